What follows belongs to an exercise in optimizing a design on an open flow for a short achievable clock period and few clock cycles; a production flow would make more cautious choices. At most, simulation tests tie the RTL to the original design; equivalence was not proved. The runs stand in the order in which they began. Some may have run side by side, so a run need not build on the results above it, and the first need not be the original design. The series may have gaps, and a smaller design here may also do less where the tests do not look. Only the layout flow was run in runs 2 to 6; the RTL was not checked for function there. No activity file was given, so power comes from the tool's default toggle rates.

==> design/flow/design.v <==
module flopenrc#(parameter M=8)(input clk,input reset,input clear,input en,
										input [M-1:0]d,output reg [M-1:0] q);
	always @(posedge clk,posedge reset)begin
		if(reset) 		q <= 0;
		else if(clear) q <= 0;
		else if(en) 	q <= d;
	end
endmodule
module adder #(parameter N=8)(input [N-1:0]a,b,input cin,output [N-1:0]s,output cout);
	assign {cout,s} = a + b + cin;
endmodule
module mux2#(parameter M=32)(input [M-1:0]d0,input [M-1:0]d1,input sel,output [M-1:0]y);
	assign y = sel ? d1:d0;
endmodule
module signextend#(parameter N=16,M=32)(input [N-1:0]a,output [M-1:0]y);
	assign y = {{(M-N){a[N-1]}},a};
endmodule
module alu#(parameter M=32)(input [M-1:0]a,input [M-1:0]b,input [2:0]f,output reg [M-1:0]y,output reg overflow,output zero);
	wire [M-1:0] s,bout;
	assign bout = f[2] ? ~b : b;
	assign s = a + bout + f[2];
	assign zero = s==0;
	always @(*)begin
		case(f[1:0])
		2'b00:y = a & bout;
		2'b01:y = a | bout;
		2'b10:y = s;
		2'b11:y = s[M-1];
		endcase
	end
	always @(*)begin
		case(f[2])
		1'b0:overflow = a[M-1] & b[M-1] & ~s[M-1] | ~a[M-1] & ~b[M-1] & s[M-1];
		1'b1:overflow = ~a[M-1] & b[M-1] & s[M-1] | a[M-1] & ~b[M-1] & ~s[M-1];
		default:overflow = 1'b0;
		endcase
	end
endmodule
module regfile#(parameter N=5,M=32)(input clk,input [N-1:0]a1
											 ,input [N-1:0]a2
											 ,input [N-1:0]a3
											 ,input [M-1:0]wd3
											 ,input we3
											 ,output [M-1:0]rd1
											 ,output [M-1:0]rd2);
	reg [M-1:0]rf[2**N-1:0];
	always @(posedge clk)
	begin
		if(we3)begin
			rf[a3] <= wd3;
		end
	end
	assign rd1 = a1==0?0:(a3 == a1 && we3 ? wd3 : rf[a1]);
	assign rd2 = a2==0?0:(a3 == a2 && we3 ? wd3 : rf[a2]);
endmodule
module controller#(parameter INST_WIDTH=32)(input [INST_WIDTH-1:0]inst,
											 output reg  [2:0]alu_control,
											 output reg reg_write,
											 output reg mem_write,
											 output reg reg_dst,
											 output reg alu_src,
											 output reg mem_to_reg,
											 output reg beq_inst,
											 output reg j_inst);
	always @(*)begin
		case(inst[31:26])
		6'b100011: begin 
			alu_control = 3'b010;
			reg_write = 1'b1;
			mem_write = 1'b0;
			reg_dst = 1'b0;
			alu_src = 1'b1;
			mem_to_reg  = 1'b1;
			beq_inst = 1'b0;
			j_inst = 1'b0;
		end
		6'b001000: begin 
			alu_control = 3'b010;
			reg_write = 1'b1;
			mem_write = 1'b0;
			reg_dst = 1'b0;
			alu_src = 1'b1;
			mem_to_reg  = 1'b0;
			beq_inst = 1'b0;
			j_inst = 1'b0;
		end
		6'b101011:begin 
			alu_control = 3'b010;
			reg_write = 1'b0;
			mem_write = 1'b1;
			reg_dst = 1'b0;
			alu_src = 1'b1;
			mem_to_reg  = 1'b0;
			beq_inst = 1'b0;
			j_inst = 1'b0;
		end
		6'b000000:begin  
			case(inst[5:0])
			6'b100000:begin 
				alu_control = 3'b010; 
				reg_write = 1'b1;
				mem_write = 1'b0;
				reg_dst = 1'b1;
				alu_src = 1'b0;
				mem_to_reg  = 1'b0;
				beq_inst = 1'b0;
				j_inst = 1'b0;
			end
			6'b100010:begin
				alu_control = 3'b110; 
				reg_write = 1'b1;
				mem_write = 1'b0;
				reg_dst = 1'b1;
				alu_src = 1'b0;
				mem_to_reg  = 1'b0;
				beq_inst = 1'b0;
				j_inst = 1'b0;
			end
			6'b100100:begin 
				alu_control = 3'b000; 
				reg_write = 1'b1;
				mem_write = 1'b0;
				reg_dst = 1'b1;
				alu_src = 1'b0;
				mem_to_reg  = 1'b0;
				beq_inst = 1'b0;
				j_inst = 1'b0;
			end
			6'b100101:begin 
				alu_control = 3'b001; 
				reg_write = 1'b1;
				mem_write = 1'b0;
				reg_dst = 1'b1;
				alu_src = 1'b0;
				mem_to_reg  = 1'b0;
				beq_inst = 1'b0;
				j_inst = 1'b0;
			end
			6'b101010:begin
				alu_control = 3'b111; 
				reg_write = 1'b1;
				mem_write = 1'b0;
				reg_dst = 1'b1;
				alu_src = 1'b0;
				mem_to_reg  = 1'b0;
				beq_inst = 1'b0;
				j_inst = 1'b0;
			end
			default:begin
				alu_control = 3'b010;
				reg_write = 1'b0;
				mem_write = 1'b0;
				reg_dst = 1'b0;
				alu_src = 1'b0;
				mem_to_reg  = 1'b0;
				beq_inst = 1'b0;
				j_inst = 1'b0;
			end
			endcase
		end
		6'b000100:begin  
			alu_control = 3'b110; 
			reg_write = 1'b0;
			mem_write = 1'b0;
			reg_dst = 1'b0;
			alu_src = 1'b0;
			mem_to_reg  = 1'b0;
			beq_inst = 1'b1;
			j_inst = 1'b0;
		end
		6'b000010:begin  
			alu_control = 3'b010; 
			reg_write = 1'b0;
			mem_write = 1'b0;
			reg_dst = 1'b0;
			alu_src = 1'b0;
			mem_to_reg  = 1'b0;
			beq_inst = 1'b0;
			j_inst = 1'b1;
		end
		default:begin
			alu_control = 3'b010;
			reg_write = 1'b0;
			mem_write = 1'b0;
			reg_dst = 1'b0;
			alu_src = 1'b0;
			mem_to_reg  = 1'b0;
			beq_inst = 1'b0;
			j_inst = 1'b0;
		end
		endcase
	end
endmodule
module datapath#(parameter WIDTH=32,INST_WIDTH=32,REG_COUNT_BITS=5)
					(input clk,input reset,output [WIDTH-1:0]pc,input [INST_WIDTH-1:0]inst,output [INST_WIDTH-1:0]inst_decode,
					input [2:0]alu_control_decode,output [WIDTH-1:0] mem_addr,input [WIDTH-1:0] read_data,input reg_write_decode,
					input mem_write_decode,output mem_write,
					output [WIDTH-1:0]write_data,
					input reg_dst_decode,
					input alu_src_decode,
					input mem_to_reg_decode,
					input beq_inst_decode,
					input j_inst_decode);
	wire [WIDTH-1:0]write_data_decode,write_data_execute,write_data_mem;
	reg [WIDTH-1:0]pc_branch;
	wire [WIDTH-1:0]pc_next;
	reg pc_jump;
	wire [WIDTH-1:0]pc_plus4,pc_plus4_decode,pc_plus4_execute;
	wire [WIDTH-1:0]rd1,rd2;
	wire [WIDTH-1:0]sign_imm;
	wire [WIDTH-1:0]alu_src_a_decode,alu_src_b_decode,alu_src_a_execute,alu_src_b_execute,alu_result_mem,alu_result_wb,read_data_wb;
	wire [WIDTH-1:0]alu_result;
	wire [REG_COUNT_BITS-1:0]dst_reg_decode,dst_reg_execute,dst_reg_mem,dst_reg_wb; 
	wire [WIDTH-1:0]wd3;
	wire [2:0]alu_control_execute;
	wire reg_write_execute,reg_write_mem,reg_write_wb;
	wire mem_write_execute,mem_write_mem;
	wire mem_to_reg_execute,mem_to_reg_mem,mem_to_reg_wb;
	wire [INST_WIDTH-1:0]inst_execute,inst_mem,inst_wb;
	reg [WIDTH-1:0]alu_src_a,alu_src_b;
	wire j_inst_execute,beq_inst_execute;
	reg fetch_enable,decode_enable,decode_clear,execute_clear,execute_clear1;
	reg forward_a_mem_decode,forward_a_wb_decode;
	reg forward_b_mem_decode,forward_b_wb_decode;
	wire forward_a_mem_execute,forward_a_wb_execute;
	wire forward_b_mem_execute,forward_b_wb_execute;
	reg forward_w_mem_decode,forward_w_wb_decode;
	wire forward_w_mem_execute,forward_w_wb_execute;
	reg [WIDTH-1:0]write_data_fwd;
	adder #(WIDTH)addr_pc_plus4(.a(pc),.b(32'd4),.cin(1'b0),.s(pc_plus4));
	mux2 #(WIDTH)pc_next_mux(.d0(pc_plus4),.d1(pc_branch),.sel(pc_jump),.y(pc_next));
	flopenrc #(WIDTH)pc_register(.clk(clk),.reset(reset),.clear(1'b0),.en(fetch_enable),.d(pc_next),.q(pc));
	flopenrc #(INST_WIDTH)inst_decode_ff(.clk(clk),.reset(reset),.clear(decode_clear),.en(decode_enable),.d(inst),.q(inst_decode));
	flopenrc #(WIDTH)pc_plus4_decode_ff(.clk(clk),.reset(reset),.clear(decode_clear),.en(decode_enable),.d(pc_plus4),.q(pc_plus4_decode));
	regfile #(REG_COUNT_BITS,WIDTH)rf(.clk(clk),.a1(inst_decode[25:21]),.a2(inst_decode[20:16]),.a3(dst_reg_wb),.wd3(wd3),.we3(reg_write_wb),.rd1(rd1),.rd2(rd2));
	signextend #(16,WIDTH)sign_extend(.a(inst_decode[15:0]),.y(sign_imm));
	assign alu_src_a_decode = rd1;
	mux2 #(32)alu_src_b_mux(.d0(rd2),.d1(sign_imm),.sel(alu_src_decode),.y(alu_src_b_decode));
	mux2 #(5)dst_reg_mux(.d0(inst_decode[20:16]),.d1(inst_decode[15:11]),.sel(reg_dst_decode),.y(dst_reg_decode));
	assign write_data_decode = rd2;
	always @(*)
	begin
		if(reg_write_execute && dst_reg_execute == inst_decode[25:21] && inst_decode[25:21]!= 0 && mem_to_reg_execute == 0)begin		 
			forward_a_mem_decode = 1'b1;
			forward_a_wb_decode  = 1'b0;
		end
		else if(reg_write_mem && dst_reg_mem == inst_decode[25:21] && inst_decode[25:21]!= 0)begin    
			forward_a_mem_decode = 1'b0;
			forward_a_wb_decode  = 1'b1;
		end
		else begin
			forward_a_mem_decode = 1'b0;
			forward_a_wb_decode  = 1'b0;
		end
		if(reg_write_execute && dst_reg_execute == inst_decode[20:16] && alu_src_decode == 0 && inst_decode[20:16] != 0 && mem_to_reg_execute == 0)begin 
			forward_b_mem_decode = 1'b1;
			forward_b_wb_decode  = 1'b0;
		end
		else if(reg_write_mem && dst_reg_mem == inst_decode[20:16] && alu_src_decode == 0 && inst_decode[20:16]!= 0)begin    
			forward_b_mem_decode = 1'b0;
			forward_b_wb_decode  = 1'b1;
		end
		else begin
			forward_b_mem_decode = 1'b0;
			forward_b_wb_decode  = 1'b0;
		end
		if(reg_write_execute && dst_reg_execute == inst_decode[20:16] && mem_write_decode && inst_decode[20:16] != 0 && mem_to_reg_execute == 0)begin
			forward_w_mem_decode = 1'b1;
			forward_w_wb_decode  = 1'b0;
		end
		else if(reg_write_mem && dst_reg_mem == inst_decode[20:16] && mem_write_decode && inst_decode[20:16]!= 0)begin
			forward_w_mem_decode = 1'b0;
			forward_w_wb_decode  = 1'b1;
		end
		else begin
			forward_w_mem_decode = 1'b0;
			forward_w_wb_decode  = 1'b0;
		end
		if((reg_write_execute && dst_reg_execute == inst_decode[25:21] && inst_decode[25:21]!= 0 && mem_to_reg_execute == 1)||
			(reg_write_execute && dst_reg_execute == inst_decode[20:16] && (alu_src_decode == 0 || mem_write_decode) && inst_decode[20:16] != 0 && mem_to_reg_execute == 1))begin
			fetch_enable = 1'b0;
			decode_enable = 1'b0;
			execute_clear = 1'b1;
		end
		else begin
			fetch_enable = 1'b1;
			decode_enable = 1'b1;
			execute_clear = 1'b0;		
		end
	end
	flopenrc #(WIDTH)pc_plus4_ex_ff(.clk(clk),.reset(reset),.clear(execute_clear || execute_clear1),.en(1'b1),.d(pc_plus4_decode),.q(pc_plus4_execute));
	flopenrc #(1)j_inst_mem_ex_ff(.clk(clk),.reset(reset),.clear(execute_clear|| execute_clear1),.en(1'b1),.d(j_inst_decode),.q(j_inst_execute));
	flopenrc #(1)beq_inst_mem_ex_ff(.clk(clk),.reset(reset),.clear(execute_clear|| execute_clear1),.en(1'b1),.d(beq_inst_decode),.q(beq_inst_execute));
	flopenrc #(1)forward_a_mem_ex_ff(.clk(clk),.reset(reset),.clear(execute_clear|| execute_clear1),.en(1'b1),.d(forward_a_mem_decode),.q(forward_a_mem_execute));
	flopenrc #(1)forward_b_mem_ex_ff(.clk(clk),.reset(reset),.clear(execute_clear|| execute_clear1),.en(1'b1),.d(forward_b_mem_decode),.q(forward_b_mem_execute));
	flopenrc #(1)forward_a_wb_ex_ff(.clk(clk),.reset(reset),.clear(execute_clear|| execute_clear1),.en(1'b1),.d(forward_a_wb_decode),.q(forward_a_wb_execute));
	flopenrc #(1)forward_b_wb_ex_ff(.clk(clk),.reset(reset),.clear(execute_clear|| execute_clear1),.en(1'b1),.d(forward_b_wb_decode),.q(forward_b_wb_execute));
	flopenrc #(1)forward_w_mem_ex_ff(.clk(clk),.reset(reset),.clear(execute_clear|| execute_clear1),.en(1'b1),.d(forward_w_mem_decode),.q(forward_w_mem_execute));
	flopenrc #(1)forward_w_wb_ex_ff(.clk(clk),.reset(reset),.clear(execute_clear|| execute_clear1),.en(1'b1),.d(forward_w_wb_decode),.q(forward_w_wb_execute));
	flopenrc #(INST_WIDTH)inst_ex_ff(.clk(clk),.reset(reset),.clear(execute_clear|| execute_clear1),.en(1'b1),.d(inst_decode),.q(inst_execute));
	flopenrc #(3)alu_control_ex_ff(.clk(clk),.reset(reset),.clear(execute_clear|| execute_clear1),.en(1'b1),.d(alu_control_decode),.q(alu_control_execute));
	flopenrc #(1)reg_write_ex_ff(.clk(clk),.reset(reset),.clear(execute_clear|| execute_clear1),.en(1'b1),.d(reg_write_decode),.q(reg_write_execute));
	flopenrc #(1)mem_write_ex_ff(.clk(clk),.reset(reset),.clear(execute_clear|| execute_clear1),.en(1'b1),.d(mem_write_decode),.q(mem_write_execute));
	flopenrc #(1)mem_to_reg_ex_ff(.clk(clk),.reset(reset),.clear(execute_clear|| execute_clear1),.en(1'b1),.d(mem_to_reg_decode),.q(mem_to_reg_execute));
	flopenrc #(WIDTH)alu_src_a_ex_ff(.clk(clk),.reset(reset),.clear(execute_clear|| execute_clear1),.en(1'b1),.d(alu_src_a_decode),.q(alu_src_a_execute));
	flopenrc #(WIDTH)alu_src_b_ex_ff(.clk(clk),.reset(reset),.clear(execute_clear|| execute_clear1),.en(1'b1),.d(alu_src_b_decode),.q(alu_src_b_execute));
	flopenrc #(WIDTH)write_data_ex_ff(.clk(clk),.reset(reset),.clear(execute_clear|| execute_clear1),.en(1'b1),.d(write_data_decode),.q(write_data_execute));
	flopenrc #(REG_COUNT_BITS)dst_reg_ex_ff(.clk(clk),.reset(reset),.clear(execute_clear|| execute_clear1),.en(1'b1),.d(dst_reg_decode),.q(dst_reg_execute));
	always @(*)
	begin
		if(forward_a_mem_execute == 1'b1)begin
			alu_src_a = alu_result_mem;
		end
		else if(forward_a_wb_execute == 1'b1)begin
			alu_src_a = wd3;
		end
		else begin
			alu_src_a = alu_src_a_execute;
		end
		if(forward_b_mem_execute == 1'b1)begin
			alu_src_b = alu_result_mem;
		end
		else if(forward_b_wb_execute == 1'b1)begin
			alu_src_b = wd3;
		end
		else begin
			alu_src_b = alu_src_b_execute;
		end
		if(forward_w_mem_execute == 1'b1)begin
			write_data_fwd = alu_result_mem;
		end
		else if(forward_w_wb_execute == 1'b1)begin
			write_data_fwd = wd3;
		end
		else begin
			write_data_fwd = write_data_execute;
		end
		if(j_inst_execute)begin
			pc_branch = {pc_plus4_execute[31:28],inst_execute[25:0],1'b0,1'b0};
			pc_jump = 1'b1;
		end
		else if(beq_inst_execute && alu_src_b == alu_src_a)begin
			pc_branch = ({{16{inst_execute[15]}},inst_execute[15:0]}<<2) + pc_plus4_execute;
			pc_jump = 1'b1;
		end
		else begin
			pc_branch = 0;
			pc_jump = 1'b0;
		end
		if(pc_jump == 1'b1)begin
			decode_clear = 1'b1;
			execute_clear1 = 1'b1;
		end
		else begin
			decode_clear = 1'b0;
			execute_clear1 = 1'b0;
		end
	end
	alu #(WIDTH)alu(.a(alu_src_a),.b(alu_src_b),.f(alu_control_execute),.y(alu_result));
	flopenrc #(INST_WIDTH)inst_mem_ff(.clk(clk),.reset(reset),.clear(1'b0),.en(1'b1),.d(inst_execute),.q(inst_mem));
	flopenrc #(WIDTH)alu_result_mem_ff(.clk(clk),.reset(reset),.clear(1'b0),.en(1'b1),.d(alu_result),.q(alu_result_mem));
	flopenrc #(1)reg_write_mem_ff(.clk(clk),.reset(reset),.clear(1'b0),.en(1'b1),.d(reg_write_execute),.q(reg_write_mem));
	flopenrc #(1)mem_write_mem_ff(.clk(clk),.reset(reset),.clear(1'b0),.en(1'b1),.d(mem_write_execute),.q(mem_write_mem));
	flopenrc #(1)mem_to_reg_mem_ff(.clk(clk),.reset(reset),.clear(1'b0),.en(1'b1),.d(mem_to_reg_execute),.q(mem_to_reg_mem));
	flopenrc #(REG_COUNT_BITS)dst_reg_mem_ff(.clk(clk),.reset(reset),.clear(1'b0),.en(1'b1),.d(dst_reg_execute),.q(dst_reg_mem));
	flopenrc #(WIDTH)write_data_mem_ff(.clk(clk),.reset(reset),.clear(1'b0),.en(1'b1),.d(write_data_fwd),.q(write_data_mem));
	assign mem_addr = alu_result_mem;
	assign write_data = write_data_mem;
	assign mem_write = mem_write_mem;
	flopenrc #(INST_WIDTH)inst_wb_ff(.clk(clk),.reset(reset),.clear(1'b0),.en(1'b1),.d(inst_mem),.q(inst_wb));
	flopenrc #(WIDTH)alu_result_wb_ff(.clk(clk),.reset(reset),.clear(1'b0),.en(1'b1),.d(alu_result_mem),.q(alu_result_wb));
	flopenrc #(WIDTH)read_data_wb_ff(.clk(clk),.reset(reset),.clear(1'b0),.en(1'b1),.d(read_data),.q(read_data_wb));
	flopenrc #(1)reg_write_wb_ff(.clk(clk),.reset(reset),.clear(1'b0),.en(1'b1),.d(reg_write_mem),.q(reg_write_wb));
	flopenrc #(1)mem_to_reg_wb_ff(.clk(clk),.reset(reset),.clear(1'b0),.en(1'b1),.d(mem_to_reg_mem),.q(mem_to_reg_wb));
	flopenrc #(REG_COUNT_BITS)dst_reg_wb_ff(.clk(clk),.reset(reset),.clear(1'b0),.en(1'b1),.d(dst_reg_mem),.q(dst_reg_wb));
	mux2 #(32)mem_to_reg_mux(.d0(alu_result_wb),.d1(read_data_wb),.sel(mem_to_reg_wb),.y(wd3));
endmodule
module mips#(parameter WIDTH=32,INST_WIDTH=32,REG_COUNT_BITS=5)
				(input clk,input reset,output [WIDTH-1:0]pc,input [INST_WIDTH-1:0]inst,
				 output [WIDTH-1:0] mem_addr,input [WIDTH-1:0] read_data,output  mem_write,output [WIDTH-1:0]write_data);
	wire [2:0]alu_control_decode;
	wire reg_write_decode,reg_dst_decode,alu_src_decode,mem_to_reg_decode,beq_inst_decode,j_inst_decode;
	wire [INST_WIDTH-1:0] inst_decode;
	wire mem_write_decode;
	datapath #(WIDTH,INST_WIDTH,REG_COUNT_BITS)dp(.clk(clk),
																 .reset(reset),
																 .pc(pc),
																 .inst(inst),
																 .inst_decode(inst_decode),
																 .alu_control_decode(alu_control_decode),
																 .mem_addr(mem_addr),
																 .read_data(read_data),
																 .reg_write_decode(reg_write_decode),
																 .mem_write_decode(mem_write_decode),
																 .mem_write(mem_write),
																 .write_data(write_data),
																 .reg_dst_decode(reg_dst_decode),
																 .alu_src_decode(alu_src_decode),
																 .mem_to_reg_decode(mem_to_reg_decode),
																 .beq_inst_decode(beq_inst_decode),
																 .j_inst_decode(j_inst_decode));
	controller #(INST_WIDTH)ctl(.inst(inst_decode),
										 .alu_control(alu_control_decode),
										 .reg_write(reg_write_decode),
										 .mem_write(mem_write_decode),
										 .reg_dst(reg_dst_decode),
										 .alu_src(alu_src_decode),
										 .mem_to_reg(mem_to_reg_decode),
										 .beq_inst(beq_inst_decode),
										 .j_inst(j_inst_decode));
endmodule
==> design/flow/run.sh <==
#!/bin/bash
# synth_recipe.tcl (not shown) runs the flow's synth.tcl, then flattens the netlist and writes it again
# the make line also repeats each setting of config.mk as NAME=value (left out here)
make -C /OpenROAD-flow-scripts/flow DESIGN_CONFIG=/design/flow/config.mk WORK_HOME=/design/flow/orfs CLKGATE_MAP_FILE= SYNTH_SCRIPT=/design/flow/synth_recipe.tcl finish
==> design/flow/config.mk <==
export PLATFORM = sky130hd
export DESIGN_NAME = mips
export DESIGN_NICKNAME = mips
export VERILOG_FILES = /design/flow/design.v
export SDC_FILE = /design/flow/constraint.sdc
export NUM_CORES = 4
export LEC_CHECK = 0
export CAP_MARGIN = 20
export CORE_MARGIN = 2
export CORE_UTILIZATION = 40
export SLEW_MARGIN = 20
==> design/flow/constraint.sdc <==
create_clock -name core_clock -period 5.2 [get_ports {clk}]
set_input_delay 1.0400 -clock core_clock [delete_from_list [all_inputs] [get_ports {clk}]]
set_output_delay 1.0400 -clock core_clock [all_outputs]
set_load 0.01 [all_outputs]
==> reports/metrics.csv, run 1 <==
stage,metric,value,unit
run_status,status,no timing/DRC/antenna violations,
die,core,0.174,mm2
place,placed_area,0.0761,mm2
yosys,synth_edf_count,1024,
sta,finalHoldWorstSlack,0.373,ns
worst_setup_path,crit_path_start,dp.mem_to_reg_wb_ff.q$_DFF_PP0_,
run,drv_cap,0,
worst_setup_path,end_kind,flop,
cts,h-tree-depth,4,
sta,rsz0062_at_grt,false,
cts,cts_tree,done,
drt,met1Wirelength,91600,um
worst_setup_path,r2r_end,dp.alu_result_mem_ff.q[0]$_DFF_PP0_,
cts,clockRootBuffer,clkbuf_16,
drt,drc,0,
cts,clk_latency,0.83,ns
cells_and_area,fill_cells,14955,
place,io_buffers,162,
worst_hold_path,hold_path.class,reg -> reg,
yosys,synth-main-ff-cell,edfxtp_1,
sta,drv_slew,0,
drt,viasPerCell,6.22,
cts,post_cts_buffers,0,
power_and_ir_drop,p_total,33000,uW
sta,period_needed,4.97,ns
yosys,syn_inst,4571,
grt,grt_start_max_net_pins,123,
grt,first_global_vias,44381,
cts,clock_sinks,1436,
place,gp_congestion,0.984,
cells_and_area,layout_commonest_cell,edfxtp_1,
drt,antenna_left,0,
die,io_pins,163,
yosys,syn_area,0.0703,mm2
worst_setup_path,crit_fanout,12,
yosys,yosys_warnings,8,
cells_and_area,layout-drive-gt1-share,24.4,%
die,dieArea,0.179,mm2
worst_setup_path,reg2reg_from,dp.mem_to_reg_wb_ff.q$_DFF_PP0_,
power_and_ir_drop,power_density,407,mW/mm2
grt,antenna_found_initial,5,
worst_setup_path,critPathLaunchType,flop,
power_and_ir_drop,leakage,0.0283,uW
die,die_w,423,um
grt,grt_usage,25.3,%
drt,dr.first_iter.drc_count,5718,
die,die_y,423,um
drt,vias,45020,
grt,grt_pass1_wl,327000,um
sta,finalCritPeriodShare,95.7,%
sta,fmax,0.201,GHz
yosys,synth_seq_area_share,58.4,%
cts,numCtsBuffers,152,
sta,worst_slew_pin_slew,1.26,ns
cells_and_area,layoutNonFillerInstCount,7243,
yosys,avgSynthCellArea,15.4,um2
drt,top_layer,met5,
worst_setup_path,arrival,5.66,ns
place,dpl.hpwl,149000,um
sta,fin_skew,0.0437,ns
worst_setup_path,crit_required,5.89,ns
die,start_util,40.4,%
worst_setup_path,path_class,reg -> reg,
worst_hold_path,hold_start,dp.mem_to_reg_mem_ff.q$_DFF_PP0_,
place,dpl.cell_count,6961,
yosys,synth-async-reset-ratio,28.7,%
worst_setup_path,critPathCapture,dp.alu_result_mem_ff.q[0]$_DFF_PP0_,
drt,dr.pass1.iters,7,
drt,wl_met3,20300,um
sta,finalSetupViolations,0,
cells_and_area,nNetsFinal,4953,
drt,wl_per_cell,31.4,um
cells_and_area,layout_common_cells,"edfxtp_1, mux4_2, dfrtp_1",
sta,hold_violations,0,
cts,clk_pin_slew,0.06,ns
worst_setup_path,regToRegSetupSlack,0.23,ns
worst_setup_path,r2r_cells,15,
drt,drt-total-wl,227000,um
cells_and_area,layout-area-overhead-vs-synth,15.3,%
power_and_ir_drop,ir_drop,0.370,mV
drt,met2_length,106000,um
sta,relSlewSlack,15.6,%
die,row_count,153,
cts,clock_path_buffers,3,
yosys,yosysUniqueCellTypes,88,
cells_and_area,fin_area,0.0811,mm2
grt,grt.overflow.total,0,
yosys,ys_ff_latch,1436,
==> cell families after synthesis <==
kind of cell	Yosys count	share of synthesized area, %
flops	1436	58.4
xor+xnor	169	2.11
fa+ha+maj	96	1.73
buf+inv	463	2.63
mux	763	22.1
simple gates	853	5.71
compound gates	791	7.33
==> cell type report <==
cell class	instances	area, um2	area share (%)
Antenna cell	1	2.50	0.00309
Clock buffer	193	4070	5.02
Clock inverter	87	917	1.13
Inverter	132	499	0.616
Multi-Input combinational cell	2672	27700	34.2
Sequential cell	1436	41100	50.7
Tap cell	2325	2910	3.59
Timing Repair Buffer	397	3880	4.79
==> state kept, by name, summed over array words and instances (netlist names), 3 cells and up <==
register	flops
dp.alu_control_ex_ff.q	3
dp.alu_result_mem_ff.q	32
dp.alu_result_wb_ff.q	32
dp.alu_src_a_ex_ff.q	32
dp.alu_src_b_ex_ff.q	32
dp.dst_reg_ex_ff.q	5
dp.dst_reg_mem_ff.q	5
dp.dst_reg_wb_ff.q	5
dp.inst_decode_ff.q	32
dp.inst_ex_ff.q	26
dp.pc_plus4_decode_ff.q	32
dp.pc_plus4_ex_ff.q	32
dp.pc_register.q	32
dp.read_data_wb_ff.q	32
dp.rf.rf	1024
dp.write_data_ex_ff.q	32
dp.write_data_mem_ff.q	32
==> per-stage QoR <==
stage	util [%]	setup WS, ns	TNS, ns
after CTS	46.5	0.244	0
final	46.5	0.225	0
after floorplan	-	-1.39	-574.17
after detailed placement	43.7	0.272	0
after global routing	46.5	0.0684	0
after global placement	43.5	0.291	0
==> critical path, stage by stage (launching register included) <==
cell and delay, ns:
dfrtp_2 0.58, buf_4 0.34, mux2i_2 0.40, inv_2 0.09, a222oi_1 0.55, inv_1 0.14, ha_1 0.37, and4_1 0.19
o21ai_0 0.08, a31oi_1 0.42, o211ai_1 0.21, a31oi_1 0.26, o22ai_1 0.13, o41a_1 0.46, xnor2_1 0.15, mux4_2 0.46
==> report_power, final <==
group	total (uW)	switching, uW	leakage [uW]	internal, uW
combinational	7000	4350	0.0118	2650
clock	10900	4760	0.00243	6110
sequential	15100	926	0.0141	14200
==> worst min-delay path by stage <==
stage,to,cells after the start
final,dp.mem_to_reg_wb_ff.q$_DFF_PP0_,0
after CTS,dp.mem_to_reg_wb_ff.q$_DFF_PP0_,0
after detailed placement,dp.mem_to_reg_wb_ff.q$_DFF_PP0_,0
after floorplan,dp.mem_to_reg_wb_ff.q$_DFF_PP0_,0
after global routing,dp.mem_to_reg_wb_ff.q$_DFF_PP0_,0
after global placement,dp.mem_to_reg_wb_ff.q$_DFF_PP0_,0
==> cell usage after synthesis, drive strengths merged (7+ instances only) <==
cell | count | area (um2)
a21o | 36 | 270
a31oi | 26 | 163
xor2 | 68 | 596
nor3 | 31 | 155
a211oi | 139 | 1040
ha | 94 | 1180
o21ai | 167 | 836
mux2i | 130 | 1360
edfxtp | 1024 | 30700
and3 | 31 | 194
or2 | 7 | 43.8
clkbuf | 202 | 758
nand4 | 12 | 75.1
dfrtp | 412 | 10300
a21oi | 204 | 1020
a221oi | 10 | 118
or3 | 18 | 113
nand3 | 36 | 180
nor4 | 15 | 100
o22ai | 31 | 194
nand2 | 253 | 952
xnor2 | 101 | 885
buf | 129 | 592
inv | 131 | 492
mux2 | 8 | 105
nand2b | 21 | 131
o31ai | 10 | 75.1
a22o | 8 | 70.1
nor2 | 279 | 1060
nor2b | 37 | 231
o211ai | 23 | 173
mux4 | 625 | 14100
and2 | 78 | 488
a21boi | 8 | 67.6
and4 | 8 | 70.1
a222oi | 14 | 140
o21a | 20 | 150
or3b | 7 | 61.3
a22oi | 25 | 188
==> repair_timing <==
item                                    CTS  global route
resized for setup                         0             2
hold buffers                              0             0
endpoints found under the setup margin    0             2
==> per-layer routing <==
metal  up-vias  track usage, %
met1     23546            35.2
met5         -               0
li1      18555               -
met2      2464            39.4
met3       451            4.81
met4         4            10.0
Testbench counts, summed over its fixed seeds: cycles 40,585.
==> run 2, diff against run 1 <==
==> design/flow/design.v (replaced) <==
module mips#(parameter WIDTH=32,INST_WIDTH=32,REG_COUNT_BITS=5)
				(input clk,input reset,output [WIDTH-1:0]pc,input [INST_WIDTH-1:0]inst,
				 output [WIDTH-1:0] mem_addr,input [WIDTH-1:0] read_data,output  mem_write,output [WIDTH-1:0]write_data);
	reg [31:0] pc_f;
	reg [31:0] inst_d, pc4_d;
	reg        valid_d;
	reg [31:0] a_x, b_x, sd_x, btgt_x;
	reg        fa_x, fb_x, fsda_x, fsdl_x;
	reg        add_x, sub_x, and_x, or_x, slt_x;
	reg        we_x, load_x, store_x, beq_x;
	reg [4:0]  dst_x;
	reg [31:0] res_m, sd_m;
	reg        we_m, load_m, store_m;
	reg [4:0]  dst_m;
	reg [31:0] rf [1:31];
	wire stall, mispredict;
	wire [31:0] pc4_f = pc_f + 32'd4;
	wire f_j  = inst[31:26] == 6'b000010;
	wire f_bt = inst[31:26] == 6'b000100 && inst[25:21] == inst[20:16];
	wire [31:0] f_jtgt = {pc4_f[31:28], inst[25:0], 2'b00};
	wire [31:0] f_btgt = pc4_f + {{14{inst[15]}}, inst[15:0], 2'b00};
	wire [31:0] f_next = f_j ? f_jtgt : f_bt ? f_btgt : pc4_f;
	always @(posedge clk, posedge reset) begin
		if (reset) pc_f <= 32'd0;
		else if (mispredict) pc_f <= btgt_x;
		else if (!stall) pc_f <= f_next;
	end
	always @(posedge clk, posedge reset) begin
		if (reset) valid_d <= 1'b0;
		else if (mispredict) valid_d <= 1'b0;
		else if (!stall) valid_d <= 1'b1;
	end
	always @(posedge clk) begin
		if (!stall) begin
			inst_d <= inst;
			pc4_d  <= pc4_f;
		end
	end
	wire [5:0] op = inst_d[31:26];
	wire [5:0] fn = inst_d[5:0];
	wire [4:0] rs = inst_d[25:21];
	wire [4:0] rt = inst_d[20:16];
	wire [4:0] rd = inst_d[15:11];
	wire rtype  = op == 6'b000000;
	wire d_add  = rtype && fn == 6'b100000;
	wire d_sub  = rtype && fn == 6'b100010;
	wire d_and  = rtype && fn == 6'b100100;
	wire d_or   = rtype && fn == 6'b100101;
	wire d_slt  = rtype && fn == 6'b101010;
	wire d_r    = d_add | d_sub | d_and | d_or | d_slt;
	wire d_lw   = op == 6'b100011;
	wire d_sw   = op == 6'b101011;
	wire d_addi = op == 6'b001000;
	wire d_beq  = op == 6'b000100 && rs != rt;
	wire [4:0] dst = d_r ? rd : rt;
	wire d_we   = valid_d && (d_r || d_lw || d_addi) && dst != 5'd0;
	wire uses_rs = d_r | d_lw | d_sw | d_addi | d_beq;
	wire uses_rt = d_r | d_beq;
	wire use_imm = d_lw | d_sw | d_addi;
	wire [31:0] simm = {{16{inst_d[15]}}, inst_d[15:0]};
	wire [31:0] wval = load_m ? read_data : res_m;
	wire [31:0] rs_val = (we_m && dst_m == rs) ? wval : (rs == 5'd0 ? 32'd0 : rf[rs]);
	wire [31:0] rt_val = (we_m && dst_m == rt) ? wval : (rt == 5'd0 ? 32'd0 : rf[rt]);
	assign stall = valid_d && load_x && ((dst_x == rs && uses_rs) || (dst_x == rt && uses_rt));
	wire bubble = stall || mispredict || !valid_d;
	always @(posedge clk) begin
		a_x    <= rs_val;
		b_x    <= use_imm ? simm : rt_val;
		sd_x   <= rt_val;
		btgt_x <= pc4_d + {simm[29:0], 2'b00};
		fa_x   <= we_x && !load_x && dst_x == rs;
		fb_x   <= we_x && !load_x && dst_x == rt && !use_imm;
		fsda_x <= we_x && !load_x && dst_x == rt;
		fsdl_x <= we_x && load_x && dst_x == rt;
		add_x  <= d_add | d_lw | d_sw | d_addi;
		sub_x  <= d_sub;
		and_x  <= d_and;
		or_x   <= d_or;
		slt_x  <= d_slt;
		dst_x  <= dst;
	end
	always @(posedge clk, posedge reset) begin
		if (reset) begin
			we_x    <= 1'b0;
			load_x  <= 1'b0;
			store_x <= 1'b0;
			beq_x   <= 1'b0;
		end else begin
			we_x    <= d_we && !bubble;
			load_x  <= d_we && d_lw && !bubble;
			store_x <= d_sw && !bubble;
			beq_x   <= d_beq && !bubble;
		end
	end
	wire [31:0] a = fa_x ? res_m : a_x;
	wire [31:0] b = fb_x ? res_m : b_x;
	wire [31:0] sum = a + b;
	wire [31:0] dif = a - b;
	wire [31:0] res = ({32{add_x}} & sum) | ({32{sub_x}} & dif) |
	                  ({32{and_x}} & (a & b)) | ({32{or_x}} & (a | b)) |
	                  {31'd0, slt_x & dif[31]};
	assign mispredict = beq_x && a == b;
	wire [31:0] sd = fsda_x ? res_m : fsdl_x ? read_data : sd_x;
	always @(posedge clk) begin
		res_m <= res;
		sd_m  <= sd;
		dst_m <= dst_x;
	end
	always @(posedge clk, posedge reset) begin
		if (reset) begin
			we_m    <= 1'b0;
			load_m  <= 1'b0;
			store_m <= 1'b0;
		end else begin
			we_m    <= we_x;
			load_m  <= load_x;
			store_m <= store_x;
		end
	end
	always @(posedge clk) begin
		if (we_m) rf[dst_m] <= wval;
	end
	assign pc = pc_f;
	assign mem_addr = res_m;
	assign mem_write = store_m;
	assign write_data = sd_m;
endmodule
==> reports/metrics.csv, run 2 <==
stage,metric,value,unit
worst_hold_path,hold_path.class,reg -> reg,
power_and_ir_drop,seqPwrFrac,45.6,%
cts,post_cts_buffers,0,
drt,dr.first_iter.drc_count,5271,
die,die_y,409,um
cts,numCtsBuffers,141,
grt,grt_pass1_wl,295000,um
yosys,synth-async-reset-ratio,3.04,%
power_and_ir_drop,ir_drop,0.324,mV
grt,first_global_vias,41340,
yosys,synthTopCellsByCount,"edfxtp_1, mux4_2, nor2_1, mux2i_1, dfxtp_1",
cells_and_area,largest_register,rf,
drt,antenna_left,0,
cts,clk_latency,0.79,ns
yosys,yosysTopAreaCell,edfxtp_1,
die,die_w,409,um
sta,relSlewSlack,20.3,%
worst_setup_path,cpMaxStageDelayCell,dfxtp_2,
place,gp_congestion,0.929,
cells_and_area,layout_commonest_cell,edfxtp_1,
worst_setup_path,arrival,5.07,ns
cells_and_area,register_area,0.0372,mm2
place,io_buffers,162,
sta,finalSetupViolations,0,
yosys,yosys_warnings,1,
yosys,syn_area,0.0655,mm2
worst_setup_path,path_cells,mux2i_1 -> ha_1 -> nor4_1 -> nand3_1 -> or4_1 -> and2_4 -> a221o_1 -> a311oi_1 -> nor2_1,
cts,hold_buffers,0,
drt,dr.pass1.iters,5,
power_and_ir_drop,internal-power,20300,uW
worst_setup_path,path_delay_family,simple AND/OR/NAND/NOR gates,
yosys,synth_most_common_cell,edfxtp_1,
grt,grt.overflow.total,0,
grt,antenna_found_initial,5,
power_and_ir_drop,p_total,28400,uW
die,dieArea,0.167,mm2
drt,vias,42131,
drt,wl_per_cell,30.1,um
die,io_pins,163,
yosys,yosysTopAreaCellShare,48.4,%
grt,grt_usage,24.2,%
worst_setup_path,crit_required,5.87,ns
power_and_ir_drop,combinationalPowerShare,19.1,%
power_and_ir_drop,power_density,379,mW/mm2
run,drv_cap,0,
cts,clk_pin_slew,0.06,ns
sta,finalHoldWorstSlack,0.348,ns
yosys,synth_seq_area_share,56.7,%
drt,drt-total-wl,205000,um
cells_and_area,layout-drive-gt1-share,21.5,%
sta,fmax,0.227,GHz
cts,clock_path_buffers,3,
cells_and_area,layout_common_cells,"edfxtp_1, mux4_2, mux2i_1",
place,dpl.cell_count,6537,
drt,drc,0,
cts,clockRootBuffer,clkbuf_16,
cts,cts_resized,0,
sta,worst_slew_pin_slew,1.16,ns
cells_and_area,layoutNonFillerInstCount,6801,
sta,period_needed,4.41,ns
cts,cts_tree,done,
drt,viasPerCell,6.19,
cells_and_area,largest_reg_flops,992,
worst_setup_path,cp_num_buf_inv,0,
cells_and_area,nNetsFinal,4735,
sta,finalSetupTns,0,ns
sta,fin_skew,0.0309,ns
yosys,synth_area_leaders,"edfxtp_1, mux4_2, dfxtp_1",
worst_setup_path,crit_fanout,19,
run_status,status,no timing/DRC/antenna violations,
cts,h-tree-depth,4,
cells_and_area,post-route-util,46.0,%
sta,rsz0062_at_grt,false,
worst_setup_path,path_class,reg -> reg,
die,core,0.163,mm2
cells_and_area,multi_input_area,0.0269,mm2
yosys,synth-main-ff-cell,edfxtp_1,
power_and_ir_drop,p_sw_share,28.5,%
worst_setup_path,max_stage_delay,0.82,ns
worst_setup_path,end_kind,flop,
grt,grt_start_max_net_pins,108,
die,row_count,148,
yosys,yosysUniqueCellTypes,81,
die,start_util,40.2,%
power_and_ir_drop,switching_power,8090,uW
cts,clock_sinks,1317,
yosys,ys_ff_latch,1317,
yosys,syn_inst,4356,
power_and_ir_drop,pwr-share-clk,35.4,%
cells_and_area,layout-area-overhead-vs-synth,14.3,%
power_and_ir_drop,leakage,0.0257,uW
cells_and_area,fill_cells,13954,
sta,drv_slew,0,
sta,finalCritPeriodShare,84.8,%
sta,hold_violations,0,
yosys,synth_edf_count,1056,
worst_setup_path,critPathLaunchType,flop,
yosys,avgSynthCellArea,15.0,um2
place,dpl.hpwl,130000,um
## run 2: final timing paths
kind	startpoint	endpoint	slack, ns	cells past startpoint
hold reg to reg	pc4_d[1]$_DFFE_PN_	btgt_x[1]$_DFF_P_	0.35	0
hold / removal	pc4_d[1]$_DFFE_PN_	btgt_x[1]$_DFF_P_	0.35	0
min in group asynchronous	reset	pc_f[4]$_DFFE_PP0P_	0.77	3
max in group asynchronous	reset	load_m$_DFF_PP0_	3.95	3
setup / recovery	fb_x$_DFF_P_	pc_f[24]$_DFFE_PP0P_	0.79	9
setup reg to reg	fb_x$_DFF_P_	pc_f[24]$_DFFE_PP0P_	0.79	9
## run 2: kinds of logic after synthesis
| kind of cell | Yosys count | synth area share [%] |
|---|---|---|
| buffers and inverters | 459 | 2.72 |
| AO/OA/AOI/OAI | 764 | 7.76 |
| adder cells (fa/ha/maj) | 164 | 3.18 |
| AND/OR/NAND/NOR | 721 | 5.06 |
| multiplexers | 822 | 23.1 |
| flip-flops | 1317 | 56.7 |
| XOR/XNOR | 109 | 1.46 |
## run 2: power by group through the flow
stage	registers [uW]	logic, uW	clock network [uW]
floorplan	12900	3460	0
finish	12900	5410	10000
detailed placement	13100	5310	0
CTS	12900	5340	10200
global placement	13100	5270	0
global route	13000	5840	10600
## run 2: stage by stage
stage                     instance area, um2  worst slack, ns
final                                  74900            0.793
after global routing                   74900            0.484
after CTS                              74900            0.821
after detailed placement               70300            0.487
after global placement                 70300            0.412
after floorplan                        65500            0.748
## run 2: routing by layer
| metal | up-vias | global-route usage (%) | wire length (um) |
|---|---|---|---|
| li1 | 17759 | - | - |
| met1 | 21945 | 33.5 | 84300 |
| met4 | 6 | 8.07 | 6540 |
| met3 | 353 | 3.79 | 16000 |
| met2 | 2068 | 39.1 | 98100 |
| met5 | - | 0 | 42 |
## run 2: layout make-up
type,count,share of cell area (%)
diodes,2,0.00668
clock buffers,192,5.16
clock inverters,70,0.937
inverters,170,0.854
multi-input cells,2580,35.9
flip-flops and latches,1317,49.6
well taps,2175,3.63
repair buffers,295,3.89
==> run 3, diff against run 2 <==
--- a/design/flow/config.mk
+++ b/design/flow/config.mk
@@ -7,2 +7,3 @@
 export LEC_CHECK = 0
+export ABC_CLOCK_PERIOD_IN_PS = 2500
 export CAP_MARGIN = 20
@@ -10,2 +11,3 @@
 export CORE_UTILIZATION = 40
+export SETUP_SLACK_MARGIN = 2.6
 export SLEW_MARGIN = 20
==> reports/metrics.csv, run 3 <==
stage,metric,value,unit
yosys,syn_inst,4356,
yosys,synth-main-ff-cell,edfxtp_1,
yosys,yosysUniqueCellTypes,81,
cts,clockRootBuffer,clkbuf_16,
cells_and_area,largest_register,rf,
yosys,synth_edf_count,1056,
cells_and_area,layout-area-overhead-vs-synth,30.6,%
yosys,yosysTopAreaCellShare,48.4,%
worst_hold_path,hold_path.class,reg -> reg,
cells_and_area,layout-drive-gt1-share,42.5,%
drt,dr.pass1.iters,5,
yosys,synth-async-reset-ratio,3.04,%
sta,relSlewSlack,31.5,%
sta,worst_slew_pin_slew,1.01,ns
drt,drt-total-wl,228000,um
cts,clk_pin_slew,0.06,ns
worst_setup_path,crit_top_cell,or4_4,
cts,clk_latency,0.80,ns
run,drv_cap,0,
worst_setup_path,max_stage_delay,0.61,ns
sta,drv_slew,0,
yosys,syn_area,0.0655,mm2
die,die_y,409,um
yosys,ys_ff_latch,1317,
grt,grt.overflow.total,0,
worst_setup_path,critPathLaunchType,flop,
worst_setup_path,path_class,reg -> reg,
sta,period_needed,3.64,ns
grt,first_global_vias,44243,
grt,grt_start_max_net_pins,79,
sta,hold_violations,0,
die,start_util,40.2,%
drt,vias,45986,
yosys,synthTopCellsByCount,"edfxtp_1, mux4_2, nor2_1, mux2i_1, dfxtp_1",
power_and_ir_drop,power_density,358,mW/mm2
worst_setup_path,path_cells,buf_12 -> buf_4 -> mux2i_1 -> ha_2 -> or2_4 -> or4_4 -> or4_4 -> and2_4 -> a221o_1 -> a311oi_2 -> nor2_1,
worst_setup_path,crit_required,5.88,ns
cts,h-tree-depth,4,
grt,grt_pass1_wl,320000,um
drt,antenna_left,0,
worst_setup_path,arrival,4.32,ns
grt,grt_usage,26.5,%
place,io_buffers,162,
run_status,status,no timing/DRC/antenna violations,
power_and_ir_drop,ir_drop,0.394,mV
cells_and_area,layout_common_cells,"edfxtp_1, mux4_2, buf_4",
die,dieArea,0.167,mm2
cells_and_area,largest_reg_flops,992,
die,core,0.163,mm2
drt,wl_per_cell,31.1,um
power_and_ir_drop,leakage,0.0299,uW
yosys,synth_seq_area_share,56.7,%
yosys,avgSynthCellArea,15.0,um2
cts,hold_buffers,0,
sta,finalSetupTns,0,ns
yosys,yosysTopAreaCell,edfxtp_1,
drt,viasPerCell,6.26,
worst_setup_path,cpMaxStageDelayCell,or4_4,
die,die_w,409,um
drt,drc,0,
die,row_count,148,
cts,clock_sinks,1317,
place,dpl.hpwl,130000,um
sta,fmax,0.275,GHz
cts,clock_path_buffers,3,
power_and_ir_drop,p_total,30700,uW
drt,dr.first_iter.drc_count,6130,
cts,numCtsBuffers,140,
yosys,yosys_warnings,1,
cells_and_area,layout_commonest_cell,edfxtp_1,
sta,fin_skew,0.0343,ns
sta,finalCritPeriodShare,70.0,%
grt,antenna_found_initial,4,
cts,cts_tree,done,
yosys,synth_most_common_cell,edfxtp_1,
sta,finalSetupViolations,0,
place,gp_congestion,0.914,
cells_and_area,nNetsFinal,5288,
worst_setup_path,end_kind,flop,
yosys,synth_area_leaders,"edfxtp_1, mux4_2, dfxtp_1",
sta,rsz0062_at_grt,true,
die,io_pins,163,
worst_setup_path,crit_fanout,9,
-- run 3: logic make-up (layout without fill, tap and decap cells) --
logic type	count (synthesis)	in the layout	synth area share (%)
adders and majority gates	164	164	3.18
muxes	822	822	23.1
and+or+nand+nor	721	721	5.06
xor gates and xnor gates	109	109	1.46
DFF	1317	1317	56.7
buffers and inverters	459	1267	2.72
AOI/OAI and AO/OA	764	764	7.76
other	0	4	0
-- run 3: worst max-delay path, delay by kind of cell (launching register included) --
family	cells	cell delay, ns
mux	1	0.24
buf+inv	2	0.27
fa+ha+maj	1	0.39
simple gates	5	1.71
compound gates	2	0.53
flops	1	0.38
-- run 3: per-layer routing --
| metal | GRT usage (%) | part of all wire [%] | vias to the layer above |
|---|---|---|---|
| met5 | 0 | 0.0057 | - |
| met4 | 11.7 | 4.6 | 2 |
| met3 | 5.10 | 9.7 | 483 |
| met2 | 41.8 | 47 | 2758 |
| met1 | 35.7 | 39 | 23822 |
| li1 | - | - | 18921 |
-- run 3: repair_timing --
action	CTS	global route
hold endpoints to repair	0	0
endpoints found under the setup margin	1529	893
cloned	47	9
pin swaps	148	168
buffers inserted	347	147
resized for setup	876	346
-- run 3: path summary, 6_finish.rpt --
path / startpoint / end / slack (ns) / cells after the start
hold / removal: pc4_d[1]$_DFFE_PN_ / btgt_x[1]$_DFF_P_ / 0.35 / 0
setup reg to reg: fa_x$_DFF_P_ / pc_f[24]$_DFFE_PP0P_ / 1.56 / 11
hold reg to reg: pc4_d[1]$_DFFE_PN_ / btgt_x[1]$_DFF_P_ / 0.35 / 0
min in group asynchronous: reset / pc_f[10]$_DFFE_PP0P_ / 0.51 / 2
max in group asynchronous: reset / load_m$_DFF_PP0_ / 4.15 / 3
setup / recovery: fa_x$_DFF_P_ / pc_f[24]$_DFFE_PP0P_ / 1.56 / 11
-- run 3: stage by stage --
stage	hold slack, ns	cells	util (%)	worst slack, ns	instance area, um2
2_1_floorplan	0.323	4356	-	1.61	66600
3_5_place_dp	0.330	6540	43.7	0.688	71100
6_report	0.346	7343	52.6	1.56	85500
3_3_place_gp	0.333	6539	43.7	0.668	71100
5_1_grt	0.354	7342	52.5	1.44	85500
4_1_cts	0.351	7182	50.7	1.61	82500
-- run 3: power breakdown --
group          internal (uW)  switching, uW
sequential             12400            572
combinational           3520           4340
clock                   5530           4260
-- run 3: layout make-up --
class                           count  area (um2)
Tap cell                         2175        2720
Multi-Input combinational cell   2580       31100
Antenna cell                        4        10.0
Timing Repair Buffer              831        9100
Fill cell                       12851       77200
Inverter                          170         723
Clock inverter                     61         484
Clock buffer                      187        3910
Timing Repair inverter             18         130
Sequential cell                  1317       37300
==> run 4, diff against run 3 <==
--- a/design/flow/config.mk
+++ b/design/flow/config.mk
@@ -7,7 +7,8 @@
 export LEC_CHECK = 0
-export ABC_CLOCK_PERIOD_IN_PS = 2500
+export ABC_CLOCK_PERIOD_IN_PS = 2000
 export CAP_MARGIN = 20
 export CORE_MARGIN = 2
-export CORE_UTILIZATION = 40
-export SETUP_SLACK_MARGIN = 2.6
+export CORE_UTILIZATION = 60
+export PLACE_DENSITY = 0.7
+export SETUP_SLACK_MARGIN = 3.0
 export SLEW_MARGIN = 20
==> reports/metrics.csv, run 4 <==
stage,metric,value,unit
place,dpl.hpwl,126000,um
cells_and_area,layout_common_cells,"edfxtp_1, mux4_2, buf_4",
worst_setup_path,cpMaxStageDelayCell,nor4_1,
yosys,avgSynthCellArea,15.0,um2
sta,finalCritPeriodShare,72.7,%
drt,antenna_left,0,
drt,drc,0,
worst_setup_path,critPathLaunchType,flop,
power_and_ir_drop,seqPwrFrac,39.9,%
yosys,yosysUniqueCellTypes,81,
cts,clk_latency,0.78,ns
grt,grt_pass1_wl,329000,um
power_and_ir_drop,power_density,369,mW/mm2
yosys,yosys_warnings,1,
die,row_count,121,
cts,hold_buffers,0,
run_status,status,no timing/DRC/antenna violations,
die,dieArea,0.112,mm2
yosys,synth_seq_area_share,56.7,%
die,die_w,334,um
yosys,yosysTopAreaCell,edfxtp_1,
cells_and_area,nNetsFinal,5446,
die,die_y,334,um
worst_setup_path,path_cells,buf_6 -> and3_1 -> nand3_1 -> xnor2_2 -> ha_1 -> nor4_1 -> o21ai_2 -> a41oi_4 -> o31ai_2 -> buf_4 -> o211ai_1 -> o21ba_2 -> mux2_4 -> o32a_1 -> o21ai_1,
power_and_ir_drop,ir_drop,0.331,mV
cells_and_area,post-route-util,81.2,%
worst_setup_path,end_kind,flop,
power_and_ir_drop,p_total,32500,uW
worst_setup_path,crit_fanout,4,
grt,grt_usage,41.1,%
power_and_ir_drop,p_sw_share,30.5,%
sta,fin_skew,0.0303,ns
power_and_ir_drop,switching_power,9910,uW
cts,clockRootBuffer,clkbuf_16,
worst_setup_path,r2r_cells,15,
power_and_ir_drop,combinationalPowerShare,28.1,%
sta,finalSetupTns,0,ns
sta,period_needed,3.78,ns
worst_setup_path,max_stage_delay,0.42,ns
sta,worst_slew_pin_slew,1.23,ns
worst_hold_path,whs_path_depth,0,
cells_and_area,fill_cells,5264,
cells_and_area,layout_commonest_cell,edfxtp_1,
cells_and_area,largest_reg_flops,992,
grt,grt.overflow.total,0,
yosys,synth_edf_count,1056,
cells_and_area,layout-drive-gt1-share,47.4,%
cts,clock_sinks,1317,
yosys,synth_most_common_cell,edfxtp_1,
place,io_buffers,162,
cells_and_area,largest_register,rf,
yosys,syn_inst,4356,
cts,clk_pin_slew,0.06,ns
sta,drv_slew,0,
yosys,ys_ff_latch,1317,
yosys,yosysTopAreaCellShare,48.4,%
worst_setup_path,arrival,4.48,ns
cells_and_area,layout-area-overhead-vs-synth,34.5,%
place,gp_congestion,0.930,
grt,grt_start_max_net_pins,65,
place,placed_area,0.0703,mm2
sta,finalSetupViolations,0,
die,core,0.109,mm2
cells_and_area,fin_area,0.0881,mm2
worst_setup_path,crit_required,5.90,ns
cts,clock_path_buffers,3,
power_and_ir_drop,pwr-share-clk,32.1,%
cts,numCtsBuffers,142,
yosys,synth-main-ff-cell,edfxtp_1,
drt,vias,49385,
sta,fin_ws,1.42,ns
drt,dr.first_iter.drc_count,7366,
place,pre_cts_ws,0.639,ns
drt,viasPerCell,7.32,
worst_hold_path,hold_path.class,reg -> reg,
yosys,syn_area,0.0655,mm2
sta,fmax,0.265,GHz
sta,hold_violations,0,
cts,h-tree-depth,4,
die,io_pins,163,
run,drv_cap,0,
grt,antenna_found_initial,8,
yosys,synth_area_leaders,"edfxtp_1, mux4_2, dfxtp_1",
grt,first_global_vias,47059,
cts,cts_tree,done,
worst_setup_path,path_class,reg -> reg,
power_and_ir_drop,leakage,0.0312,uW
yosys,synthTopCellsByCount,"edfxtp_1, mux4_2, nor2_1, mux2i_1, dfxtp_1",
drt,wl_per_cell,35.9,um
drt,drt-total-wl,242000,um
drt,dr.pass1.iters,8,
power_and_ir_drop,internal-power,22600,uW
die,start_util,60.3,%
yosys,synth-async-reset-ratio,3.04,%
sta,rsz0062_at_grt,true,
sta,relSlewSlack,18.1,%
## run 4: cell counts after synthesis
No cell type changed its count.
## run 4: cell type report
class,instances,area [um2],share of cell area (%)
clock buffers,185,3860,4.38
inverters,170,766,0.869
repair inverters,28,204,0.231
repair buffers,973,11400,13.0
flip-flops and latches,1317,37400,42.4
clock inverters,73,877,0.995
diodes,5,12.5,0.0142
well taps,1414,1770,2.01
multi-input cells,2584,31800,36.1
## run 4: through the flow
step	hold WS, ns	cells
6_report	0.353	6749
4_1_cts	0.348	6537
5_1_grt	0.359	6745
2_1_floorplan	0.323	4356
3_3_place_gp	0.328	5767
3_5_place_dp	0.334	5772
## run 4: final timing paths
path | start | endpoint | slack, ns
setup / recovery | pc_f[6]$_DFFE_PP0P_ | pc_f[31]$_DFFE_PP0P_ | 1.42
hold / removal | pc4_d[0]$_DFFE_PN_ | btgt_x[0]$_DFF_P_ | 0.35
setup reg to reg | pc_f[6]$_DFFE_PP0P_ | pc_f[31]$_DFFE_PP0P_ | 1.42
hold reg to reg | pc4_d[0]$_DFFE_PN_ | btgt_x[0]$_DFF_P_ | 0.35
max in group asynchronous | reset | load_m$_DFF_PP0_ | 3.66
min in group asynchronous | reset | pc_f[4]$_DFFE_PP0P_ | 0.82
## run 4: cells by family (layout without fill, tap and decap cells)
family	count (synthesis)	in the layout	synth area share, %
other cells	0	5	0
xor+xnor	109	109	1.46
mux	822	822	23.1
compound gates	764	765	7.76
simple gates	721	724	5.06
buf+inv	459	1429	2.72
flops	1317	1317	56.7
fa+ha+maj	164	164	3.18
## run 4: worst max-delay path, delay by kind of cell (launching register included)
kind / cells / cell delay [ns]
AOI/OAI and AO/OA: 7 / 1.51
muxes: 1 / 0.30
adders and majority gates: 1 / 0.29
DFF: 1 / 0.38
xor gates and xnor gates: 1 / 0.22
buffers and inverters: 2 / 0.30
and+or+nand+nor: 3 / 0.69
## run 4: repair_timing
item                                     CTS  global route
endpoints found under the setup margin  2284          1132
gates cloned                              70            19
setup buffers                            437           188
pin swaps                                207           213
gates resized for setup                 1336           434
## run 4: power groups by stage
stage | combinational (uW) | sequential [uW] | clock [uW]
final | 9120 | 13000 | 10400
after global routing | 9460 | 13000 | 10800
after CTS | 7480 | 12900 | 10400
after detailed placement | 5500 | 13200 | 0
after global placement | 5450 | 13200 | 0
after floorplan | 3770 | 13000 | 0
## run 4: metal layers
| metal | GRT usage, % | up-vias | wire, um |
|---|---|---|---|
| li1 | - | 19239 | - |
| met1 | 54.3 | 24828 | 81600 |
| met4 | 21.6 | 6 | 17300 |
| met5 | 0 | - | 39 |
| met3 | 11.6 | 1060 | 34000 |
| met2 | 62.9 | 4252 | 109000 |
==> run 5, diff against run 4 <==
--- a/design/flow/design.v
+++ b/design/flow/design.v
@@ -1 +1,29 @@
+module adder #(parameter N=32)(input [N-1:0] a, input [N-1:0] b, input cin, output [N-1:0] s);
+	localparam L = $clog2(N);
+	wire [N-1:0] p0 = a ^ b;
+	wire [N-1:0] g0 = a & b;
+	wire [N-1:0] gl [0:L];
+	wire [N-1:0] pl [0:L];
+	assign gl[0] = {g0[N-1:1], g0[0] | (p0[0] & cin)};
+	assign pl[0] = p0;
+	genvar k, i;
+	generate
+		for (k = 0; k < L; k = k + 1) begin : lvl
+			for (i = 0; i < N; i = i + 1) begin : bit_
+				if (i >= (1 << k)) begin : comb
+					pgcell c(.gh(gl[k][i]), .ph(pl[k][i]), .gl(gl[k][i - (1 << k)]), .pl(pl[k][i - (1 << k)]),
+					         .g(gl[k+1][i]), .p(pl[k+1][i]));
+				end else begin : pass
+					assign gl[k+1][i] = gl[k][i];
+					assign pl[k+1][i] = pl[k][i];
+				end
+			end
+		end
+	endgenerate
+	assign s = p0 ^ {gl[L][N-2:0], cin};
+endmodule
+module pgcell(input gh, input ph, input gl, input pl, output g, output p);
+	assign g = gh | (ph & gl);
+	assign p = ph & pl;
+endmodule
 module mips#(parameter WIDTH=32,INST_WIDTH=32,REG_COUNT_BITS=5)
@@ -8,4 +36,8 @@
 	reg        fa_x, fb_x, fsda_x, fsdl_x;
-	reg        add_x, sub_x, and_x, or_x, slt_x;
-	reg        we_x, load_x, store_x, beq_x;
+	reg        and_x, or_x;
+	reg        add_xx, add_mx, add_xm, add_mm;
+	reg        sub_xx, sub_mx, sub_xm;
+	reg        slt_xx, slt_mx, slt_xm;
+	reg        we_x, load_x, store_x;
+	reg        bq_xx, bq_mx, bq_xm, bq_mm;
 	reg [4:0]  dst_x;
@@ -20,3 +52,5 @@
 	wire [31:0] f_jtgt = {pc4_f[31:28], inst[25:0], 2'b00};
-	wire [31:0] f_btgt = pc4_f + {{14{inst[15]}}, inst[15:0], 2'b00};
+	wire [29:0] f_btgt_w;
+	adder #(30) u_fbt(.a(pc_f[31:2]), .b({{14{inst[15]}}, inst[15:0]}), .cin(1'b1), .s(f_btgt_w));
+	wire [31:0] f_btgt = {f_btgt_w, 2'b00};
 	wire [31:0] f_next = f_j ? f_jtgt : f_bt ? f_btgt : pc4_f;
@@ -60,2 +94,4 @@
 	wire [31:0] simm = {{16{inst_d[15]}}, inst_d[15:0]};
+	wire [29:0] d_btgt;
+	adder #(30) u_dbt(.a(pc4_d[31:2]), .b(simm[29:0]), .cin(1'b0), .s(d_btgt));
 	wire [31:0] wval = load_m ? read_data : res_m;
@@ -65,2 +101,6 @@
 	wire bubble = stall || mispredict || !valid_d;
+	wire fa = we_x && !load_x && dst_x == rs;
+	wire fb = we_x && !load_x && dst_x == rt && !use_imm;
+	wire d_addop = d_add | d_lw | d_sw | d_addi;
+	wire d_bq = d_beq && !bubble;
 	always @(posedge clk) begin
@@ -69,12 +109,19 @@
 		sd_x   <= rt_val;
-		btgt_x <= pc4_d + {simm[29:0], 2'b00};
-		fa_x   <= we_x && !load_x && dst_x == rs;
-		fb_x   <= we_x && !load_x && dst_x == rt && !use_imm;
+		btgt_x <= {d_btgt, 2'b00};
+		fa_x   <= fa;
+		fb_x   <= fb;
 		fsda_x <= we_x && !load_x && dst_x == rt;
 		fsdl_x <= we_x && load_x && dst_x == rt;
-		add_x  <= d_add | d_lw | d_sw | d_addi;
-		sub_x  <= d_sub;
 		and_x  <= d_and;
 		or_x   <= d_or;
-		slt_x  <= d_slt;
+		add_xx <= d_addop && !fa && !fb;
+		add_mx <= d_addop &&  fa && !fb;
+		add_xm <= d_addop && !fa &&  fb;
+		add_mm <= d_addop &&  fa &&  fb;
+		sub_xx <= d_sub && !fa && !fb;
+		sub_mx <= d_sub &&  fa && !fb;
+		sub_xm <= d_sub && !fa &&  fb;
+		slt_xx <= d_slt && !fa && !fb;
+		slt_mx <= d_slt &&  fa && !fb;
+		slt_xm <= d_slt && !fa &&  fb;
 		dst_x  <= dst;
@@ -86,3 +133,6 @@
 			store_x <= 1'b0;
-			beq_x   <= 1'b0;
+			bq_xx   <= 1'b0;
+			bq_mx   <= 1'b0;
+			bq_xm   <= 1'b0;
+			bq_mm   <= 1'b0;
 		end else begin
@@ -90,14 +140,27 @@
 			load_x  <= d_we && d_lw && !bubble;
-			store_x <= d_sw && !bubble;
-			beq_x   <= d_beq && !bubble;
+			store_x <= d_sw && valid_d && !bubble;
+			bq_xx   <= d_bq && !fa && !fb;
+			bq_mx   <= d_bq &&  fa && !fb;
+			bq_xm   <= d_bq && !fa &&  fb;
+			bq_mm   <= d_bq &&  fa &&  fb;
 		end
 	end
+	wire [31:0] sum_xx, sum_mx, sum_xm, dif_xx, dif_mx, dif_xm;
+	adder #(32) u_sum_xx(.a(a_x),   .b(b_x),    .cin(1'b0), .s(sum_xx));
+	adder #(32) u_sum_mx(.a(res_m), .b(b_x),    .cin(1'b0), .s(sum_mx));
+	adder #(32) u_sum_xm(.a(a_x),   .b(res_m),  .cin(1'b0), .s(sum_xm));
+	adder #(32) u_dif_xx(.a(a_x),   .b(~b_x),   .cin(1'b1), .s(dif_xx));
+	adder #(32) u_dif_mx(.a(res_m), .b(~b_x),   .cin(1'b1), .s(dif_mx));
+	adder #(32) u_dif_xm(.a(a_x),   .b(~res_m), .cin(1'b1), .s(dif_xm));
+	wire [31:0] sum_mm = {res_m[30:0], 1'b0};
 	wire [31:0] a = fa_x ? res_m : a_x;
 	wire [31:0] b = fb_x ? res_m : b_x;
-	wire [31:0] sum = a + b;
-	wire [31:0] dif = a - b;
-	wire [31:0] res = ({32{add_x}} & sum) | ({32{sub_x}} & dif) |
+	wire [31:0] res = ({32{add_xx}} & sum_xx) | ({32{add_mx}} & sum_mx) |
+	                  ({32{add_xm}} & sum_xm) | ({32{add_mm}} & sum_mm) |
+	                  ({32{sub_xx}} & dif_xx) | ({32{sub_mx}} & dif_mx) |
+	                  ({32{sub_xm}} & dif_xm) |
 	                  ({32{and_x}} & (a & b)) | ({32{or_x}} & (a | b)) |
-	                  {31'd0, slt_x & dif[31]};
-	assign mispredict = beq_x && a == b;
+	                  {31'd0, (slt_xx & dif_xx[31]) | (slt_mx & dif_mx[31]) | (slt_xm & dif_xm[31])};
+	assign mispredict = (bq_xx && a_x == b_x) || (bq_mx && res_m == b_x) ||
+	                    (bq_xm && a_x == res_m) || bq_mm;
 	wire [31:0] sd = fsda_x ? res_m : fsdl_x ? read_data : sd_x;
==> design/flow/config.mk (replaced) <==
export PLATFORM = sky130hd
export DESIGN_NAME = mips
export DESIGN_NICKNAME = mips
export VERILOG_FILES = /design/flow/design.v
export SDC_FILE = /design/flow/constraint.sdc
export NUM_CORES = 4
export LEC_CHECK = 0
export CAP_MARGIN = 20
export CORE_MARGIN = 2
export CORE_UTILIZATION = 40
export SETUP_SLACK_MARGIN = 2.6
export SLEW_MARGIN = 20
export SYNTH_HIERARCHICAL = 1
export SYNTH_MINIMUM_KEEP_SIZE = 0
==> reports/metrics.csv, run 5 <==
stage,metric,value,unit
run_status,status,no timing/DRC/antenna violations,
power_and_ir_drop,ir_drop,0.329,mV
place,io_buffers,160,
grt,first_global_vias,58967,
worst_setup_path,end_kind,flop,
sta,finalSetupTns,0,ns
drt,wl_per_cell,34.0,um
sta,finalCritPeriodShare,57.5,%
sta,fin_skew,0.0677,ns
drt,viasPerCell,6.30,
worst_setup_path,crit_required,5.85,ns
cts,clk_pin_slew,0.06,ns
place,dpl.hpwl,211000,um
worst_setup_path,cp_num_buf_inv,1,
cts,clock_sinks,1321,
die,row_count,162,
worst_setup_path,arrival,3.64,ns
worst_setup_path,critPathCapture,res_m[8]$_DFF_P_,
drt,vias,60772,
grt,grt.overflow.total,0,
worst_setup_path,path_delay_family,compound AO/OA/AOI/OAI gates,
cts,cts_tree,done,
cells_and_area,layout-drive-gt1-share,36.3,%
cts,numCtsBuffers,143,
drt,drt-total-wl,328000,um
place,gp_congestion,1.00,
yosys,syn_area,0.0783,mm2
drt,dr.first_iter.drc_count,8487,
cts,clock_path_buffers,3,
grt,grt_start_max_net_pins,65,
drt,antenna_left,0,
cells_and_area,fill_cells,16012,
worst_setup_path,crit_top_cell,a21o_1,
worst_setup_path,r2r_end,res_m[8]$_DFF_P_,
worst_hold_path,hold_path.class,reg -> reg,
yosys,yosys_warnings,9,
sta,relSlewSlack,30.3,%
worst_setup_path,critPathLaunchType,flop,
sta,rsz0062_at_grt,true,
die,core,0.195,mm2
cells_and_area,layout_common_cells,"edfxtp_1, a21o_1, and2_1",
worst_setup_path,reg2reg_from,a_x[1]$_DFF_P_,
sta,worst_slew_pin_slew,1.05,ns
sta,drv_slew,0,
drt,drc,0,
worst_setup_path,path_class,reg -> reg,
sta,finalSetupViolations,0,
cts,h-tree-depth,4,
yosys,avgSynthCellArea,13.1,um2
worst_setup_path,cp.depth,8,
sta,fmax,0.334,GHz
cells_and_area,layout_commonest_cell,edfxtp_1,
sta,period_needed,2.99,ns
cells_and_area,nNetsFinal,7216,
drt,dr.pass1.iters,12,
worst_setup_path,regToRegSetupSlack,2.21,ns
worst_setup_path,crit_path_start,a_x[1]$_DFF_P_,
worst_setup_path,crit_fanout,4,
cts,clk_latency,0.85,ns
yosys,syn_inst,5970,
grt,antenna_found_initial,24,
die,start_util,40.2,%
place,placed_area,0.0843,mm2
sta,finalHoldWorstSlack,0.350,ns
cells_and_area,layout-area-overhead-vs-synth,30.5,%
die,die_y,447,um
cells_and_area,fin_area,0.102,mm2
worst_setup_path,path_cells,buf_12 -> ha_2 -> a21o_1 -> a21o_1 -> a21o_1 -> xor2_1 -> a222oi_1 -> nand4_1,
die,dieArea,0.199,mm2
power_and_ir_drop,leakage,0.0426,uW
worst_setup_path,r2r_cells,8,
cells_and_area,largest_reg_flops,992,
die,die_w,447,um
cts,clockRootBuffer,clkbuf_16,
run,drv_cap,0,
power_and_ir_drop,power_density,331,mW/mm2
sta,hold_violations,0,
grt,grt_usage,31.7,%
grt,grt_pass1_wl,447000,um
worst_setup_path,cpMaxStageDelayCell,a222oi_1,
cells_and_area,largest_register,rf,
worst_setup_path,max_stage_delay,0.90,ns
die,io_pins,163,
## run 5: layer usage
layer	vias up	part of all wire (%)	wire (um)	track usage [%]
met4	12	6.7	22100	17.3
met1	30833	38	123000	40.9
met2	3786	45	149000	49.7
met5	-	0.026	85	0
li1	25207	-	-	-
met3	934	10	33400	6.91
## run 5: stage by stage
stage / power, uW / utilization (%) / std cells / setup slack, ns
3_5_place_dp: 21100 / 43.3 / 8623 / 1.15
3_3_place_gp: 21200 / 43.3 / 8622 / 1.15
4_1_cts: 32700 / 50.4 / 9402 / 2.32
5_1_grt: 34800 / 52.5 / 9650 / 2.18
2_1_floorplan: 17900 / - / 5979 / 2.34
6_report: 33800 / 52.5 / 9653 / 2.21
## run 5: repair_timing
action | in CTS | in global routing
endpoints found under the setup margin | 1386 | 476
setup buffers | 493 | 214
hold buffers | 0 | 0
gates cloned | 28 | 26
pin swaps | 189 | 215
gates resized for setup | 1088 | 349
## run 5: worst min-delay path by stage
stage / to / depth (start not counted) / slack [ns] / from
2_1_floorplan: store_m$_DFF_PP0_ / 0 / 0.33 / store_x$_DFF_PP0_
3_3_place_gp: store_m$_DFF_PP0_ / 0 / 0.34 / store_x$_DFF_PP0_
3_5_place_dp: store_m$_DFF_PP0_ / 0 / 0.34 / store_x$_DFF_PP0_
4_1_cts: store_m$_DFF_PP0_ / 0 / 0.36 / store_x$_DFF_PP0_
5_1_grt: store_m$_DFF_PP0_ / 0 / 0.37 / store_x$_DFF_PP0_
6_report: store_m$_DFF_PP0_ / 0 / 0.35 / store_x$_DFF_PP0_
## run 5: cell type report
class / count / area, um2 / area share [%]
tap: 2624 / 3280 / 3.21
multi-input combinational: 4238 / 44200 / 43.3
clock buffer: 182 / 3830 / 3.75
inverter: 110 / 539 / 0.528
timing repair buffer: 1078 / 11700 / 11.4
antenna: 11 / 27.5 / 0.0269
timing repair inverter: 13 / 95.1 / 0.0930
clock inverter: 76 / 878 / 0.859
sequential: 1321 / 37600 / 36.8
## run 5: power breakdown
group,switching [uW],internal (uW)
clock,4610,5620
sequential,602,11900
combinational,5980,5060
==> run 6, diff against run 5 <==
--- a/design/flow/design.v
+++ b/design/flow/design.v
@@ -33,2 +33,3 @@
 	reg [31:0] inst_d, pc4_d;
+	reg [31:0] rs_oh_d, rt_oh_d;    
 	reg        valid_d;
@@ -44,4 +45,6 @@
 	reg [31:0] res_m, sd_m;
-	reg        we_m, load_m, store_m;
+	reg        we_m, load_m, alu_m, store_m;
 	reg [4:0]  dst_m;
+	reg [31:1] we_oh_m;    
+	reg        stall_r;    
 	reg [31:0] rf [1:31];
@@ -70,2 +73,4 @@
 			pc4_d  <= pc4_f;
+			rs_oh_d <= {31'd0, inst[25:21] != 5'd0} << inst[25:21];
+			rt_oh_d <= {31'd0, inst[20:16] != 5'd0} << inst[20:16];
 		end
@@ -96,6 +101,29 @@
 	adder #(30) u_dbt(.a(pc4_d[31:2]), .b(simm[29:0]), .cin(1'b0), .s(d_btgt));
-	wire [31:0] wval = load_m ? read_data : res_m;
-	wire [31:0] rs_val = (we_m && dst_m == rs) ? wval : (rs == 5'd0 ? 32'd0 : rf[rs]);
-	wire [31:0] rt_val = (we_m && dst_m == rt) ? wval : (rt == 5'd0 ? 32'd0 : rf[rt]);
-	assign stall = valid_d && load_x && ((dst_x == rs && uses_rs) || (dst_x == rt && uses_rt));
+	wire [31:0] wval = ({32{load_m}} & read_data) | ({32{alu_m}} & res_m);
+	reg [31:0] rf_rs, rf_rt;
+	integer j, w;
+	always @(*) begin
+		rf_rs = 32'd0;
+		rf_rt = 32'd0;
+		for (j = 1; j < 32; j = j + 1) begin
+			rf_rs = rf_rs | ({32{rs_oh_d[j]}} & rf[j]);
+			rf_rt = rf_rt | ({32{rt_oh_d[j]}} & rf[j]);
+		end
+	end
+	wire [31:0] rs_val = (we_m && dst_m == rs) ? wval : rf_rs;
+	wire [31:0] rt_val = (we_m && dst_m == rt) ? wval : rf_rt;
+	assign stall = stall_r;
+	wire [5:0] f_op = inst[31:26];
+	wire [5:0] f_fn = inst[5:0];
+	wire f_r = f_op == 6'b000000 && (f_fn == 6'b100000 || f_fn == 6'b100010 || f_fn == 6'b100100 ||
+	                                 f_fn == 6'b100101 || f_fn == 6'b101010);
+	wire f_cbeq = f_op == 6'b000100 && inst[25:21] != inst[20:16];
+	wire f_uses_rs = f_r || f_op == 6'b100011 || f_op == 6'b101011 || f_op == 6'b001000 || f_cbeq;
+	wire f_uses_rt = f_r || f_cbeq;
+	wire stall_next = !stall && !mispredict && d_we && d_lw &&
+	                  ((f_uses_rs && inst[25:21] == dst) || (f_uses_rt && inst[20:16] == dst));
+	always @(posedge clk, posedge reset) begin
+		if (reset) stall_r <= 1'b0;
+		else stall_r <= stall_next;
+	end
 	wire bubble = stall || mispredict || !valid_d;
@@ -172,2 +200,6 @@
 	always @(posedge clk, posedge reset) begin
+		if (reset) we_oh_m <= 31'd0;
+		else we_oh_m <= {31{we_x}} & ({31'd0, 1'b1} << (dst_x - 5'd1));
+	end
+	always @(posedge clk, posedge reset) begin
 		if (reset) begin
@@ -175,2 +207,3 @@
 			load_m  <= 1'b0;
+			alu_m   <= 1'b0;
 			store_m <= 1'b0;
@@ -179,2 +212,3 @@
 			load_m  <= load_x;
+			alu_m   <= we_x && !load_x;
 			store_m <= store_x;
@@ -183,3 +217,4 @@
 	always @(posedge clk) begin
-		if (we_m) rf[dst_m] <= wval;
+		for (w = 1; w < 32; w = w + 1)
+			if (we_oh_m[w]) rf[w] <= wval;
 	end
==> reports/metrics.csv, run 6 <==
stage,metric,value,unit
run_status,status,no timing/DRC/antenna violations,
drt,vias,70189,
die,die_w,441,um
worst_setup_path,arrival,3.93,ns
cts,numCtsBuffers,152,
cells_and_area,multi_input_area,0.0385,mm2
cts,clk_latency,0.87,ns
sta,relSlewSlack,6.49,%
grt,grt.overflow.total,0,
worst_setup_path,cpMaxStageDelayCell,a222oi_1,
die,row_count,160,
cells_and_area,nNetsFinal,7448,
drt,dr.first_iter.drc_count,14582,
power_and_ir_drop,power_density,329,mW/mm2
run,drv_cap,0,
worst_setup_path,critPathCapture,res_m[17]$_DFF_P_,
grt,grt_start_max_net_pins,92,
cts,clk_pin_slew,0.06,ns
cells_and_area,layout-drive-gt1-share,23.3,%
worst_setup_path,path_cells,buf_8 -> clkinvlp_4 -> buf_4 -> buf_6 -> ha_4 -> and2_1 -> a21o_1 -> a21o_1 -> a21o_1 -> a21o_1 -> xor2_1 -> a222oi_1 -> nand4_1,
worst_setup_path,r2r_cells,13,
cells_and_area,layout_common_cells,"edfxtp_1, a21o_1, and2_1",
grt,antenna_found_initial,18,
die,io_pins,163,
place,gp_congestion,1.05,
cells_and_area,fill_cells,16617,
sta,period_needed,3.26,ns
die,dieArea,0.194,mm2
worst_setup_path,cp_num_buf_inv,4,
worst_hold_path,hold_start,store_x$_DFF_PP0_,
sta,finalSetupTns,0,ns
worst_setup_path,r2r_end,res_m[17]$_DFF_P_,
place,dpl.hpwl,252000,um
place,dpl.cell_count,9013,
worst_hold_path,hold_path.class,reg -> reg,
worst_setup_path,regToRegSetupSlack,1.94,ns
worst_setup_path,max_stage_delay,0.62,ns
cells_and_area,largest_register,rf,
cts,clock_sinks,1406,
cts,clock_path_buffers,3,
worst_setup_path,crit_top_cell,a21o_1,
worst_setup_path,reg2reg_from,b_x[11]$_DFF_P_,
die,die_y,441,um
cts,h-tree-depth,4,
worst_setup_path,crit_path_start,b_x[11]$_DFF_P_,
worst_setup_path,end_kind,flop,
cts,cts_tree,done,
drt,antenna_left,0,
drt,drt-total-wl,412000,um
sta,finalCritPeriodShare,62.6,%
sta,finalSetupViolations,0,
yosys,avgSynthCellArea,11.9,um2
yosys,yosys_warnings,10,
die,start_util,40.2,%
place,io_buffers,160,
cts,hold_buffers,0,
sta,fmax,0.307,GHz
worst_setup_path,crit_fanout,4,
sta,worst_slew_pin_slew,1.39,ns
power_and_ir_drop,p_total,31400,uW
yosys,syn_area,0.0764,mm2
worst_setup_path,critPathLaunchType,flop,
cts,clockRootBuffer,clkbuf_16,
cells_and_area,layoutNonFillerInstCount,9796,
sta,fin_skew,0.0635,ns
drt,wl_per_cell,42.0,um
power_and_ir_drop,leakage,0.0401,uW
worst_setup_path,cp.depth,13,
cells_and_area,layout_commonest_cell,edfxtp_1,
cells_and_area,largest_reg_flops,992,
power_and_ir_drop,ir_drop,0.383,mV
grt,grt_pass1_wl,546000,um
cells_and_area,register_area,0.0401,mm2
worst_setup_path,crit_required,5.87,ns
worst_setup_path,path_delay_family,compound AO/OA/AOI/OAI gates,
drt,dr.pass1.iters,12,
cells_and_area,layout-area-overhead-vs-synth,25.1,%
die,core,0.190,mm2
worst_setup_path,path_class,reg -> reg,
drt,drc,0,
cells_and_area,post-route-util,50.3,%
grt,grt_usage,40.8,%
sta,rsz0062_at_grt,true,
sta,hold_violations,0,
yosys,syn_inst,6428,
sta,drv_slew,0,
grt,first_global_vias,66501,
drt,viasPerCell,7.17,
run 6: worst min-delay path by stage:
stage,end,depth (start not counted)
5_1_grt,store_m$_DFF_PP0_,0
2_1_floorplan,dst_m[4]$_DFF_P_,0
3_5_place_dp,store_m$_DFF_PP0_,0
6_report,store_m$_DFF_PP0_,0
3_3_place_gp,store_m$_DFF_PP0_,0
4_1_cts,store_m$_DFF_PP0_,0
run 6: layer usage:
metal  vias to the layer above  track usage, %  wire (um)
met5                         -           0.149        476
met3                      2091            18.1      67900
met1                     33947            50.7     144000
met4                        28            28.4      38500
met2                      7175            56.2     161000
li1                      26948               -          -
run 6: report_power, final:
part / switching (uW) / total, uW / internal, uW
combinational: 4090 / 7310 / 3220
sequential: 417 / 12900 / 12500
clock: 4990 / 11200 / 6240
run 6: layout make-up:
class	instances	share of cell area, %
Multi-Input combinational cell	4587	40.3
Timing Repair Buffer	878	8.53
Inverter	109	0.555
Antenna cell	22	0.0576
Clock buffer	193	4.37
Sequential cell	1406	42.0
Timing Repair inverter	3	0.0157
Clock inverter	87	0.935
Tap cell	2511	3.29
run 6: worst register-to-register path, stage by stage, from the launching register on:
cell and delay [ns]:
dfxtp_2 0.33, buf_8 0.14, clkinvlp_4 0.22, buf_4 0.21, buf_6 0.11, ha_4 0.22
and2_1 0.17, a21o_1 0.20, a21o_1 0.19, a21o_1 0.16, a21o_1 0.16, xor2_1 0.16
a222oi_1 0.62, nand4_1 0.19
run 6: timing repair:
item	4_1_cts	5_1_grt
resized for setup	841	269
pin swaps	106	126
gates cloned	5	9
setup buffers	349	117
setup endpoints to repair	413	229
run 6: per-stage QoR:
step	instance area (um2)	hold WS [ns]	setup slack [ns]
2_1_floorplan	76900	0.329	2.30
4_1_cts	93100	0.351	2.23
3_5_place_dp	82300	0.338	1.08
5_1_grt	95500	0.363	1.98
6_report	95500	0.350	1.94
3_3_place_gp	82300	0.341	1.07
==> run 7, diff against run 6 <==
--- a/design/flow/design.v
+++ b/design/flow/design.v
@@ -1,3 +1,3 @@
 module adder #(parameter N=32)(input [N-1:0] a, input [N-1:0] b, input cin, output [N-1:0] s);
-	localparam L = $clog2(N);
+	localparam L = (N > 32) ? 6 : (N > 16) ? 5 : (N > 8) ? 4 : (N > 4) ? 3 : (N > 2) ? 2 : 1;
 	wire [N-1:0] p0 = a ^ b;
@@ -33,3 +33,2 @@
 	reg [31:0] inst_d, pc4_d;
-	reg [31:0] rs_oh_d, rt_oh_d;    
 	reg        valid_d;
@@ -45,6 +44,4 @@
 	reg [31:0] res_m, sd_m;
-	reg        we_m, load_m, alu_m, store_m;
+	reg        we_m, load_m, store_m;
 	reg [4:0]  dst_m;
-	reg [31:1] we_oh_m;    
-	reg        stall_r;    
 	reg [31:0] rf [1:31];
@@ -73,4 +70,2 @@
 			pc4_d  <= pc4_f;
-			rs_oh_d <= {31'd0, inst[25:21] != 5'd0} << inst[25:21];
-			rt_oh_d <= {31'd0, inst[20:16] != 5'd0} << inst[20:16];
 		end
@@ -101,29 +96,6 @@
 	adder #(30) u_dbt(.a(pc4_d[31:2]), .b(simm[29:0]), .cin(1'b0), .s(d_btgt));
-	wire [31:0] wval = ({32{load_m}} & read_data) | ({32{alu_m}} & res_m);
-	reg [31:0] rf_rs, rf_rt;
-	integer j, w;
-	always @(*) begin
-		rf_rs = 32'd0;
-		rf_rt = 32'd0;
-		for (j = 1; j < 32; j = j + 1) begin
-			rf_rs = rf_rs | ({32{rs_oh_d[j]}} & rf[j]);
-			rf_rt = rf_rt | ({32{rt_oh_d[j]}} & rf[j]);
-		end
-	end
-	wire [31:0] rs_val = (we_m && dst_m == rs) ? wval : rf_rs;
-	wire [31:0] rt_val = (we_m && dst_m == rt) ? wval : rf_rt;
-	assign stall = stall_r;
-	wire [5:0] f_op = inst[31:26];
-	wire [5:0] f_fn = inst[5:0];
-	wire f_r = f_op == 6'b000000 && (f_fn == 6'b100000 || f_fn == 6'b100010 || f_fn == 6'b100100 ||
-	                                 f_fn == 6'b100101 || f_fn == 6'b101010);
-	wire f_cbeq = f_op == 6'b000100 && inst[25:21] != inst[20:16];
-	wire f_uses_rs = f_r || f_op == 6'b100011 || f_op == 6'b101011 || f_op == 6'b001000 || f_cbeq;
-	wire f_uses_rt = f_r || f_cbeq;
-	wire stall_next = !stall && !mispredict && d_we && d_lw &&
-	                  ((f_uses_rs && inst[25:21] == dst) || (f_uses_rt && inst[20:16] == dst));
-	always @(posedge clk, posedge reset) begin
-		if (reset) stall_r <= 1'b0;
-		else stall_r <= stall_next;
-	end
+	wire [31:0] wval = load_m ? read_data : res_m;
+	wire [31:0] rs_val = (we_m && dst_m == rs) ? wval : (rs == 5'd0 ? 32'd0 : rf[rs]);
+	wire [31:0] rt_val = (we_m && dst_m == rt) ? wval : (rt == 5'd0 ? 32'd0 : rf[rt]);
+	assign stall = valid_d && load_x && ((dst_x == rs && uses_rs) || (dst_x == rt && uses_rt));
 	wire bubble = stall || mispredict || !valid_d;
@@ -200,6 +172,2 @@
 	always @(posedge clk, posedge reset) begin
-		if (reset) we_oh_m <= 31'd0;
-		else we_oh_m <= {31{we_x}} & ({31'd0, 1'b1} << (dst_x - 5'd1));
-	end
-	always @(posedge clk, posedge reset) begin
 		if (reset) begin
@@ -207,3 +175,2 @@
 			load_m  <= 1'b0;
-			alu_m   <= 1'b0;
 			store_m <= 1'b0;
@@ -212,3 +179,2 @@
 			load_m  <= load_x;
-			alu_m   <= we_x && !load_x;
 			store_m <= store_x;
@@ -217,4 +183,3 @@
 	always @(posedge clk) begin
-		for (w = 1; w < 32; w = w + 1)
-			if (we_oh_m[w]) rf[w] <= wval;
+		if (we_m) rf[dst_m] <= wval;
 	end
==> reports/metrics.csv, run 7 <==
stage,metric,value,unit
run_status,status,no timing/DRC/antenna violations,
sta,drv_slew,0,
cells_and_area,layout_common_cells,"edfxtp_1, a21o_1, and2_1",
die,io_pins,163,
cts,clk_pin_slew,0.06,ns
power_and_ir_drop,leakage,0.0426,uW
worst_setup_path,critPathLaunchType,flop,
grt,antenna_found_initial,24,
place,gp_congestion,1.00,
cells_and_area,layout-drive-gt1-share,36.3,%
power_and_ir_drop,power_density,331,mW/mm2
worst_setup_path,end_kind,flop,
worst_setup_path,path_cells,buf_12 -> ha_2 -> a21o_1 -> a21o_1 -> a21o_1 -> xor2_1 -> a222oi_1 -> nand4_1,
die,start_util,40.2,%
sta,finalCritPeriodShare,57.5,%
drt,vias,60772,
worst_setup_path,crit_top_cell,a21o_1,
cells_and_area,largest_reg_flops,992,
sta,relSlewSlack,30.3,%
worst_setup_path,arrival,3.64,ns
drt,drt-total-wl,328000,um
cells_and_area,layout_commonest_cell,edfxtp_1,
worst_setup_path,path_delay_family,compound AO/OA/AOI/OAI gates,
cells_and_area,register_area,0.0376,mm2
worst_setup_path,crit_fanout,4,
sta,hold_violations,0,
sta,finalSetupTns,0,ns
grt,grt_use_met1,40.9,%
die,die_y,447,um
grt,grt_pass1_wl,447000,um
power_and_ir_drop,ir_drop,0.329,mV
cells_and_area,largest_register,rf,
worst_hold_path,hold_path.class,reg -> reg,
cts,clockRootBuffer,clkbuf_16,
sta,fin_skew,0.0677,ns
sta,finalHoldWorstSlack,0.350,ns
die,row_count,162,
cells_and_area,nNetsFinal,7216,
run,drv_cap,0,
grt,grtUsageMet2,49.7,%
sta,period_needed,2.99,ns
drt,dr.pass1.iters,12,
sta,finalSetupViolations,0,
place,io_buffers,160,
cells_and_area,fill_cells,16012,
grt,first_global_vias,58967,
yosys,syn_inst,5970,
grt,globalRouteMet3Util,6.91,%
drt,dr.first_iter.drc_count,8487,
grt,grt_usage,31.7,%
yosys,syn_area,0.0783,mm2
cts,h-tree-depth,4,
worst_setup_path,crit_required,5.85,ns
cts,hold_buffers,0,
worst_setup_path,max_stage_delay,0.90,ns
grt,grt.overflow.total,0,
sta,fmax,0.334,GHz
grt,grt_start_max_net_pins,65,
yosys,avgSynthCellArea,13.1,um2
yosys,yosys_warnings,9,
drt,drc,0,
cts,numCtsBuffers,143,
die,core,0.195,mm2
cells_and_area,layout-area-overhead-vs-synth,30.5,%
cts,cts_tree,done,
place,dpl.hpwl,211000,um
sta,rsz0062_at_grt,true,
grt,gr-max-usage-layer,met2,
drt,antenna_left,0,
die,dieArea,0.199,mm2
cts,clock_path_buffers,3,
sta,worst_slew_pin_slew,1.05,ns
cts,clock_sinks,1321,
cells_and_area,multi_input_area,0.0442,mm2
die,die_w,447,um
cts,clk_latency,0.85,ns
drt,wl_per_cell,34.0,um
drt,viasPerCell,6.30,
worst_setup_path,path_class,reg -> reg,
worst_setup_path,cpMaxStageDelayCell,a222oi_1,
worst_setup_path,cp_num_buf_inv,1,
run 7: cell type report:
| class | count | area share [%] |
|---|---|---|
| Timing Repair inverter | 13 | 0.0930 |
| Tap cell | 2624 | 3.21 |
| Timing Repair Buffer | 1078 | 11.4 |
| Clock buffer | 182 | 3.75 |
| Multi-Input combinational cell | 4238 | 43.3 |
| Inverter | 110 | 0.528 |
| Sequential cell | 1321 | 36.8 |
| Antenna cell | 11 | 0.0269 |
| Clock inverter | 76 | 0.859 |
run 7: path summary, 6_finish.rpt:
check	startpoint	to	slack, ns	cells past startpoint
min in group asynchronous	reset	pc_f[4]$_DFFE_PP0P_	0.69	3
max in group asynchronous	reset	load_m$_DFF_PP0_	3.97	3
max reg2reg	a_x[1]$_DFF_P_	res_m[8]$_DFF_P_	2.21	8
min	store_x$_DFF_PP0_	store_m$_DFF_PP0_	0.35	0
min reg2reg	store_x$_DFF_PP0_	store_m$_DFF_PP0_	0.35	0
max	a_x[1]$_DFF_P_	res_m[8]$_DFF_P_	2.21	8
run 7: stage by stage:
step                      std cells  total power [uW]  cell area (um2)  util, %  worst slack [ns]
after floorplan                5979             17900            78900        -              2.34
after global placement         8622             21200            84300     43.3              1.15
after detailed placement       8623             21100            84300     43.3              1.15
after CTS                      9402             32700            98200     50.4              2.32
after global routing           9650             34800           102000     52.5              2.18
final                          9653             33800           102000     52.5              2.21
run 7: metal layers:
layer / vias to the layer above / wire, um
li1: 25207 / -
met1: 30833 / 123000
met2: 3786 / 149000
met3: 934 / 33400
met4: 12 / 22100
met5: - / 85
run 7: what timing repair did:
action	CTS	global route
buffers inserted	493	214
cloned	28	26
setup endpoints to repair	1386	476
resized for setup	1088	349
pin swaps	189	215
run 7: worst reg2reg max path: stages (launching register included):
cell	delay, ns
dfxtp_4	0.44
buf_12	0.14
ha_2	0.32
a21o_1	0.23
a21o_1	0.23
a21o_1	0.23
xor2_1	0.17
a222oi_1	0.90
nand4_1	0.15
run 7: report_power, final:
part           total (uW)  switching (uW)  internal (uW)
logic               11000            5980           5060
registers           12500             602          11900
clock network       10200            4610           5620
total               33800           11200          22600
Testbench counts for the RTL of run 7, summed over its fixed seeds: cycles 34,677.
==> run 8, diff against run 7 <==
--- a/design/flow/design.v
+++ b/design/flow/design.v
@@ -28,2 +28,31 @@
 endmodule
+module incr #(parameter N=30)(input [N-1:0] a, output [N-1:0] s);
+	wire [N-1:0] c;    
+	genvar i;
+	generate
+		for (i = 0; i < N; i = i + 1) begin : bit_
+			if (i == 0) begin : b0
+				assign c[i] = 1'b1;
+			end else begin : bn
+				assign c[i] = &a[i-1:0];
+			end
+		end
+	endgenerate
+	assign s = a ^ c;
+endmodule
+module aoi22(input a0, input b0, input a1, input b1, output y);
+	assign y = ~((a0 & b0) | (a1 & b1));
+endmodule
+module aoi21(input a0, input b0, input c, output y);
+	assign y = ~((a0 & b0) | c);
+endmodule
+module nand4m(input a, input b, input c, input d, output y);
+	assign y = ~(a & b & c & d);
+endmodule
+module nand2m(input a, input b, output y);
+	assign y = ~(a & b);
+endmodule
+module mux2m(input s, input d0, input d1, output y);
+	assign y = s ? d1 : d0;
+endmodule
 module mips#(parameter WIDTH=32,INST_WIDTH=32,REG_COUNT_BITS=5)
@@ -33,2 +62,3 @@
 	reg [31:0] inst_d, pc4_d;
+	reg [31:0] rs_oh_d, rt_oh_d;    
 	reg        valid_d;
@@ -44,7 +74,11 @@
 	reg [31:0] res_m, sd_m;
-	reg        we_m, load_m, store_m;
+	reg        we_m, load_m, alu_m, store_m;
 	reg [4:0]  dst_m;
+	reg [31:1] we_oh_m;    
+	reg        stall_r;    
 	reg [31:0] rf [1:31];
 	wire stall, mispredict;
-	wire [31:0] pc4_f = pc_f + 32'd4;
+	wire [29:0] pc4_w;
+	incr #(30) u_pc4(.a(pc_f[31:2]), .s(pc4_w));
+	wire [31:0] pc4_f = {pc4_w, 2'b00};
 	wire f_j  = inst[31:26] == 6'b000010;
@@ -55,7 +89,19 @@
 	wire [31:0] f_btgt = {f_btgt_w, 2'b00};
-	wire [31:0] f_next = f_j ? f_jtgt : f_bt ? f_btgt : pc4_f;
+	wire s_m = mispredict;
+	wire s_b = !mispredict && !stall && f_bt;
+	wire s_4 = !mispredict && !stall && !f_bt && !f_j;
+	wire s_o = !mispredict && (stall || f_j);
+	wire [31:0] f_other = stall ? pc_f : f_jtgt;
+	wire [31:0] n_p1, n_p2, pc_next;
+	genvar gp;
+	generate
+		for (gp = 0; gp < 32; gp = gp + 1) begin : pcsel
+			aoi22 u_p1(.a0(s_b), .b0(f_btgt[gp]), .a1(s_4), .b1(pc4_f[gp]), .y(n_p1[gp]));
+			aoi22 u_p2(.a0(s_m), .b0(btgt_x[gp]), .a1(s_o), .b1(f_other[gp]), .y(n_p2[gp]));
+			nand2m u_p(.a(n_p1[gp]), .b(n_p2[gp]), .y(pc_next[gp]));
+		end
+	endgenerate
 	always @(posedge clk, posedge reset) begin
 		if (reset) pc_f <= 32'd0;
-		else if (mispredict) pc_f <= btgt_x;
-		else if (!stall) pc_f <= f_next;
+		else pc_f <= pc_next;
 	end
@@ -70,2 +116,4 @@
 			pc4_d  <= pc4_f;
+			rs_oh_d <= {31'd0, inst[25:21] != 5'd0} << inst[25:21];
+			rt_oh_d <= {31'd0, inst[20:16] != 5'd0} << inst[20:16];
 		end
@@ -96,6 +144,29 @@
 	adder #(30) u_dbt(.a(pc4_d[31:2]), .b(simm[29:0]), .cin(1'b0), .s(d_btgt));
-	wire [31:0] wval = load_m ? read_data : res_m;
-	wire [31:0] rs_val = (we_m && dst_m == rs) ? wval : (rs == 5'd0 ? 32'd0 : rf[rs]);
-	wire [31:0] rt_val = (we_m && dst_m == rt) ? wval : (rt == 5'd0 ? 32'd0 : rf[rt]);
-	assign stall = valid_d && load_x && ((dst_x == rs && uses_rs) || (dst_x == rt && uses_rt));
+	wire [31:0] wval = ({32{load_m}} & read_data) | ({32{alu_m}} & res_m);
+	reg [31:0] rf_rs, rf_rt;
+	integer j, w;
+	always @(*) begin
+		rf_rs = 32'd0;
+		rf_rt = 32'd0;
+		for (j = 1; j < 32; j = j + 1) begin
+			rf_rs = rf_rs | ({32{rs_oh_d[j]}} & rf[j]);
+			rf_rt = rf_rt | ({32{rt_oh_d[j]}} & rf[j]);
+		end
+	end
+	wire [31:0] rs_val = (we_m && dst_m == rs) ? wval : rf_rs;
+	wire [31:0] rt_val = (we_m && dst_m == rt) ? wval : rf_rt;
+	assign stall = stall_r;
+	wire [5:0] f_op = inst[31:26];
+	wire [5:0] f_fn = inst[5:0];
+	wire f_r = f_op == 6'b000000 && (f_fn == 6'b100000 || f_fn == 6'b100010 || f_fn == 6'b100100 ||
+	                                 f_fn == 6'b100101 || f_fn == 6'b101010);
+	wire f_cbeq = f_op == 6'b000100 && inst[25:21] != inst[20:16];
+	wire f_uses_rs = f_r || f_op == 6'b100011 || f_op == 6'b101011 || f_op == 6'b001000 || f_cbeq;
+	wire f_uses_rt = f_r || f_cbeq;
+	wire stall_next = !stall && !mispredict && d_we && d_lw &&
+	                  ((f_uses_rs && inst[25:21] == dst) || (f_uses_rt && inst[20:16] == dst));
+	always @(posedge clk, posedge reset) begin
+		if (reset) stall_r <= 1'b0;
+		else stall_r <= stall_next;
+	end
 	wire bubble = stall || mispredict || !valid_d;
@@ -157,8 +228,19 @@
 	wire [31:0] b = fb_x ? res_m : b_x;
-	wire [31:0] res = ({32{add_xx}} & sum_xx) | ({32{add_mx}} & sum_mx) |
-	                  ({32{add_xm}} & sum_xm) | ({32{add_mm}} & sum_mm) |
-	                  ({32{sub_xx}} & dif_xx) | ({32{sub_mx}} & dif_mx) |
-	                  ({32{sub_xm}} & dif_xm) |
-	                  ({32{and_x}} & (a & b)) | ({32{or_x}} & (a | b)) |
-	                  {31'd0, (slt_xx & dif_xx[31]) | (slt_mx & dif_mx[31]) | (slt_xm & dif_xm[31])};
+	wire [31:0] lg = ({32{and_x}} & (a & b)) | ({32{or_x}} & (a | b)) | ({32{add_mm}} & sum_mm);
+	wire [31:0] n_xx, n_mx, n_xm, res;
+	wire f0 = lg[0] | (add_xx & sum_xx[0]) | (sub_xx & dif_xx[0]) | (add_mx & sum_mx[0]) |
+	          (sub_mx & dif_mx[0]) | (add_xm & sum_xm[0]) | (sub_xm & dif_xm[0]);
+	wire n_a0, n_b0;
+	aoi22 u_a0(.a0(slt_xx), .b0(dif_xx[31]), .a1(slt_mx), .b1(dif_mx[31]), .y(n_a0));
+	aoi21 u_b0(.a0(slt_xm), .b0(dif_xm[31]), .c(f0), .y(n_b0));
+	nand2m u_r0(.a(n_a0), .b(n_b0), .y(res[0]));
+	genvar gi;
+	generate
+		for (gi = 1; gi < 32; gi = gi + 1) begin : rsel
+			aoi22 u_xx(.a0(add_xx), .b0(sum_xx[gi]), .a1(sub_xx), .b1(dif_xx[gi]), .y(n_xx[gi]));
+			aoi22 u_mx(.a0(add_mx), .b0(sum_mx[gi]), .a1(sub_mx), .b1(dif_mx[gi]), .y(n_mx[gi]));
+			aoi22 u_xm(.a0(add_xm), .b0(sum_xm[gi]), .a1(sub_xm), .b1(dif_xm[gi]), .y(n_xm[gi]));
+			nand4m u_r(.a(n_xx[gi]), .b(n_mx[gi]), .c(n_xm[gi]), .d(~lg[gi]), .y(res[gi]));
+		end
+	endgenerate
 	assign mispredict = (bq_xx && a_x == b_x) || (bq_mx && res_m == b_x) ||
@@ -172,2 +254,6 @@
 	always @(posedge clk, posedge reset) begin
+		if (reset) we_oh_m <= 31'd0;
+		else we_oh_m <= {31{we_x}} & ({31'd0, 1'b1} << (dst_x - 5'd1));
+	end
+	always @(posedge clk, posedge reset) begin
 		if (reset) begin
@@ -175,2 +261,3 @@
 			load_m  <= 1'b0;
+			alu_m   <= 1'b0;
 			store_m <= 1'b0;
@@ -179,2 +266,3 @@
 			load_m  <= load_x;
+			alu_m   <= we_x && !load_x;
 			store_m <= store_x;
@@ -183,3 +271,4 @@
 	always @(posedge clk) begin
-		if (we_m) rf[dst_m] <= wval;
+		for (w = 1; w < 32; w = w + 1)
+			if (we_oh_m[w]) rf[w] <= wval;
 	end
==> reports/metrics.csv, run 8 <==
stage,metric,value,unit
worst_setup_path,path_delay_family,simple AND/OR/NAND/NOR gates,
sta,fmax,0.343,GHz
drt,viasPerCell,7.16,
power_and_ir_drop,power_density,376,mW/mm2
grt,grt_pass1_wl,535000,um
worst_setup_path,end_kind,flop,
cts,hold_buffers,0,
cells_and_area,multi_input_area,0.0379,mm2
power_and_ir_drop,pwr-share-clk,31.2,%
sta,finalCritPeriodShare,56.1,%
cells_and_area,layoutNonFillerInstCount,9681,
sta,drv_slew,0,
cts,clk_pin_slew,0.06,ns
power_and_ir_drop,internal-power,23300,uW
cells_and_area,layout-area-overhead-vs-synth,23.2,%
drt,antenna_left,0,
power_and_ir_drop,switching_power,12300,uW
grt,grt_usage,39.2,%
sta,fin_ws,2.29,ns
drt,dr.first_iter.drc_count,14901,
sta,worst_slew_pin_slew,1.33,ns
worst_setup_path,critPathLaunchType,flop,
power_and_ir_drop,combinationalPowerShare,30.6,%
sta,finalSetupViolations,0,
cells_and_area,register_area,0.0402,mm2
grt,grt_start_max_net_pins,126,
grt,first_global_vias,65913,
cts,cts_tree,done,
drt,drc,0,
sta,rsz0062_at_grt,true,
worst_setup_path,path_cells,buf_6 -> buf_6 -> xor2_2 -> nor4_2 -> nand4_1 -> or3_4 -> nand4_1 -> buf_6 -> nor4b_4 -> buf_6 -> buf_6 -> buf_12 -> a22oi_2 -> nand2_1,
power_and_ir_drop,ir_drop,0.331,mV
yosys,syn_area,0.0767,mm2
drt,wl_per_cell,41.3,um
grt,grt.overflow.total,0,
cts,clk_latency,0.87,ns
cells_and_area,largest_register,rf,
grt,antenna_found_initial,14,
worst_setup_path,arrival,3.61,ns
power_and_ir_drop,p_sw_share,34.5,%
cells_and_area,layout_commonest_cell,edfxtp_1,
cells_and_area,layout_common_cells,"edfxtp_1, a21o_1, and2_1",
yosys,yosys_warnings,10,
yosys,syn_inst,6364,
cells_and_area,layout-drive-gt1-share,22.8,%
place,dpl.cell_count,8958,
worst_setup_path,path_class,reg -> reg,
power_and_ir_drop,leakage,0.0418,uW
place,gp_congestion,0.992,
drt,drt-total-wl,400000,um
cts,h-tree-depth,4,
die,die_w,442,um
sta,fin_skew,0.0825,ns
die,io_pins,163,
worst_setup_path,cpMaxStageDelayCell,or3_4,
sta,finalHoldWorstSlack,0.434,ns
worst_setup_path,cp_num_buf_inv,6,
die,row_count,160,
yosys,avgSynthCellArea,12.1,um2
cells_and_area,nNetsFinal,7340,
cts,clockRootBuffer,clkbuf_16,
worst_setup_path,crit_top_cell,buf_6,
cts,numCtsBuffers,153,
die,die_y,442,um
sta,hold_violations,0,
die,dieArea,0.195,mm2
worst_setup_path,max_stage_delay,0.44,ns
worst_setup_path,crit_fanout,8,
cts,clock_path_buffers,3,
place,dpl.hpwl,247000,um
drt,dr.pass1.iters,22,
place,pre_cts_ws,1.21,ns
drt,vias,69276,
cells_and_area,fill_cells,16582,
cts,clock_sinks,1408,
worst_hold_path,hold_path.class,reg -> reg,
sta,period_needed,2.91,ns
run,drv_cap,0,
die,core,0.190,mm2
cells_and_area,largest_reg_flops,992,
die,start_util,40.3,%
place,io_buffers,162,
run_status,status,no timing/DRC/antenna violations,
power_and_ir_drop,seqPwrFrac,38.2,%
worst_setup_path,crit_required,5.89,ns
cells_and_area,post-route-util,49.7,%
sta,finalSetupTns,0,ns
sta,relSlewSlack,11.7,%
-- run 8: metrics by stage --
step	power, uW	instance area (um2)
detailed placement	22800	82300
floorplan	19100	76800
finish	35600	94600
global placement	22900	82300
CTS	34800	93000
global route	36400	94500
-- run 8: what timing repair did --
item,4_1_cts,5_1_grt
hold endpoints to repair,0,0
pin swaps,150,134
setup buffers,319,76
resized for setup,836,175
endpoints found under the setup margin,871,590
cloned,23,4
-- run 8: path summary, 6_finish.rpt --
| check | start | end | slack (ns) | depth (start not counted) |
|---|---|---|---|---|
| setup / recovery | res_m[0]$_DFF_P_ | pc_f[5]$_DFF_PP0_ | 2.29 | 14 |
| hold / removal | load_x$_DFF_PP0_ | load_m$_DFF_PP0_ | 0.43 | 0 |
| setup reg to reg | res_m[0]$_DFF_P_ | pc_f[5]$_DFF_PP0_ | 2.29 | 14 |
| hold reg to reg | load_x$_DFF_PP0_ | load_m$_DFF_PP0_ | 0.43 | 0 |
| max in group asynchronous | reset | we_oh_m[4]$_DFF_PP0_ | 3.73 | 3 |
| min in group asynchronous | reset | pc_f[0]$_DFF_PP0_ | 0.53 | 2 |
-- run 8: layer usage --
layer	wire, um	GRT usage [%]	up-vias
met4	36300	26.8	16
met1	141000	49.4	33661
li1	-	-	26585
met2	158000	54.4	7003
met5	180	0.366	-
met3	63500	16.3	2011
-- run 8: area by class of cell --
cell class                 count  share of cell area [%]
antenna                       15                  0.0397
clock buffer                 190                    4.28
clock inverter                95                    1.05
inverter                     114                   0.618
multi-input combinational   4551                    40.1
sequential                  1408                    42.5
tap                         2511                    3.32
timing repair buffer         783                    7.98
timing repair inverter        14                   0.106
-- run 8: power groups by stage --
| stage | combinational, uW | clock [uW] | sequential (uW) |
|---|---|---|---|
| floorplan | 5820 | 0 | 13300 |
| global placement | 8950 | 0 | 13900 |
| detailed placement | 8870 | 0 | 13900 |
| CTS | 10300 | 11100 | 13500 |
| global route | 11400 | 11500 | 13600 |
| finish | 10900 | 11100 | 13600 |
Testbench counts for the RTL of run 8, summed over its fixed seeds: cycles 34,677.
==> run 9, diff against run 8 <==
--- a/design/flow/config.mk
+++ b/design/flow/config.mk
@@ -9,3 +9,3 @@
 export CORE_MARGIN = 2
-export CORE_UTILIZATION = 40
+export CORE_UTILIZATION = 50
 export SETUP_SLACK_MARGIN = 2.6
==> reports/metrics.csv, run 9 <==
stage,metric,value,unit
cells_and_area,layout-area-overhead-vs-synth,20.9,%
die,start_util,50.4,%
power_and_ir_drop,power_density,381,mW/mm2
cells_and_area,nNetsFinal,7246,
cells_and_area,largest_register,rf,
worst_setup_path,critPathLaunchType,flop,
die,die_y,396,um
worst_setup_path,cp_num_buf_inv,1,
cells_and_area,layout-drive-gt1-share,21.2,%
worst_setup_path,crit_required,5.80,ns
yosys,syn_inst,6364,
cts,hold_buffers,0,
yosys,syn_area,0.0767,mm2
grt,grt_start_max_net_pins,85,
drt,viasPerCell,7.50,
power_and_ir_drop,p_total,35400,uW
drt,dr.pass1.iters,13,
cts,clock_sinks,1408,
worst_setup_path,path_class,reg -> reg,
sta,period_needed,2.81,ns
cells_and_area,fill_cells,12307,
grt,grt_pass1_wl,513000,um
cts,numCtsBuffers,152,
grt,grt.overflow.total,0,
grt,antenna_found_initial,22,
cells_and_area,layout_commonest_cell,edfxtp_1,
sta,finalSetupTns,0,ns
sta,drv_slew,0,
sta,worst_slew_pin_slew,1.20,ns
place,io_buffers,162,
worst_setup_path,arrival,3.40,ns
cts,clockRootBuffer,clkbuf_16,
worst_setup_path,cpMaxStageDelayCell,edfxtp_1,
cts,h-tree-depth,4,
sta,finalCritPeriodShare,53.9,%
power_and_ir_drop,leakage,0.0415,uW
drt,drt-total-wl,382000,um
grt,first_global_vias,63768,
die,dieArea,0.157,mm2
sta,rsz0062_at_grt,true,
cells_and_area,register_area,0.0402,mm2
die,die_w,396,um
place,dpl.hpwl,233000,um
cells_and_area,layout_common_cells,"edfxtp_1, a21o_1, and2_1",
cells_and_area,largest_reg_flops,992,
drt,wl_per_cell,42.0,um
worst_setup_path,crit_fanout,26,
cts,cts_tree,done,
sta,finalSetupViolations,0,
worst_hold_path,hold_path.class,reg -> reg,
drt,drc,0,
drt,vias,68306,
worst_setup_path,end_kind,flop,
worst_setup_path,path_cells,buf_6 -> a22o_1 -> a221oi_1 -> nand4_1 -> nor3_1 -> a21oi_1,
place,gp_congestion,1.01,
worst_setup_path,path_delay_family,compound AO/OA/AOI/OAI gates,
worst_setup_path,max_stage_delay,0.80,ns
sta,fin_skew,0.0909,ns
cts,clk_latency,0.85,ns
die,core,0.152,mm2
run_status,status,no timing/DRC/antenna violations,
yosys,yosys_warnings,10,
run,drv_cap,0,
sta,relSlewSlack,19.9,%
die,row_count,143,
grt,grt_usage,47.1,%
cells_and_area,multi_input_area,0.0379,mm2
drt,antenna_left,0,
sta,fmax,0.356,GHz
cts,clk_pin_slew,0.06,ns
die,io_pins,163,
sta,hold_violations,0,
power_and_ir_drop,ir_drop,0.385,mV
yosys,avgSynthCellArea,12.1,um2
drt,dr.first_iter.drc_count,14175,
cts,clock_path_buffers,3,
run 9: timing repair:
item	in CTS	in global routing
pin swaps	64	165
endpoints found under the hold margin	0	0
endpoints found under the setup margin	400	341
setup buffers	253	114
gates cloned	4	2
resized for setup	670	187
run 9: worst reg2reg max path: stages, from the launching register on:
cell	delay (ns)
edfxtp_1	0.80
buf_6	0.58
a22o_1	0.25
a221oi_1	0.05
nand4_1	0.21
nor3_1	0.11
a21oi_1	0.58
run 9: layout make-up:
| cell class | instances | area share [%] |
|---|---|---|
| Timing Repair Buffer | 704 | 6.99 |
| Timing Repair inverter | 1 | 0.00809 |
| Sequential cell | 1408 | 43.3 |
| Antenna cell | 14 | 0.0377 |
| Tap cell | 2030 | 2.74 |
| Clock inverter | 92 | 1.23 |
| Clock buffer | 191 | 4.36 |
| Multi-Input combinational cell | 4550 | 40.8 |
| Inverter | 114 | 0.524 |
run 9: layer usage:
layer | share of wire (%) | GRT usage (%) | routed length, um
met1 | 37 | 62.0 | 140000
met2 | 40 | 64.6 | 151000
met3 | 17 | 20.4 | 63100
met4 | 7.3 | 26.3 | 27800
met5 | 0.060 | 0.216 | 231
run 9: stage by stage:
step,utilization (%),std cells,worst slack (ns),hold slack [ns],area [um2]
floorplan,-,6377,0.288,0.329,76800
global placement,53.4,8434,1.18,0.346,81300
detailed placement,53.4,8434,1.15,0.343,81300
CTS,59.7,8974,2.40,0.356,90800
global route,60.9,9090,2.42,0.368,92800
finish,61.0,9104,2.39,0.360,92800
run 9: power by group:
group	leakage (uW)	internal, uW	switching, uW	total, uW
clock	0.00252	6370	4980	11300
combinational	0.0233	4530	5930	10500
sequential	0.0157	12700	920	13600
run 9: path summary, 6_finish.rpt:
path / startpoint / to / slack (ns) / depth (start not counted)
min in group asynchronous: reset / stall_r$_DFF_PP0_ / 0.83 / 3
worst max register to register: rs_oh_d[17]$_SDFFCE_PN0N_ / a_x[14]$_DFF_P_ / 2.39 / 6
worst max-delay path: rs_oh_d[17]$_SDFFCE_PN0N_ / a_x[14]$_DFF_P_ / 2.39 / 6
worst min-delay path: store_x$_DFF_PP0_ / store_m$_DFF_PP0_ / 0.36 / 0
max in group asynchronous: reset / we_oh_m[26]$_DFF_PP0_ / 3.74 / 3
worst min register to register: store_x$_DFF_PP0_ / store_m$_DFF_PP0_ / 0.36 / 0
==> run 10, diff against run 9 <==
--- a/design/flow/design.v
+++ b/design/flow/design.v
@@ -13,7 +13,12 @@
 				if (i >= (1 << k)) begin : comb
-					pgcell c(.gh(gl[k][i]), .ph(pl[k][i]), .gl(gl[k][i - (1 << k)]), .pl(pl[k][i - (1 << k)]),
-					         .g(gl[k+1][i]), .p(pl[k+1][i]));
+					if (k % 2 == 0) begin : inv
+						pgcell_n c(.gh(gl[k][i]), .ph(pl[k][i]), .gl(gl[k][i - (1 << k)]), .pl(pl[k][i - (1 << k)]),
+						           .gn(gl[k+1][i]), .pn(pl[k+1][i]));
+					end else begin : tru
+						pgcell_p c(.ghn(gl[k][i]), .phn(pl[k][i]), .gln(gl[k][i - (1 << k)]), .pln(pl[k][i - (1 << k)]),
+						           .g(gl[k+1][i]), .p(pl[k+1][i]));
+					end
 				end else begin : pass
-					assign gl[k+1][i] = gl[k][i];
-					assign pl[k+1][i] = pl[k][i];
+					invm ig(.a(gl[k][i]), .y(gl[k+1][i]));
+					invm ip(.a(pl[k][i]), .y(pl[k+1][i]));
 				end
@@ -22,7 +27,30 @@
 	endgenerate
-	assign s = p0 ^ {gl[L][N-2:0], cin};
-endmodule
-module pgcell(input gh, input ph, input gl, input pl, output g, output p);
-	assign g = gh | (ph & gl);
-	assign p = ph & pl;
+	generate
+		for (i = 0; i < N; i = i + 1) begin : sum_
+			if (i == 0) begin : s0
+				xor2m x(.a(p0[i]), .b(cin), .y(s[i]));
+			end else if (L % 2 == 1) begin : sn
+				xnor2m x(.a(p0[i]), .b(gl[L][i-1]), .y(s[i]));
+			end else begin : sp
+				xor2m x(.a(p0[i]), .b(gl[L][i-1]), .y(s[i]));
+			end
+		end
+	endgenerate
+endmodule
+module pgcell_n(input gh, input ph, input gl, input pl, output gn, output pn);
+	assign gn = ~(gh | (ph & gl));
+	assign pn = ~(ph & pl);
+endmodule
+module pgcell_p(input ghn, input phn, input gln, input pln, output g, output p);
+	assign g = ~(ghn & (phn | gln));
+	assign p = ~(phn | pln);
+endmodule
+module invm(input a, output y);
+	assign y = ~a;
+endmodule
+module xnor2m(input a, input b, output y);
+	assign y = ~(a ^ b);
+endmodule
+module xor2m(input a, input b, output y);
+	assign y = a ^ b;
 endmodule
@@ -63,4 +91,5 @@
 	reg [31:0] rs_oh_d, rt_oh_d;    
+	reg [31:0] rs_ohn_d, rt_ohn_d;  
 	reg        valid_d;
-	reg [31:0] a_x, b_x, sd_x, btgt_x;
+	reg [31:0] a_x, b_x, nb_x, sd_x, btgt_x;
 	reg        fa_x, fb_x, fsda_x, fsdl_x;
@@ -73,3 +102,4 @@
 	reg [4:0]  dst_x;
-	reg [31:0] res_m, sd_m;
+	reg [31:0] res_m, nres_m, sd_m;
+	reg [31:0] addr_m;    
 	reg        we_m, load_m, alu_m, store_m;
@@ -89,8 +119,7 @@
 	wire [31:0] f_btgt = {f_btgt_w, 2'b00};
-	wire s_m = mispredict;
-	wire s_b = !mispredict && !stall && f_bt;
-	wire s_4 = !mispredict && !stall && !f_bt && !f_j;
-	wire s_o = !mispredict && (stall || f_j);
+	wire s_b = !stall && f_bt;
+	wire s_4 = !stall && !f_bt && !f_j;
+	wire s_o = stall || f_j;
 	wire [31:0] f_other = stall ? pc_f : f_jtgt;
-	wire [31:0] n_p1, n_p2, pc_next;
+	wire [31:0] n_p1, n_p2, f_next, pc_next;
 	genvar gp;
@@ -99,4 +128,5 @@
 			aoi22 u_p1(.a0(s_b), .b0(f_btgt[gp]), .a1(s_4), .b1(pc4_f[gp]), .y(n_p1[gp]));
-			aoi22 u_p2(.a0(s_m), .b0(btgt_x[gp]), .a1(s_o), .b1(f_other[gp]), .y(n_p2[gp]));
-			nand2m u_p(.a(n_p1[gp]), .b(n_p2[gp]), .y(pc_next[gp]));
+			nand2m u_p2(.a(s_o), .b(f_other[gp]), .y(n_p2[gp]));
+			nand2m u_p(.a(n_p1[gp]), .b(n_p2[gp]), .y(f_next[gp]));
+			mux2m u_m(.s(mispredict), .d0(f_next[gp]), .d1(btgt_x[gp]), .y(pc_next[gp]));
 		end
@@ -118,2 +148,4 @@
 			rt_oh_d <= {31'd0, inst[20:16] != 5'd0} << inst[20:16];
+			rs_ohn_d <= ~({31'd0, inst[25:21] != 5'd0} << inst[25:21]);
+			rt_ohn_d <= ~({31'd0, inst[20:16] != 5'd0} << inst[20:16]);
 		end
@@ -151,4 +183,4 @@
 		for (j = 1; j < 32; j = j + 1) begin
-			rf_rs = rf_rs | ({32{rs_oh_d[j]}} & rf[j]);
-			rf_rt = rf_rt | ({32{rt_oh_d[j]}} & rf[j]);
+			rf_rs = rf_rs | ({{16{~rs_ohn_d[j]}}, {16{rs_oh_d[j]}}} & rf[j]);
+			rf_rt = rf_rt | ({{16{~rt_ohn_d[j]}}, {16{rt_oh_d[j]}}} & rf[j]);
 		end
@@ -179,2 +211,3 @@
 		b_x    <= use_imm ? simm : rt_val;
+		nb_x   <= ~(use_imm ? simm : rt_val);
 		sd_x   <= rt_val;
@@ -222,5 +255,5 @@
 	adder #(32) u_sum_xm(.a(a_x),   .b(res_m),  .cin(1'b0), .s(sum_xm));
-	adder #(32) u_dif_xx(.a(a_x),   .b(~b_x),   .cin(1'b1), .s(dif_xx));
-	adder #(32) u_dif_mx(.a(res_m), .b(~b_x),   .cin(1'b1), .s(dif_mx));
-	adder #(32) u_dif_xm(.a(a_x),   .b(~res_m), .cin(1'b1), .s(dif_xm));
+	adder #(32) u_dif_xx(.a(a_x),   .b(nb_x),   .cin(1'b1), .s(dif_xx));
+	adder #(32) u_dif_mx(.a(res_m), .b(nb_x),   .cin(1'b1), .s(dif_mx));
+	adder #(32) u_dif_xm(.a(a_x),   .b(nres_m), .cin(1'b1), .s(dif_xm));
 	wire [31:0] sum_mm = {res_m[30:0], 1'b0};
@@ -250,2 +283,4 @@
 		res_m <= res;
+		addr_m <= fa_x ? sum_mx : sum_xx;
+		nres_m <= ~res;
 		sd_m  <= sd;
@@ -275,3 +310,3 @@
 	assign pc = pc_f;
-	assign mem_addr = res_m;
+	assign mem_addr = addr_m;
 	assign mem_write = store_m;
--- a/design/flow/config.mk
+++ b/design/flow/config.mk
@@ -10,2 +10,4 @@
 export CORE_UTILIZATION = 50
+export CTS_CLUSTER_DIAMETER = 100
+export CTS_CLUSTER_SIZE = 30
 export SETUP_SLACK_MARGIN = 2.6
==> reports/metrics.csv, run 10 <==
stage,metric,value,unit
cts,hold_buffers,0,
sta,period_needed,2.80,ns
power_and_ir_drop,p_total,36300,uW
sta,rsz0062_at_grt,true,
die,die_y,410,um
sta,hold_violations,0,
drt,drt-total-wl,392000,um
worst_setup_path,crit_path_start,load_m$_DFF_PP0_,
cells_and_area,layout_commonest_cell,edfxtp_1,
sta,drv_slew,0,
worst_setup_path,cp_num_buf_inv,2,
sta,fin_ws,2.40,ns
worst_hold_path,whs_path_depth,0,
drt,viasPerCell,7.29,
grt,first_global_vias,64796,
sta,fin_skew,0.0860,ns
worst_hold_path,hold_start,store_x$_DFF_PP0_,
worst_setup_path,reg2reg_from,load_m$_DFF_PP0_,
die,core,0.163,mm2
cts,clk_pin_slew,0.11,ns
worst_setup_path,crit_required,5.54,ns
drt,dr.pass1.iters,13,
grt,grt_pass1_wl,523000,um
cells_and_area,largest_reg_flops,992,
cts,clock_path_buffers,3,
worst_setup_path,cpMaxStageDelayCell,a22oi_1,
worst_setup_path,r2r_cells,3,
yosys,syn_area,0.0823,mm2
cts,clk_latency,0.77,ns
run_status,status,no timing/DRC/antenna violations,
cells_and_area,largest_register,rf,
drt,antenna_left,0,
place,io_buffers,162,
cts,clock_sinks,1566,
worst_setup_path,regToRegSetupSlack,2.40,ns
die,io_pins,163,
grt,antenna_found_initial,14,
cells_and_area,nNetsFinal,7692,
drt,drc,0,
run,drv_cap,0,
cells_and_area,layout_common_cells,"edfxtp_1, nand2_1, a21oi_2",
yosys,yosys_warnings,10,
worst_setup_path,path_cells,buf_4 -> a22oi_1 -> inv_1,
grt,grt_start_max_net_pins,169,
cts,numCtsBuffers,68,
grt,grt_usage,45.0,%
die,die_w,410,um
worst_setup_path,r2r_end,rf[29][12]$_DFFE_PP_,
drt,vias,70051,
place,pre_cts_ws,1.03,ns
sta,worst_slew_pin_slew,1.24,ns
grt,grt.overflow.total,0,
sta,finalHoldWorstSlack,0.370,ns
worst_setup_path,max_stage_delay,0.72,ns
worst_setup_path,end_kind,flop,
cells_and_area,layout-area-overhead-vs-synth,16.0,%
sta,finalSetupTns,0,ns
worst_setup_path,path_class,reg -> reg,
place,gp_congestion,1.08,
cts,cts_tree,done,
sta,finalSetupViolations,0,
worst_hold_path,min_to,store_m$_DFF_PP0_,
drt,dr.first_iter.drc_count,14540,
die,dieArea,0.168,mm2
die,start_util,50.4,%
worst_setup_path,crit_fanout,31,
drt,wl_per_cell,40.8,um
worst_setup_path,path_delay_family,buffers and inverters,
sta,relSlewSlack,16.2,%
sta,fmax,0.358,GHz
power_and_ir_drop,power_density,380,mW/mm2
sta,finalCritPeriodShare,53.8,%
place,dpl.cell_count,9254,
cells_and_area,layout-drive-gt1-share,32.7,%
yosys,syn_inst,6985,
power_and_ir_drop,leakage,0.0358,uW
cells_and_area,fill_cells,13622,
place,dpl.hpwl,253000,um
die,row_count,148,
power_and_ir_drop,ir_drop,0.386,mV
cts,h-tree-depth,3,
worst_setup_path,critPathLaunchType,flop,
worst_hold_path,hold_path.class,reg -> reg,
yosys,avgSynthCellArea,11.8,um2
worst_setup_path,arrival,3.13,ns
cells_and_area,layoutNonFillerInstCount,9603,
cts,clockRootBuffer,clkbuf_16,
run 10: where the power goes:
group          leakage, uW  switching [uW]  internal (uW)
sequential          0.0170            1030          14200
combinational       0.0178            8950           5260
clock              0.00102            4240           2640
total               0.0358           14200          22100
run 10: cell type report:
class	instances	area, um2	share of cell area (%)
antenna	10	25.0	0.0262
clock inverter	16	258	0.270
inverter	491	1930	2.02
timing repair buffer	601	5470	5.73
sequential	1566	43900	46.0
tap	2175	2720	2.85
multi-input combinational	4639	39200	41.1
timing repair inverter	10	75.1	0.0786
clock buffer	95	1870	1.95
run 10: per-stage QoR:
step           area [um2]  util, %
3_5_place_dp        87200     53.5
4_1_cts             92600     56.7
5_1_grt             95400     58.5
3_3_place_gp        87200     53.5
2_1_floorplan       82400        -
6_report            95500     58.5
run 10: worst max path at each step:
stage / endpoint / slack, ns / cells after the start
floorplan: pc_f[10]$_DFF_PP0_ / 0.37 / 7
global placement: pc_f[22]$_DFF_PP0_ / 1.04 / 11
detailed placement: pc_f[22]$_DFF_PP0_ / 1.03 / 11
CTS: pc_f[28]$_DFF_PP0_ / 2.47 / 11
global route: rf[3][1]$_DFFE_PP_ / 2.41 / 3
finish: rf[29][12]$_DFFE_PP_ / 2.40 / 3
run 10: what timing repair did:
| item | 4_1_cts | 5_1_grt |
|---|---|---|
| buffers inserted | 130 | 80 |
| setup endpoints to repair | 480 | 582 |
| resized for setup | 583 | 467 |
| gates cloned | 11 | 7 |
| hold endpoints to repair | 0 | 0 |
| pin swaps | 36 | 119 |
run 10: routing by layer:
| layer | share of wire [%] | vias to the layer above | global-route usage, % |
|---|---|---|---|
| met5 | 0.029 | - | 0.172 |
| met4 | 7.2 | 12 | 24.4 |
| met3 | 16 | 1672 | 17.9 |
| met2 | 39 | 6760 | 61.5 |
| met1 | 37 | 33995 | 60.6 |
| li1 | - | 27612 | - |
Testbench counts for the RTL of run 10, summed over its fixed seeds: cycles 34,677.
==> run 11, diff against run 10 <==
--- a/design/flow/config.mk
+++ b/design/flow/config.mk
@@ -10,4 +10,2 @@
 export CORE_UTILIZATION = 50
-export CTS_CLUSTER_DIAMETER = 100
-export CTS_CLUSTER_SIZE = 30
 export SETUP_SLACK_MARGIN = 2.6
==> reports/metrics.csv, run 11 <==
stage,metric,value,unit
run_status,status,no timing/DRC/antenna violations,
cells_and_area,layout_commonest_cell,edfxtp_1,
worst_setup_path,path_class,reg -> reg,
sta,finalSetupViolations,0,
yosys,yosys_warnings,10,
worst_setup_path,regToRegSetupSlack,2.42,ns
place,gp_congestion,1.08,
cells_and_area,layout-drive-gt1-share,34.3,%
grt,first_global_vias,66024,
grt,grt_pass1_wl,529000,um
worst_setup_path,crit_path_start,load_m$_DFF_PP0_,
drt,vias,70851,
cells_and_area,layoutNonFillerInstCount,9799,
sta,rsz0062_at_grt,true,
die,start_util,50.4,%
sta,finalSetupTns,0,ns
drt,antenna_left,0,
die,die_y,410,um
cts,clock_sinks,1566,
drt,dr.pass1.iters,13,
sta,worst_slew_pin_slew,1.19,ns
cts,clock_path_buffers,3,
worst_hold_path,min_to,store_m$_DFF_PP0_,
drt,wl_per_cell,40.4,um
worst_setup_path,arrival,3.18,ns
power_and_ir_drop,power_density,421,mW/mm2
grt,grt.overflow.total,0,
worst_setup_path,r2r_cells,3,
cts,clk_pin_slew,0.06,ns
cts,h-tree-depth,4,
worst_setup_path,end_kind,flop,
worst_hold_path,hold_path.class,reg -> reg,
yosys,avgSynthCellArea,11.8,um2
die,die_w,410,um
worst_setup_path,crit_required,5.61,ns
worst_setup_path,critPathLaunchType,flop,
cells_and_area,fill_cells,13214,
sta,period_needed,2.78,ns
cts,cts_tree,done,
sta,hold_violations,0,
cells_and_area,layout_common_cells,"edfxtp_1, nand2_1, a21oi_2",
cells_and_area,layout-area-overhead-vs-synth,20.6,%
place,dpl.hpwl,253000,um
power_and_ir_drop,ir_drop,0.391,mV
worst_setup_path,crit_fanout,31,
die,io_pins,163,
die,row_count,148,
run,drv_cap,0,
sta,finalCritPeriodShare,53.5,%
die,dieArea,0.168,mm2
cts,clk_latency,0.88,ns
power_and_ir_drop,leakage,0.0375,uW
cells_and_area,post-route-util,60.8,%
drt,dr.first_iter.drc_count,14897,
grt,grt_usage,45.4,%
grt,antenna_found_initial,16,
sta,relSlewSlack,20.4,%
sta,fmax,0.360,GHz
cts,clockRootBuffer,clkbuf_16,
place,io_buffers,162,
drt,drt-total-wl,396000,um
sta,fin_skew,0.0762,ns
cts,numCtsBuffers,165,
cells_and_area,nNetsFinal,7795,
yosys,syn_area,0.0823,mm2
place,dpl.cell_count,9254,
drt,drc,0,
sta,drv_slew,0,
grt,grt_start_max_net_pins,169,
die,core,0.163,mm2
cells_and_area,largest_reg_flops,992,
worst_hold_path,hold_start,store_x$_DFF_PP0_,
drt,viasPerCell,7.23,
cells_and_area,largest_register,rf,
worst_hold_path,whs_path_depth,0,
yosys,syn_inst,6985,
sta,finalHoldWorstSlack,0.358,ns
worst_setup_path,reg2reg_from,load_m$_DFF_PP0_,
worst_setup_path,r2r_end,rf[4][29]$_DFFE_PP_,
## run 11: layer usage
layer	share of wire, %	global-route usage, %	up-vias
met2	39	61.7	6850
met3	16	19.9	1764
met5	0.043	0	-
met1	37	60.4	34278
met4	7.2	24.5	12
li1	-	-	27947
## run 11: report_power, final
group          leakage [uW]  internal (uW)  switching, uW
clock network       0.00269           6890           5340
registers            0.0170          14200           1040
logic                0.0179           5310           9000
## run 11: repair_timing
action | 4_1_cts | 5_1_grt
setup buffers | 135 | 79
resized for setup | 656 | 493
gates cloned | 10 | 9
hold buffers | 0 | 0
endpoints found under the setup margin | 547 | 540
pin swaps | 41 | 112
## run 11: critical path, cell delays in order, from the launching register on
cell and delay, ns:
dfrtp_1 0.68, buf_4 0.34, a22oi_1 0.65, inv_1 0.64
## run 11: through the flow
stage | cell area [um2] | total power [uW] | worst slack, ns
after CTS | 96100 | 40400 | 2.51
after global placement | 87200 | 27600 | 1.04
final | 99200 | 41800 | 2.42
after global routing | 99200 | 42900 | 2.48
after detailed placement | 87200 | 27500 | 1.03
after floorplan | 82400 | 23200 | 0.366
## run 11: worst max-delay path by stage
stage                                      to  slack, ns  cells after the start
after detailed placement   pc_f[22]$_DFF_PP0_       1.03                     11
final                     rf[4][29]$_DFFE_PP_       2.42                      3
after CTS                  pc_f[27]$_DFF_PP0_       2.51                      9
after floorplan            pc_f[10]$_DFF_PP0_       0.37                      7
after global placement     pc_f[22]$_DFF_PP0_       1.04                     11
after global routing       pc_f[27]$_DFF_PP0_       2.48                      9
## run 11: area by class of cell
| class | instances | area, um2 | area share, % |
|---|---|---|---|
| antenna | 10 | 25.0 | 0.0252 |
| clock buffer | 210 | 4390 | 4.42 |
| clock inverter | 91 | 1130 | 1.13 |
| inverter | 491 | 1940 | 1.96 |
| multi-input combinational | 4638 | 39500 | 39.8 |
| sequential | 1566 | 43900 | 44.2 |
| tap | 2175 | 2720 | 2.74 |
| timing repair buffer | 606 | 5560 | 5.60 |
| timing repair inverter | 12 | 90.1 | 0.0908 |
==> run 12, diff against run 11 <==
==> design/flow/flow/run.sh (new file) <==
#!/bin/bash
# The standard layout (standard.sh, ORFS from synthesis to finish),
# with one change: the buffers that ORFS puts on every input and output port
# are sky130_fd_sc_hd__buf_4 instead of the cell buffer_ports picks by
# default (a slow clkdlybuf4s50_1, which repair_timing leaves in place).
# Make's full output goes to standard.log; ORFS keeps each step's own log
# under orfs/logs/.
set -euo pipefail
bash standard.sh "BUFFER_PORTS_ARGS=-buffer_cell sky130_fd_sc_hd__buf_4" finish > standard.log 2>&1
==> design/flow/standard.sh (new file) <==
#!/bin/bash
# synth_recipe.tcl (not shown) runs the flow's synth.tcl, then flattens the netlist and writes it again
# the make line also repeats each setting of config.mk as NAME=value (left out here)
make -C /OpenROAD-flow-scripts/flow DESIGN_CONFIG=/design/flow/config.mk WORK_HOME=/design/flow/orfs CLKGATE_MAP_FILE= SYNTH_SCRIPT=/design/flow/synth_recipe.tcl "${@:-finish}"
removed: design/flow/run.sh
==> reports/metrics.csv, run 12 <==
stage,metric,value,unit
cts,h-tree-depth,4,
cts,clk_latency,0.87,ns
sta,drv_slew,0,
cells_and_area,multi_input_area,0.0388,mm2
worst_hold_path,hold_path.class,in -> async,
yosys,syn_inst,6985,
drt,wl_per_cell,41.3,um
yosys,syn_area,0.0823,mm2
power_and_ir_drop,internal-power,26300,uW
cts,clock_sinks,1566,
die,core,0.163,mm2
place,gp_congestion,1.05,
worst_setup_path,end_kind,flop,
cts,numCtsBuffers,166,
grt,grt_pass1_wl,535000,um
grt,gr-max-usage-layer,met2,
place,dpl.hpwl,259000,um
drt,vias,70985,
worst_setup_path,regToRegSetupSlack,2.31,ns
cells_and_area,layout-drive-gt1-share,35.1,%
drt,dr.first_iter.drc_count,14827,
cells_and_area,fin_area,0.0975,mm2
power_and_ir_drop,pwr-share-clk,30.4,%
sta,finalCritPeriodShare,55.7,%
die,dieArea,0.168,mm2
grt,antenna_found_initial,12,
worst_setup_path,crit_fanout,31,
cells_and_area,post-route-util,59.7,%
grt,first_global_vias,65697,
die,die_w,410,um
cts,clockRootBuffer,clkbuf_16,
grt,grt.overflow.total,0,
drt,viasPerCell,7.31,
cells_and_area,nNetsFinal,7701,
grt,grt_use_met1,61.8,%
cts,cts_tree,done,
yosys,yosys_warnings,10,
grt,globalRouteMet3Util,17.8,%
power_and_ir_drop,seqPwrFrac,37.2,%
cells_and_area,register_area,0.0439,mm2
cells_and_area,largest_register,rf,
cells_and_area,fill_cells,13273,
sta,fmax,0.346,GHz
power_and_ir_drop,switching_power,15200,uW
cells_and_area,layout_commonest_cell,edfxtp_1,
worst_setup_path,crit_required,5.63,ns
sta,finalSetupViolations,0,
worst_setup_path,path_class,reg -> reg,
yosys,avgSynthCellArea,11.8,um2
sta,fin_skew,0.0575,ns
sta,period_needed,2.89,ns
die,die_y,410,um
run_status,status,no timing/DRC/antenna violations,
die,start_util,50.4,%
worst_setup_path,critPathLaunchType,flop,
sta,worst_slew_pin_slew,1.42,ns
power_and_ir_drop,ir_drop,0.381,mV
cells_and_area,layout-area-overhead-vs-synth,18.5,%
power_and_ir_drop,leakage,0.0371,uW
grt,grtUsageMet2,63.2,%
sta,hold_violations,0,
grt,grt_usage,46.0,%
cells_and_area,largest_reg_flops,992,
drt,antenna_left,0,
cts,clk_pin_slew,0.06,ns
cells_and_area,layout_common_cells,"edfxtp_1, nand2_1, a21oi_2",
worst_setup_path,arrival,3.33,ns
power_and_ir_drop,p_total,41500,uW
place,placed_area,0.0867,mm2
drt,dr.pass1.iters,14,
die,io_pins,163,
drt,drt-total-wl,401000,um
place,io_buffers,162,
die,row_count,148,
run,drv_cap,0,
power_and_ir_drop,combinationalPowerShare,32.4,%
power_and_ir_drop,p_sw_share,36.7,%
sta,relSlewSlack,4.39,%
sta,finalSetupTns,0,ns
drt,drc,0,
cts,clock_path_buffers,3,
sta,rsz0062_at_grt,true,
grt,grt_start_max_net_pins,187,
sta,finalHoldWorstSlack,0.373,ns
power_and_ir_drop,power_density,426,mW/mm2
run 12: path summary, 6_finish.rpt:
kind	start	cells after the start	endpoint
setup / recovery	load_m$_DFF_PP0_	3	rf[24][9]$_DFFE_PP_
hold / removal	reset	2	pc_f[25]$_DFF_PP0_
setup reg to reg	load_m$_DFF_PP0_	3	rf[24][9]$_DFFE_PP_
hold reg to reg	store_x$_DFF_PP0_	0	store_m$_DFF_PP0_
max in group asynchronous	reset	3	stall_r$_DFF_PP0_
min in group core_clock	inst[30]	1	inst_d[30]$_DFFE_PN_
run 12: metrics by stage:
| step | setup WS, ns | instances |
|---|---|---|
| final | 2.31 | 9706 |
| after global routing | 2.40 | 9702 |
| after CTS | 2.52 | 9632 |
| after detailed placement | 1.49 | 9238 |
| after global placement | 1.48 | 9237 |
| after floorplan | 0.366 | 7006 |
run 12: layout make-up:
| type | instances | area share [%] |
|---|---|---|
| clock inverters | 105 | 1.37 |
| repair buffers | 506 | 4.40 |
| well taps | 2175 | 2.79 |
| multi-input cells | 4638 | 39.8 |
| flip-flops and latches | 1566 | 45.0 |
| diodes | 5 | 0.0128 |
| clock buffers | 203 | 4.55 |
| repair inverters | 17 | 0.128 |
| inverters | 491 | 1.98 |
run 12: critical path, cell delays in order (launching register included):
cell,delay [ns]
dfrtp_1,0.70
buf_4,0.35
a22oi_1,0.75
inv_1,0.66
run 12: power groups by stage:
| stage | combinational [uW] | sequential (uW) | clock [uW] |
|---|---|---|---|
| 2_1_floorplan | 8150 | 15100 | 0 |
| 3_3_place_gp | 12000 | 15600 | 0 |
| 3_5_place_dp | 11900 | 15600 | 0 |
| 4_1_cts | 12400 | 15400 | 12600 |
| 5_1_grt | 14100 | 15400 | 13100 |
| 6_report | 13500 | 15400 | 12600 |
run 12: timing repair:
action | in CTS | in global routing
pin swaps | 38 | 69
buffers inserted | 77 | 57
hold buffers | 0 | 0
hold endpoints to repair | 0 | 0
cloned | 9 | 12
endpoints found under the setup margin | 575 | 735
gates resized for setup | 433 | 401
run 12: routing by layer:
metal  part of all wire [%]  routed length [um]
met1                     37              149000
met2                     39              158000
met3                     16               63700
met4                    7.6               30500
met5                  0.039                 155
==> run 13, diff against run 12 <==
==> design/flow/run.sh (new file) <==
#!/bin/bash
# synth_recipe.tcl (not shown) runs the flow's synth.tcl, then flattens the netlist and writes it again
# the make line also repeats each setting of config.mk as NAME=value (left out here)
make -C /OpenROAD-flow-scripts/flow DESIGN_CONFIG=/design/flow/config.mk WORK_HOME=/design/flow/orfs CLKGATE_MAP_FILE= SYNTH_SCRIPT=/design/flow/synth_recipe.tcl finish
--- a/design/flow/config.mk
+++ b/design/flow/config.mk
@@ -9,3 +9,3 @@
 export CORE_MARGIN = 2
-export CORE_UTILIZATION = 50
+export CORE_UTILIZATION = 55
 export SETUP_SLACK_MARGIN = 2.6
removed: design/flow/flow/run.sh
removed: design/flow/standard.sh
==> reports/metrics.csv, run 13 <==
stage,metric,value,unit
cells_and_area,register_area,0.0439,mm2
yosys,syn_inst,6985,
place,placed_area,0.0869,mm2
worst_setup_path,crit_fanout,20,
grt,first_global_vias,65297,
sta,fin_ws,2.40,ns
drt,wl_per_cell,40.2,um
worst_setup_path,crit_required,5.57,ns
sta,finalCritPeriodShare,53.8,%
cts,clockRootBuffer,clkbuf_16,
drt,drt-total-wl,384000,um
sta,relSlewSlack,15.0,%
sta,finalHoldWorstSlack,0.367,ns
cells_and_area,layout_commonest_cell,edfxtp_1,
worst_hold_path,hold_path.class,reg -> reg,
cts,clk_latency,0.85,ns
place,dpl.hpwl,246000,um
sta,fmax,0.357,GHz
cts,clock_path_buffers,3,
worst_setup_path,end_kind,flop,
yosys,syn_area,0.0823,mm2
place,pre_cts_ws,1.09,ns
place,io_buffers,162,
grt,grt_usage,48.6,%
drt,antenna_left,0,
sta,fin_skew,0.0665,ns
cells_and_area,post-route-util,66.4,%
cts,clk_pin_slew,0.06,ns
drt,drc,0,
drt,dr.pass1.iters,14,
die,die_w,391,um
sta,finalSetupViolations,0,
worst_setup_path,path_class,reg -> reg,
cells_and_area,largest_reg_flops,992,
drt,top_layer,met5,
drt,dr.first_iter.drc_count,15874,
drt,vias,71291,
die,core,0.148,mm2
cells_and_area,nNetsFinal,7788,
sta,period_needed,2.80,ns
cts,clock_sinks,1566,
cts,h-tree-depth,4,
grt,antenna_found_initial,14,
yosys,avgSynthCellArea,11.8,um2
worst_setup_path,arrival,3.17,ns
power_and_ir_drop,ir_drop,0.457,mV
drt,met2_length,149000,um
worst_setup_path,critPathLaunchType,flop,
run,drv_cap,0,
cells_and_area,multi_input_area,0.0389,mm2
yosys,yosys_warnings,10,
cells_and_area,largest_register,rf,
cells_and_area,layout-drive-gt1-share,33.5,%
cts,numCtsBuffers,165,
die,io_pins,163,
die,start_util,55.5,%
sta,drv_slew,0,
run_status,status,no timing/DRC/antenna violations,
sta,rsz0062_at_grt,true,
sta,finalSetupTns,0,ns
grt,grt_pass1_wl,515000,um
drt,met1Wirelength,137000,um
cells_and_area,fill_cells,11265,
cts,cts_tree,done,
drt,viasPerCell,7.46,
cells_and_area,layout_common_cells,"edfxtp_1, nand2_1, a21oi_2",
grt,grt_start_max_net_pins,124,
power_and_ir_drop,power_density,423,mW/mm2
cells_and_area,fin_area,0.0984,mm2
power_and_ir_drop,leakage,0.0375,uW
die,die_y,391,um
die,row_count,141,
sta,worst_slew_pin_slew,1.26,ns
grt,grt.overflow.total,0,
place,gp_congestion,1.07,
drt,wl_met3,67500,um
sta,hold_violations,0,
cells_and_area,layout-area-overhead-vs-synth,19.6,%
die,dieArea,0.153,mm2
cts,hold_buffers,0,
-- run 13: final cells by class --
cell class,instances,area share (%)
clock inverters,101,1.30
diodes,13,0.0331
repair inverters,8,0.0585
flip-flops and latches,1566,44.6
clock buffers,210,4.47
repair buffers,603,5.67
multi-input cells,4638,39.5
inverters,491,1.95
well taps,1930,2.45
-- run 13: final timing paths --
check	start	to	slack, ns	cells past startpoint
setup / recovery	load_m$_DFF_PP0_	rf[26][25]$_DFFE_PP_	2.40	3
hold / removal	store_x$_DFF_PP0_	store_m$_DFF_PP0_	0.37	0
setup reg to reg	load_m$_DFF_PP0_	rf[26][25]$_DFFE_PP_	2.40	3
hold reg to reg	store_x$_DFF_PP0_	store_m$_DFF_PP0_	0.37	0
max in group asynchronous	reset	stall_r$_DFF_PP0_	3.33	3
min in group asynchronous	reset	pc_f[28]$_DFF_PP0_	0.72	2
-- run 13: repair_timing --
item | CTS | global route
pin swaps | 35 | 110
cloned | 8 | 10
endpoints found under the setup margin | 463 | 474
buffers inserted | 125 | 91
gates resized for setup | 553 | 451
-- run 13: critical path, stage by stage, from the launching register on --
cell and delay [ns]:
dfrtp_1 0.58, buf_4 0.36, a22oi_2 0.74, clkinvlp_4 0.63
-- run 13: routing by layer --
layer  up-vias  track usage, %
li1      27933               -
met1     33977            64.9
met2      7428            65.7
met3      1937            21.2
met4        16            27.0
met5         -          0.0638
-- run 13: through the flow --
stage / instances / total power, uW
after floorplan: 7006 / 23200
after global placement: 9002 / 27400
after detailed placement: 9002 / 27400
after CTS: 9446 / 40100
after global routing: 9548 / 42700
final: 9560 / 41600
-- run 13: power breakdown --
part	switching, uW	leakage (uW)	internal, uW
sequential	984	0.0170	14200
clock	5380	0.00275	7000
combinational	8880	0.0178	5180

-- afterwards: timing with drivers on the ports --
No port has a modelled driver above. Below, the same layouts with a new extraction and two added sets of constraints.
Step 1, drivers: a clkbuf_16 drives clk and a buf_2 each remaining input, both assumed.
Step 2 moves the port delays by t, midway between the first and last clock arrival at a register: inputs arrive t later, outputs are due t later. That takes back most of the time a late clock gives input paths.
Slacks: ideal / step 1 / step 2; pairs: ideal / step 1.
run	shift t [ns]	setup WS [ns]	hold WS [ns]	pins driven straight from the clock port
run 1	0.889	0.225 / 0.225 / 0.225	0.373 / 0.373 / 0.373	1
run 2	0.857	0.793 / 0.793 / 0.408	0.348 / 0.348 / 0.348	1
run 3	0.873	1.562 / 1.562 / 0.930	0.346 / 0.346 / 0.346	1
run 4	0.845	1.420 / 1.420 / 0.778	0.353 / 0.353 / 0.353	1
run 5	0.899	2.209 / 2.209 / 1.708	0.350 / 0.350 / 0.350	1
run 6	0.928	1.945 / 1.945 / 1.333	0.350 / 0.350 / 0.350	1
run 7	0.899	2.209 / 2.209 / 1.708	0.350 / 0.350 / 0.350	1
run 8	0.918	2.285 / 2.285 / 1.647	0.434 / 0.434 / 0.434	1
run 9	0.889	2.395 / 2.395 / 1.718	0.360 / 0.360 / 0.360	1
run 10	0.824	2.403 / 2.403 / 1.795	0.370 / 0.370 / 0.370	1
run 11	0.936	2.421 / 2.421 / 1.731	0.358 / 0.358 / 0.358	1
run 12	0.933	2.306 / 2.306 / 1.835	0.373 / 0.309 / 0.411	1
run 13	0.901	2.401 / 2.401 / 1.663	0.367 / 0.367 / 0.367	1
After both steps setup and hold are still met in every run listed. For run 13, which loses most, drivers alone change the setup slack by 0.000 ns; drivers and shift together by -0.738 ns.
